From an optimization exercise on the open Yosys and OpenROAD flow, aimed at small area, a short achievable clock period and few clock cycles; shortcuts taken in it are not production practice. In this exercise RTL edits were held to simulation tests only and were not proved equivalent to the original. Order is by start time. A run may have started before the one above it ended, and the first run may already hold edits. The series may have gaps, and a smaller design here may also do less where the tests do not look. Power and IR drop assume default switching activity.

--- flow/run.sh ---
#!/bin/bash
# synth_recipe.tcl (not shown) runs the flow's synth.tcl, then flattens the netlist and writes it again
# the make line also repeats each setting of config.mk as NAME=value (left out here)
make -C /OpenROAD-flow-scripts/flow DESIGN_CONFIG=/design/flow/config.mk WORK_HOME=/design/flow/orfs CLKGATE_MAP_FILE= SYNTH_SCRIPT=/design/flow/synth_recipe.tcl finish
--- flow/config.mk ---
export PLATFORM = sky130hd
export DESIGN_NAME = cpu
export DESIGN_NICKNAME = cpu
export VERILOG_FILES = /design/flow/design.v
export SDC_FILE = /design/flow/constraint.sdc
export NUM_CORES = 4
export LEC_CHECK = 0
export CAP_MARGIN = 20
export CORE_MARGIN = 2
export CORE_UTILIZATION = 40
export SLEW_MARGIN = 20
--- flow/constraint.sdc ---
create_clock -name core_clock -period 8.0 [get_ports {clk}]
set_input_delay 1.6000 -clock core_clock [delete_from_list [all_inputs] [get_ports {clk}]]
set_output_delay 1.6000 -clock core_clock [all_outputs]
set_load 0.01 [all_outputs]
--- flow/design.v ---
`default_nettype none
typedef enum {
    ADD,
    SUB,
    AND,
    OR,
    XOR,
    SLL,
    SRL,
    SRA,
    EQ,
    NE,
    LT,
    LTU,
    GE,
    GEU
} alu_op_t;
module alu(
    input alu_op_t op,
    input [31:0] lhs,
    input [31:0] rhs,
    output logic [31:0] res);
    logic [4:0] shift_amt;
    assign shift_amt = rhs[4:0];
    always_comb begin
        case (op)
            ADD: res = lhs + rhs;
            SUB: res = lhs - rhs;
            AND: res = lhs & rhs;
            OR: res = lhs | rhs;
            XOR: res = lhs ^ rhs;
            SLL: res = lhs << shift_amt;
            SRL: res = lhs >> shift_amt;
            SRA: res = $signed(lhs) >>> shift_amt;
            EQ: res = lhs == rhs ? 32'h1 : 32'h0;
            NE: res = lhs != rhs ? 32'h1 : 32'h0;
            LT: res = $signed(lhs) < $signed(rhs) ? 32'h1 : 32'h0;
            LTU: res = lhs < rhs ? 32'h1 : 32'h0;
            GE: res = $signed(lhs) >= $signed(rhs) ? 32'h1 : 32'h0;
            GEU: res = lhs >= rhs ? 32'h1 : 32'h0;
            default: res = 32'h0;
        endcase
    end
endmodule
`default_nettype none
module register_file(
    input clk,
    input reset_n,
    input [4:0] read_addr1,
    output [31:0] read_data1,
    input [4:0] read_addr2,
    output [31:0] read_data2,
    input write_enable,
    input [4:0] write_addr,
    input [31:0] write_data);
    logic [31:0] regs[0:31];
    assign read_data1 = read_addr1 == 5'h0 ? 32'h0 : regs[read_addr1];
    assign read_data2 = read_addr2 == 5'h0 ? 32'h0 : regs[read_addr2];
    always_ff @(posedge clk) begin
        if (!reset_n) begin
        end
        else begin
            if (write_enable && write_addr != 0) begin
                regs[write_addr] <= write_data;
            end
        end
    end
endmodule
`default_nettype none
module read_buffer(
    input reset_n,
    input clk,
    input clear,
    input [31:0] mem_read_data,
    input mem_read_data_valid,
    output logic [1:0][31:0] data,
    output logic [1:0] count);
    logic [1:0] count_next;
    always_comb begin
        count_next = count;
        if (clear) begin
            count_next = 2'h0;
        end
        if (mem_read_data_valid) begin
            count_next = count + 2'h1;
        end
    end
    always_ff @(posedge clk) begin
        if (!reset_n) begin
            data <= 64'h0;
            count <= 2'h0;
        end
        else begin
            if (mem_read_data_valid) begin
                data[count[0]] <= mem_read_data;
            end
            count <= count_next;
        end
    end
endmodule
`default_nettype none
module load_unit(
    input reset_n,
    input clk,
    output read_ready,
    input read_req,
    input [31:0] read_addr,
    input [3:0] read_byte_enable,
    output logic [31:0] read_data,
    output logic read_data_valid,
    input mem_ready,
    output logic [31:0] mem_addr,
    output logic [3:0] mem_byte_enable,
    output logic mem_read_req,
    input [31:0] mem_read_data,
    input mem_read_data_valid);
    logic [31:0] read_data_next;
    logic read_data_valid_next;
    logic [31:0] mem_addr_next;
    logic [3:0] mem_byte_enable_next;
    logic mem_read_req_next;
    logic [7:0] read_word_byte_enable;
    logic [7:0] read_word_byte_enable_next;
    localparam STATE_IDLE = 2'h0;
    localparam STATE_LOAD_LOW = 2'h1;
    localparam STATE_LOAD_HIGH = 2'h2;
    logic [1:0] state;
    logic [1:0] state_next;
    logic [1:0] read_addr_low;
    logic [1:0] read_addr_low_next;
    assign read_ready = state == STATE_IDLE;
    logic [1:0][31:0] read_buffer_data;
    logic [1:0] read_buffer_count;
    read_buffer read_buffer0(
        .clk(clk),
        .reset_n(reset_n),
        .clear(read_req),
        .mem_read_data(mem_read_data),
        .mem_read_data_valid(mem_read_data_valid),
        .data(read_buffer_data),
        .count(read_buffer_count));
    always_comb begin
        read_data_next = read_data;
        read_data_valid_next = read_data_valid;
        mem_addr_next = mem_addr;
        mem_byte_enable_next = mem_byte_enable;
        mem_read_req_next = mem_read_req;
        read_word_byte_enable_next = read_word_byte_enable;
        state_next = state;
        read_addr_low_next = read_addr_low;
        read_data_valid_next = 0;
        case (state)
            STATE_IDLE: begin
                if (read_req) begin
                    read_addr_low_next = read_addr[1:0];
                    read_word_byte_enable_next = {4'h0, read_byte_enable} << read_addr_low_next;
                    mem_addr_next = {read_addr[31:2], 2'h0};
                    mem_byte_enable_next = read_word_byte_enable_next[3:0];
                    mem_read_req_next = 1;
                    state_next = STATE_LOAD_LOW;
                end
            end
            STATE_LOAD_LOW: begin
                if (mem_ready) begin
                    if (read_word_byte_enable[7:4] == 4'h0) begin
                        mem_read_req_next = 0;
                        if (read_buffer_count == 2'h1) begin
                            read_data_next = {read_buffer_data[1], read_buffer_data[0]} >> {read_addr_low, 3'h0};
                            read_data_valid_next = 1;
                            state_next = STATE_IDLE;
                        end
                    end
                    else begin
                        mem_addr_next = {mem_addr[31:2] + 30'h1, 2'h0};
                        mem_byte_enable_next = read_word_byte_enable[7:4];
                        state_next = STATE_LOAD_HIGH;
                    end
                end
            end
            STATE_LOAD_HIGH: begin
                if (mem_ready) begin
                    mem_read_req_next = 0;
                end
                if (!mem_read_req_next) begin
                    if (read_buffer_count == 2'h2) begin
                        read_data_next = {read_buffer_data[1], read_buffer_data[0]} >> {read_addr_low, 3'h0};
                        read_data_valid_next = 1;
                        state_next = STATE_IDLE;
                    end
                end
            end
        endcase
    end
    always @(posedge clk) begin
        if (!reset_n) begin
            read_data <= 32'h0;
            read_data_valid <= 0;
            mem_addr <= 32'h0;
            mem_byte_enable <= 4'h0;
            mem_read_req <= 0;
            read_word_byte_enable <= 8'h0;
            state <= STATE_IDLE;
            read_addr_low <= 2'h0;
        end
        else begin
            read_data <= read_data_next;
            read_data_valid <= read_data_valid_next;
            mem_addr <= mem_addr_next;
            mem_byte_enable <= mem_byte_enable_next;
            mem_read_req <= mem_read_req_next;
            read_word_byte_enable <= read_word_byte_enable_next;
            state <= state_next;
            read_addr_low <= read_addr_low_next;
        end
    end
endmodule
`default_nettype none
module store_unit(
    input clk,
    input reset_n,
    output write_ready,
    input write_req,
    input [31:0] write_addr,
    input [31:0] write_data,
    input [3:0] write_byte_enable,
    input mem_ready,
    output logic [31:0] mem_addr,
    output logic [31:0] mem_write_data,
    output logic [3:0] mem_byte_enable,
    output logic mem_write_req);
    logic [31:0] mem_addr_next;
    logic [31:0] mem_write_data_next;
    logic [3:0] mem_byte_enable_next;
    logic mem_write_req_next;
    logic [63:0] write_word;
    logic [63:0] write_word_next;
    logic [7:0] write_word_byte_enable;
    logic [7:0] write_word_byte_enable_next;
    localparam STATE_IDLE = 2'h0;
    localparam STATE_STORE_LOW = 2'h1;
    localparam STATE_STORE_HIGH = 2'h2;
    logic [1:0] state;
    logic [1:0] state_next;
    assign write_ready = state == STATE_IDLE;
    always_comb begin
        mem_addr_next = mem_addr;
        mem_write_data_next = mem_write_data;
        mem_byte_enable_next = mem_byte_enable;
        mem_write_req_next = mem_write_req;
        write_word_next = write_word;
        write_word_byte_enable_next = write_word_byte_enable;
        state_next = state;
        case (state)
            STATE_IDLE: begin
                if (write_req) begin
                    write_word_next = {32'h0, write_data} << {write_addr[1:0], 3'h0};
                    write_word_byte_enable_next = {4'h0, write_byte_enable} << write_addr[1:0];
                    mem_addr_next = {write_addr[31:2], 2'h0};
                    mem_write_data_next = write_word_next[31:0];
                    mem_byte_enable_next = write_word_byte_enable_next[3:0];
                    mem_write_req_next = 1;
                    state_next = STATE_STORE_LOW;
                end
            end
            STATE_STORE_LOW: begin
                if (mem_ready) begin
                    if (write_word_byte_enable[7:4] == 4'h0) begin
                        mem_write_req_next = 0;
                        state_next = STATE_IDLE;
                    end
                    else begin
                        mem_addr_next = {mem_addr[31:2] + 30'h1, 2'h0};
                        mem_write_data_next = write_word_next[63:32];
                        mem_byte_enable_next = write_word_byte_enable[7:4];
                        state_next = STATE_STORE_HIGH;
                    end
                end
            end
            STATE_STORE_HIGH: begin
                if (mem_ready) begin
                    mem_write_req_next = 0;
                    state_next = STATE_IDLE;
                end
            end
        endcase
    end
    always @(posedge clk) begin
        if (!reset_n) begin
            mem_addr <= 32'h0;
            mem_write_data <= 32'h0;
            mem_byte_enable <= 4'h0;
            mem_write_req <= 0;
            write_word <= 64'h0;
            write_word_byte_enable <= 8'h0;
            state <= STATE_IDLE;
        end
        else begin
            mem_addr <= mem_addr_next;
            mem_write_data <= mem_write_data_next;
            mem_byte_enable <= mem_byte_enable_next;
            mem_write_req <= mem_write_req_next;
            write_word <= write_word_next;
            write_word_byte_enable <= write_word_byte_enable_next;
            state <= state_next;
        end
    end
endmodule
`default_nettype none
module core(
    input reset_n,
    input clk,
    input mem_ready,
    output logic [31:0] mem_addr,
    output logic [3:0] mem_byte_enable,
    output logic mem_read_req,
    input [31:0] mem_read_data,
    input mem_read_data_valid,
    input load_unit_read_ready,
    output logic load_unit_read_req,
    output logic [31:0] load_unit_read_addr,
    output logic [3:0] load_unit_read_byte_enable,
    input [31:0] load_unit_read_data,
    input load_unit_read_data_valid,
    input store_unit_write_ready,
    output logic store_unit_write_req,
    output logic [31:0] store_unit_write_addr,
    output logic [31:0] store_unit_write_data,
    output logic [3:0] store_unit_write_byte_enable);
    logic [31:0] mem_addr_next;
    logic [3:0] mem_byte_enable_next;
    logic mem_read_req_next;
    logic load_unit_read_req_next;
    logic [31:0] load_unit_read_addr_next;
    logic [3:0] load_unit_read_byte_enable_next;
    logic [31:0] load_data;
    logic [31:0] load_data_next;
    logic store_unit_write_req_next;
    logic [31:0] store_unit_write_addr_next;
    logic [31:0] store_unit_write_data_next;
    logic [3:0] store_unit_write_byte_enable_next;
    logic [31:0] pc;
    logic [31:0] pc_next;
    logic [31:0] rs1_value;
    logic [31:0] rs2_value;
    logic rd_write_enable;
    logic [31:0] rd_write_value;
    register_file register_file0(
        .clk(clk),
        .reset_n(reset_n),
        .read_addr1(rs1),
        .read_data1(rs1_value),
        .read_addr2(rs2),
        .read_data2(rs2_value),
        .write_enable(rd_write_enable),
        .write_addr(rd),
        .write_data(rd_write_value));
    logic [63:0] cycle;
    logic [63:0] cycle_next;
    logic [63:0] instret;
    logic [63:0] instret_next;
    localparam STATE_INITIAL_INSTRUCTION_FETCH_SETUP = 3'h0;
    localparam STATE_ERROR = 3'h1;
    localparam STATE_INSTRUCTION_FETCH = 3'h2;
    localparam STATE_INSTRUCTION_DECODE = 3'h3;
    localparam STATE_MEM_LOAD = 3'h4;
    localparam STATE_MEM_LOAD_WAIT = 3'h5;
    localparam STATE_MEM_STORE = 3'h6;
    localparam STATE_REG_WRITEBACK = 3'h7;
    logic [2:0] state;
    logic [2:0] state_next;
    alu_op_t alu_op;
    alu_op_t alu_op_next;
    logic [31:0] alu_lhs;
    logic [31:0] alu_lhs_next;
    logic [31:0] alu_rhs;
    logic [31:0] alu_rhs_next;
    logic [31:0] alu_res;
    logic [31:0] instruction;
    logic [31:0] instruction_next;
    logic [6:0] opcode;
    logic [4:0] rd;
    logic [4:0] rs1;
    logic [4:0] rs2;
    logic [2:0] funct3;
    logic [31:0] load_offset;
    logic [31:0] store_offset;
    logic [31:0] jump_offset;
    logic [31:0] branch_offset;
    logic [31:0] i_immediate;
    logic [31:0] u_immediate;
    logic [11:0] csr;
    assign opcode = instruction[6:0];
    assign rd = instruction[11:7];
    assign rs1 = instruction[19:15];
    assign rs2 = instruction[24:20];
    assign funct3 = instruction[14:12];
    assign load_offset = {{20{instruction[31]}}, instruction[31:20]};
    assign store_offset = {{20{instruction[31]}}, {instruction[31:25], instruction[11:7]}};
    assign jump_offset = {{11{instruction[31]}}, {instruction[31], instruction[19:12], instruction[20], instruction[30:21]}, 1'b0};
    assign branch_offset = {{19{instruction[31]}}, instruction[31], instruction[7], instruction[30:25], instruction[11:8], 1'b0};
    assign i_immediate = {{20{instruction[31]}}, instruction[31:20]};
    assign u_immediate = {instruction[31:12], 12'h0};
    assign csr = instruction[31:20];
    alu alu0(
        .op(alu_op),
        .lhs(alu_lhs),
        .rhs(alu_rhs),
        .res(alu_res));
    always_comb begin
        mem_addr_next = mem_addr;
        mem_byte_enable_next = mem_byte_enable;
        mem_read_req_next = mem_read_req;
        load_unit_read_req_next = load_unit_read_req;
        load_unit_read_addr_next = load_unit_read_addr;
        load_unit_read_byte_enable_next = load_unit_read_byte_enable;
        load_data_next = load_data;
        store_unit_write_req_next = store_unit_write_req;
        store_unit_write_addr_next = store_unit_write_addr;
        store_unit_write_data_next = store_unit_write_data;
        store_unit_write_byte_enable_next = store_unit_write_byte_enable;
        pc_next = pc;
        rd_write_enable = 0;
        rd_write_value = 32'h0;
        cycle_next = cycle;
        instret_next = instret;
        state_next = state;
        alu_op_next = alu_op;
        alu_lhs_next = alu_lhs;
        alu_rhs_next = alu_rhs;
        instruction_next = instruction;
        cycle_next = cycle + 64'h1;
        case (state)
            STATE_INITIAL_INSTRUCTION_FETCH_SETUP: begin
                mem_addr_next = pc;
                mem_byte_enable_next = 4'hf;
                mem_read_req_next = 1;
                state_next = STATE_INSTRUCTION_FETCH;
            end
            STATE_ERROR: begin
            end
            STATE_INSTRUCTION_FETCH: begin
                if (mem_ready) begin
                    mem_read_req_next = 0;
                end
                if (!mem_read_req_next && mem_read_data_valid) begin
                    instruction_next = mem_read_data;
                    state_next = STATE_INSTRUCTION_DECODE;
                end
            end
            STATE_INSTRUCTION_DECODE: begin
                state_next = STATE_REG_WRITEBACK;
                case (funct3)
                    3'b000: alu_op_next = ADD;
                    3'b001: alu_op_next = SLL;
                    3'b010: alu_op_next = LT;
                    3'b011: alu_op_next = LTU;
                    3'b100: alu_op_next = XOR;
                    3'b101: alu_op_next = SRL;
                    3'b110: alu_op_next = OR;
                    3'b111: alu_op_next = AND;
                endcase
                alu_lhs_next = rs1_value;
                alu_rhs_next = rs2_value;
                case (opcode)
                    7'b0110111: begin
                    end
                    7'b0010111: begin
                        alu_op_next = ADD;
                        alu_lhs_next = u_immediate;
                        alu_rhs_next = pc;
                    end
                    7'b1101111: begin
                        alu_op_next = ADD;
                        alu_lhs_next = jump_offset;
                        alu_rhs_next = pc;
                    end
                    7'b1100111: begin
                        alu_op_next = ADD;
                        alu_rhs_next = i_immediate;
                    end
                    7'b1100011: begin
                        case (funct3)
                            3'b000: alu_op_next = EQ;
                            3'b001: alu_op_next = NE;
                            3'b100: alu_op_next = LT;
                            3'b101: alu_op_next = GE;
                            3'b110: alu_op_next = LTU;
                            3'b111: alu_op_next = GEU;
                            default: state_next = STATE_ERROR;
                        endcase
                    end
                    7'b0000011: begin
                        state_next = STATE_MEM_LOAD;
                        alu_op_next = ADD;
                        alu_rhs_next = load_offset;
                    end
                    7'b0100011: begin
                        state_next = STATE_MEM_STORE;
                        alu_op_next = ADD;
                        alu_rhs_next = store_offset;
                    end
                    7'b0010011: begin
                        alu_rhs_next = (funct3 == 3'b001 || funct3 == 3'b101) ? {27'h0, rs2} : i_immediate;
                        if (funct3 == 3'b101 && instruction[30]) begin
                            alu_op_next = SRA;
                        end
                    end
                    7'b0110011: begin
                        if (funct3 == 3'b000 && instruction[30]) begin
                            alu_op_next = SUB;
                        end
                        else if (funct3 == 3'b101 && instruction[30]) begin
                            alu_op_next = SRA;
                        end
                    end
                    7'b0001111: begin
                    end
                    7'b1110011: begin
                        case (funct3)
                            3'b000: begin
                            end
                            3'b001, 3'b010, 3'b011, 3'b101, 3'b110, 3'b111: begin
                            end
                            default: state_next = STATE_ERROR;
                        endcase
                    end
                    default: state_next = STATE_ERROR;
                endcase
            end
            STATE_MEM_LOAD: begin
                state_next = STATE_MEM_LOAD_WAIT;
                load_unit_read_req_next = 1;
                load_unit_read_addr_next = alu_res;
                case (funct3)
                    3'b000, 3'b100: load_unit_read_byte_enable_next = 4'b0001;  
                    3'b001, 3'b101: load_unit_read_byte_enable_next = 4'b0011;  
                    3'b010: load_unit_read_byte_enable_next = 4'b1111;  
                endcase
            end
            STATE_MEM_LOAD_WAIT: begin
                if (load_unit_read_ready) begin
                    load_unit_read_req_next = 0;
                    if (load_unit_read_data_valid) begin
                        load_data_next = load_unit_read_data;
                        state_next = STATE_REG_WRITEBACK;
                    end
                end
            end
            STATE_MEM_STORE: begin
                state_next = STATE_REG_WRITEBACK;
                store_unit_write_req_next = 1;
                store_unit_write_addr_next = alu_res;
                store_unit_write_data_next = rs2_value;
                case (funct3)
                    3'b000: store_unit_write_byte_enable_next = 4'b0001;  
                    3'b001: store_unit_write_byte_enable_next = 4'b0011;  
                    3'b010: store_unit_write_byte_enable_next = 4'b1111;  
                endcase
            end
            STATE_REG_WRITEBACK: begin
                if (store_unit_write_ready) begin
                    store_unit_write_req_next = 0;
                end
                if (!store_unit_write_req_next) begin
                    state_next = STATE_INSTRUCTION_FETCH;
                    pc_next = pc + 32'h4;
                    case (opcode)
                        7'b0110111: begin
                            rd_write_enable = 1;
                            rd_write_value = u_immediate;
                        end
                        7'b0010111, 7'b0010011, 7'b0110011: begin
                            rd_write_enable = 1;
                            rd_write_value = alu_res;
                        end
                        7'b1101111: begin
                            rd_write_enable = 1;
                            rd_write_value = pc + 32'h4;
                            pc_next = alu_res;
                        end
                        7'b1100111: begin
                            rd_write_enable = 1;
                            rd_write_value = pc + 32'h4;
                            pc_next = {alu_res[31:1], 1'b0};
                        end
                        7'b1100011: begin
                            if (alu_res[0]) begin
                                pc_next = pc + branch_offset;
                            end
                        end
                        7'b0000011: begin
                            rd_write_enable = 1;
                            case (funct3)
                                3'b000: begin
                                    rd_write_value = {{24{load_data[7]}}, load_data[7:0]};
                                end
                                3'b100: begin
                                    rd_write_value = {24'b0, load_data[7:0]};
                                end
                                3'b001: begin
                                    rd_write_value = {{16{load_data[15]}}, load_data[15:0]};
                                end
                                3'b101: begin
                                    rd_write_value = {16'b0, load_data[15:0]};
                                end
                                3'b010: begin
                                    rd_write_value = load_data;
                                end
                            endcase
                        end
                        7'b1110011: begin
                            case (funct3)
                                3'b001, 3'b010, 3'b011, 3'b101, 3'b110, 3'b111: begin
                                    rd_write_enable = 1;
                                    case (csr)
                                        12'hc00, 12'hc01: rd_write_value = cycle[31:0];  
                                        12'hc02: rd_write_value = instret[31:0];  
                                        12'hc80, 12'hc81: rd_write_value = cycle[63:32];  
                                        12'hc82: rd_write_value = instret[63:32];  
                                        default: state_next = STATE_ERROR;
                                    endcase
                                end
                            endcase
                        end
                    endcase
                    if (pc_next[1:0] != 2'b0) begin
                        state_next = STATE_ERROR;
                    end
                    else begin
                        mem_addr_next = pc_next;
                        mem_byte_enable_next = 4'hf;
                        mem_read_req_next = 1;
                        instret_next = instret + 64'h1;
                    end
                end
            end
            default: state_next = STATE_ERROR;
        endcase
    end
    always_ff @(posedge clk) begin
        if (!reset_n) begin
            mem_addr <= 32'h0;
            mem_byte_enable <= 4'h0;
            mem_read_req <= 0;
            load_unit_read_req <= 0;
            load_unit_read_addr <= 32'h0;
            load_unit_read_byte_enable <= 4'h0;
            load_data <= 32'h0;
            store_unit_write_req <= 0;
            store_unit_write_addr <= 32'h0;
            store_unit_write_data <= 32'h0;
            store_unit_write_byte_enable <= 4'h0;
            pc <= 32'h10000000;
            cycle <= 64'h0;
            instret <= 64'h0;
            state <= STATE_INITIAL_INSTRUCTION_FETCH_SETUP;
            alu_op <= ADD;
            alu_lhs <= 32'h0;
            alu_rhs <= 32'h0;
            instruction <= 32'h0;
        end
        else begin
            mem_addr <= mem_addr_next;
            mem_byte_enable <= mem_byte_enable_next;
            mem_read_req <= mem_read_req_next;
            load_unit_read_req <= load_unit_read_req_next;
            load_unit_read_addr <= load_unit_read_addr_next;
            load_unit_read_byte_enable <= load_unit_read_byte_enable_next;
            load_data <= load_data_next;
            store_unit_write_req <= store_unit_write_req_next;
            store_unit_write_addr <= store_unit_write_addr_next;
            store_unit_write_data <= store_unit_write_data_next;
            store_unit_write_byte_enable <= store_unit_write_byte_enable_next;
            pc <= pc_next;
            cycle <= cycle_next;
            instret <= instret_next;
            state <= state_next;
            alu_op <= alu_op_next;
            alu_lhs <= alu_lhs_next;
            alu_rhs <= alu_rhs_next;
            instruction <= instruction_next;
        end
    end
endmodule
`default_nettype none
module cpu(
    input reset_n,
    input clk,
    input mem_ready,
    output logic [31:0] mem_addr,
    output [31:0] mem_write_data,
    output logic [3:0] mem_byte_enable,
    output logic mem_write_req,
    output logic mem_read_req,
    input [31:0] mem_read_data,
    input mem_read_data_valid);
    logic load_unit_read_ready;
    logic load_unit_read_req;
    logic [31:0] load_unit_read_addr;
    logic [3:0] load_unit_read_byte_enable;
    logic [31:0] load_unit_read_data;
    logic load_unit_read_data_valid;
    logic load_unit_mem_ready;
    logic [31:0] load_unit_mem_addr;
    logic [3:0] load_unit_mem_byte_enable;
    logic load_unit_mem_read_req;
    load_unit load_unit0(
        .reset_n(reset_n),
        .clk(clk),
        .read_ready(load_unit_read_ready),
        .read_req(load_unit_read_req),
        .read_addr(load_unit_read_addr),
        .read_byte_enable(load_unit_read_byte_enable),
        .read_data(load_unit_read_data),
        .read_data_valid(load_unit_read_data_valid),
        .mem_ready(load_unit_mem_ready),
        .mem_addr(load_unit_mem_addr),
        .mem_byte_enable(load_unit_mem_byte_enable),
        .mem_read_req(load_unit_mem_read_req),
        .mem_read_data(mem_read_data),
        .mem_read_data_valid(mem_read_data_valid));
    logic store_unit_write_req;
    logic [31:0] store_unit_write_addr;
    logic [31:0] store_unit_write_data;
    logic [3:0] store_unit_write_byte_enable;
    logic store_unit_write_ready;
    logic store_unit_mem_ready;
    logic [31:0] store_unit_mem_addr;
    logic [3:0] store_unit_mem_byte_enable;
    logic store_unit_mem_write_req;
    store_unit store_unit0(
        .clk(clk),
        .reset_n(reset_n),
        .write_ready(store_unit_write_ready),
        .write_req(store_unit_write_req),
        .write_addr(store_unit_write_addr),
        .write_data(store_unit_write_data),
        .write_byte_enable(store_unit_write_byte_enable),
        .mem_ready(store_unit_mem_ready),
        .mem_addr(store_unit_mem_addr),
        .mem_write_data(mem_write_data),
        .mem_byte_enable(store_unit_mem_byte_enable),
        .mem_write_req(store_unit_mem_write_req));
    logic core_mem_ready;
    logic [31:0] core_mem_addr;
    logic [3:0] core_mem_byte_enable;
    logic core_mem_read_req;
    core core0(
        .reset_n(reset_n),
        .clk(clk),
        .mem_ready(core_mem_ready),
        .mem_addr(core_mem_addr),
        .mem_byte_enable(core_mem_byte_enable),
        .mem_read_req(core_mem_read_req),
        .mem_read_data(mem_read_data),
        .mem_read_data_valid(mem_read_data_valid),
        .load_unit_read_ready(load_unit_read_ready),
        .load_unit_read_req(load_unit_read_req),
        .load_unit_read_addr(load_unit_read_addr),
        .load_unit_read_byte_enable(load_unit_read_byte_enable),
        .load_unit_read_data(load_unit_read_data),
        .load_unit_read_data_valid(load_unit_read_data_valid),
        .store_unit_write_ready(store_unit_write_ready),
        .store_unit_write_req(store_unit_write_req),
        .store_unit_write_addr(store_unit_write_addr),
        .store_unit_write_data(store_unit_write_data),
        .store_unit_write_byte_enable(store_unit_write_byte_enable));
    always_comb begin
        mem_addr = 32'h0;
        mem_byte_enable = 4'h0;
        mem_write_req = 0;
        mem_read_req = 0;
        load_unit_mem_ready = mem_ready;
        store_unit_mem_ready = mem_ready;
        core_mem_ready = mem_ready;
        if (load_unit_mem_read_req) begin
            mem_addr = load_unit_mem_addr;
            mem_byte_enable = load_unit_mem_byte_enable;
            mem_read_req = load_unit_mem_read_req;
            store_unit_mem_ready = 0;
            core_mem_ready = 0;
        end
        else if (store_unit_mem_write_req) begin
            mem_addr = store_unit_mem_addr;
            mem_byte_enable = store_unit_mem_byte_enable;
            mem_write_req = store_unit_mem_write_req;
            load_unit_mem_ready = 0;
            core_mem_ready = 0;
        end
        else if (core_mem_read_req) begin
            mem_addr = core_mem_addr;
            mem_byte_enable = core_mem_byte_enable;
            mem_read_req = core_mem_read_req;
            load_unit_mem_ready = 0;
            store_unit_mem_ready = 0;
        end
    end
endmodule
==> results.cfg, run 1 <==
[status]
outcome = timing/DRC/antenna clean

[routing]
num_vias = 70800
post-route-drc-count = 0
wl_per_cell_um = 32.1
dr.pass1.iters = 7
via_per_inst = 6.49
ant_nets = 0
wirelength_um = 350000
drt_iter0_markers = 9564

[cells_and_area]
drive_gt1_share_pct = 18.6
layout.nets = 7945
regArea_sq_um = 44300
nFillCells = 20400
mostFrequentLayoutCell = edfxtp_1
utilization_pct = 45.3
layout_common_cells = edfxtp_1, nand2_1, mux4_2, nor2_1, dfxtp_1
synthToLayoutAreaGrowth_pct = 12.6
multi_input_area_sq_um = 44200

[run]
cap_violations = 0

[grt]
antenna_found_initial = 14
grt.total_usage_pct = 29.8
grt_max_degree = 222
grt_pass1_wl_um = 496000
overflow = 0
grt_pass1_vias = 67800

[yosys]
synth-seq-area-share_pct = 48.9
synth_edf_count = 1024
synthCells = 7876
synth_area_sq_um = 90600
synth_area_leaders = edfxtp_1, mux4_2, dfxtp_1
yosysTopAreaCell = edfxtp_1
syn_avg_cell_area_sq_um = 11.5
yosys_warnings = 7
ys_seq_elements = 1700
yosysUniqueCellTypes = 92
ys.flop_type = edfxtp_1
netlist.area_leader.share_pct = 33.9
ys_async_sr_fraction_pct = 0

[sta]
worst_pin_slew_ps = 1330
final.setup.tns_ps = 0
rsz0062_at_grt = false
fmax_mhz = 148
final-hold-violation-count = 0
relSlewSlack_pct = 10.5
setup_viol = 0
fin_crit_sh_pct = 84.7
period_minus_slack_ps = 6780
drv_slew = 0
worst_clock_skew_ps = 51.0

[placement]
routabilityCongestion = 1.06
place_hpwl_um = 237000
port_buffers = 105

[cts]
clk_pin_slew_ps = 70
ctsHoldBuffers = 0
cts_setup_buffers = 0
max-clock-path-buffers = 3
ctsResizeCount = 0
clock_sinks = 1700
clk_latency_ps = 880
cts_made_buffers = 186
cts-root-buf = clkbuf_16
cts_tree = yes
htreeDepth = 4

[min_path]
min_path_cells = 2
hp-class = reg2reg

[critical_path]
cp_top_family = simple AND/OR/NAND/NOR gates
slowest_delay_ps = 800
cp_num_cells = 14
cp.arrival_ps = 7490
path_max_fanout = 34
endpoint_kind = flip-flop
critPathSlowestCell = o31ai_4
path_class = reg2reg
start_kind = flip-flop
critical_path_buf_inv_count = 2
cp_data_required_time_ps = 8720
r2r_cells = 14
crit_chain = inv_1 -> ha_1 -> or4_1 -> or4_4 -> o21ai_1 -> a21oi_1 -> or4b_1 -> a31oi_2 -> o311ai_4 -> o31ai_4 -> nand3_2 -> buf_4 -> o311ai_0 -> o41ai_1

[die]
dieArea_sq_um = 230000
rows = 174
num_io_pins = 106
initial_core_util_pct = 40.3
die-width_um = 480
core_area_sq_um = 225000
die_height_um = 480

[power]
leakage_nw = 30.6
max-vdd-ir-drop_uv = 227
powerDensity_nw_per_um2 = 258
[where the power goes]
part,internal [mW],leakage [nW],switching (mW)
Sequential,9.48,14.3,0.580
Combinational,2.32,13.3,4.98
Clock,5.21,3.08,3.73
[metrics by stage]
step / setup slack [ps] / cell area (sq um) / hold WS [ps] / total power, mW / cells
after floorplan: 1900 / 90700 / 417 / 14.3 / 7907
after global placement: 1740 / 95300 / 438 / 17.3 / 10600
after detailed placement: 1560 / 95400 / 444 / 17.3 / 10600
after CTS: 1430 / 102000 / 453 / 26.2 / 10900
after global routing: 950 / 102000 / 469 / 27.1 / 10900
final: 1220 / 102000 / 450 / 26.3 / 10900
[flip-flops by register name (all words and copies together) (netlist names), 32 cells and up, named ones only]
signal / count
core0.mem_addr: 32
store_unit0.mem_write_data: 32
core0.pc: 32
core0.load_unit_read_addr: 32
core0.store_unit_write_addr: 32
core0.instruction: 32
core0.instret: 64
load_unit0.read_data: 32
core0.alu_lhs: 32
core0.store_unit_write_data: 32
core0.load_data: 32
core0.alu_rhs: 32
core0.cycle: 64
core0.register_file0.regs: 1024
[worst paths after layout]
check                     startpoint                  to  slack (ps)
max                core0.alu_lhs[18]   core0.instret[38]        1220
min          load_unit0.read_data[6]  core0.load_data[6]         450
max reg2reg        core0.alu_lhs[18]   core0.instret[38]        1220
min reg2reg  load_unit0.read_data[6]  core0.load_data[6]         450
[cell families (layout without fill, tap and decap cells)]
logic type,count (synthesis),after routing,share of synthesized area (%)
buf+inv,806,821,3.38
fa+ha+maj,145,145,2.03
compound gates,1802,1802,13.0
other cells,1,37,0.00414
xor+xnor,125,125,1.21
flops,1700,1700,48.9
simple gates,2387,2387,11.7
mux,910,910,19.7
[Yosys cell counts (all sizes together), types with 12 or more instances]
master,instances
and4,19
o311ai,26
or4,29
and3,88
a22oi,83
nor2b,42
a221oi,122
mux2,95
nor4,32
o22ai,42
mux2i,124
buf,128
or3,31
nor3,153
mux4,691
o211ai,70
xor2,82
o31ai,23
a211oi,165
a211o,20
and2,38
o41ai,25
clkbuf,518
a22o,28
xnor2,43
dfxtp,676
nor2,750
or2,26
a2111oi,22
edfxtp,1024
o21a,30
o2111ai,12
ha,142
a21o,28
a31oi,30
inv,156
a21oi,611
o21ai,294
nand2b,59
nand2,878
nand3,166
nand4,52
a221o,18
o221ai,36
o21bai,16
[metal layers]
| metal | up-vias | global-route usage [%] | routed length (um) |
|---|---|---|---|
| met1 | 35900 | 39.4 | 136000 |
| met4 | 8 | 16.3 | 22400 |
| met3 | 891 | 6.45 | 34300 |
| met2 | 3927 | 45.6 | 158000 |
| li1 | 30100 | - | - |
| met5 | - | 0 | 54 |
[cell type report]
cell class	instances	area share, %
repair buffers	315	2.71
clock buffers	245	5.00
clock inverters	101	1.21
inverters	160	0.596
multi-input cells	5401	43.3
flip-flops and latches	1700	43.5
well taps	2992	3.67
diodes	5	0.0123
[worst reg2reg max path: cells and delay by family (launching register included)]
family | cells | cell delay, ps
fa+ha+maj | 1 | 550
buf+inv | 2 | 630
flops | 1 | 610
simple gates | 4 | 2650
compound gates | 7 | 2180
Testbench counts, summed over its fixed seeds: cycles 398,543.
==> inputs of run 2 (changes only) <==
==> flow/design.v (replaced) <==
`default_nettype none
module cpu(
    input reset_n,
    input clk,
    input mem_ready,
    output logic [31:0] mem_addr,
    output logic [31:0] mem_write_data,
    output logic [3:0] mem_byte_enable,
    output logic mem_write_req,
    output logic mem_read_req,
    input [31:0] mem_read_data,
    input mem_read_data_valid);
    logic halted;
    logic [31:2] pc_f;       
    logic [31:2] pc_n;       
    logic skid_v;
    logic [31:0] skid;
    logic fo;                
    logic f_after;           
    logic [1:0] disc;        
    logic [1:0] lo;          
    logic e_valid;
    logic [31:0] A;
    logic [31:0] op2;
    logic [31:0] tgt;        
    logic e_cin;
    logic [4:0] e_rd;
    logic e_wen;
    logic [2:0] e_f3;
    logic e_ill;
    logic e_br, e_jal, e_jalr, e_ld, e_st, e_brmis;
    logic e_r_sum, e_r_slt, e_r_sltu, e_r_xor, e_r_or, e_r_and, e_r_sh, e_r_tgt;
    logic e_sll, e_sra;
    logic m_hi, m_done, got_lo;
    logic [63:0] cycle;
    logic [63:0] instret;
    logic [31:0] rf[1:31];
    logic [32:0] sum33;
    logic [31:0] sum;
    logic cout, eq, ltu, lt, taken;
    assign sum33 = {1'b0, A} + {1'b0, op2} + {32'h0, e_cin};
    assign sum = sum33[31:0];
    assign cout = sum33[32];
    assign eq = &(A ^ op2);
    assign ltu = ~cout;
    assign lt = (A[31] == op2[31]) ? A[31] : ltu;
    always_comb begin
        case (e_f3)
            3'b000: taken = eq;
            3'b001: taken = ~eq;
            3'b100: taken = lt;
            3'b101: taken = ~lt;
            3'b110: taken = ltu;
            3'b111: taken = ~ltu;
            default: taken = 1'b0;
        endcase
    end
    function automatic [31:0] rev32(input [31:0] x);
        for (int i = 0; i < 32; i++) rev32[i] = x[31 - i];
    endfunction
    logic [31:0] sh_in, sh_r, sh_res;
    logic [32:0] sh_ext;
    assign sh_in = e_sll ? rev32(A) : A;
    assign sh_ext = $signed({e_sra & A[31], sh_in}) >>> op2[4:0];
    assign sh_r = sh_ext[31:0];
    assign sh_res = e_sll ? rev32(sh_r) : sh_r;
    logic [31:0] res;
    assign res = ({32{e_r_sum}} & sum)
               | {31'h0, (e_r_slt & lt) | (e_r_sltu & ltu)}
               | ({32{e_r_xor}} & (A ^ op2))
               | ({32{e_r_or}} & (A | op2))
               | ({32{e_r_and}} & (A & op2))
               | ({32{e_r_sh}} & sh_res)
               | ({32{e_r_tgt}} & tgt);
    logic [1:0] off;
    logic xw;
    assign off = sum[1:0];
    assign xw = e_f3[1] ? (off != 2'b00) : (e_f3[0] & (off == 2'b11));
    logic [31:0] rot_cur;
    always_comb begin
        case (off)
            2'b00: rot_cur = mem_read_data;
            2'b01: rot_cur = {mem_read_data[7:0], mem_read_data[31:8]};
            2'b10: rot_cur = {mem_read_data[15:0], mem_read_data[31:16]};
            default: rot_cur = {mem_read_data[23:0], mem_read_data[31:24]};
        endcase
    end
    logic [31:0] ld_raw;
    always_comb begin
        ld_raw = rot_cur;
        if (got_lo) begin
            ld_raw[7:0] = tgt[7:0];
            if (off != 2'b11) ld_raw[15:8] = tgt[15:8];
            if (off == 2'b01) ld_raw[23:16] = tgt[23:16];
        end
    end
    logic [31:0] ld_val;
    always_comb begin
        case (e_f3)
            3'b000: ld_val = {{24{ld_raw[7]}}, ld_raw[7:0]};
            3'b100: ld_val = {24'h0, ld_raw[7:0]};
            3'b001: ld_val = {{16{ld_raw[15]}}, ld_raw[15:0]};
            3'b101: ld_val = {16'h0, ld_raw[15:0]};
            default: ld_val = ld_raw;
        endcase
    end
    logic [31:0] wb_data;
    assign wb_data = e_ld ? ld_val : res;
    logic [3:0] be4;
    logic [7:0] be8;
    assign be4 = e_f3[1] ? 4'hf : (e_f3[0] ? 4'h3 : 4'h1);
    assign be8 = {4'h0, be4} << off;
    logic r_disc, r_fetch, r_load;
    assign r_disc = mem_read_data_valid && (disc != 2'd0);
    assign r_fetch = mem_read_data_valid && (disc == 2'd0) && fo && !((lo != 2'd0) && f_after);
    assign r_load = mem_read_data_valid && (disc == 2'd0) && (lo != 2'd0) && !(fo && !f_after);
    logic e_act;
    assign e_act = e_valid && !halted;
    logic e_bus;
    assign e_bus = e_act && (e_ld || e_st) && !m_done;
    logic illegal_now;
    assign illegal_now = e_act && (e_ill || (e_jalr && sum[1]) || (e_br && taken && e_brmis));
    logic e_done;
    always_comb begin
        if (e_ld) e_done = r_load && (!xw || got_lo);
        else if (e_st) e_done = mem_ready && (!xw || m_hi);
        else e_done = 1'b1;
        e_done = e_done && e_act && !illegal_now;
    end
    logic redirect;
    logic [31:2] target;
    assign redirect = e_done && (e_jal || e_jalr || (e_br && taken));
    assign target = e_jalr ? sum[31:2] : tgt[31:2];
    logic e_take;
    assign e_take = (!e_valid || (e_done && !redirect)) && (skid_v || r_fetch) && !halted;
    logic seq_req;
    assign seq_req = !halted && !e_bus && !redirect
                   && ((!fo && !skid_v) || ((fo != skid_v) && e_take));
    always_comb begin
        mem_write_data = tgt;
        case (off)
            2'b01: mem_write_data = {tgt[23:0], tgt[31:24]};
            2'b10: mem_write_data = {tgt[15:0], tgt[31:16]};
            2'b11: mem_write_data = {tgt[7:0], tgt[31:8]};
            default: ;
        endcase
        mem_byte_enable = m_hi ? be8[7:4] : be8[3:0];
        if (e_bus) begin
            mem_addr = {sum[31:2], 2'b00};
            mem_read_req = e_ld;
            mem_write_req = e_st;
        end
        else begin
            mem_addr = {redirect ? target : pc_f, 2'b00};
            mem_read_req = redirect || seq_req;
            mem_write_req = 1'b0;
        end
    end
    logic i_ld, i_mem, i_redir, i_seq;
    assign i_mem = e_bus && mem_ready;
    assign i_ld = i_mem && e_ld;
    assign i_redir = redirect && mem_ready;
    assign i_seq = !e_bus && !redirect && seq_req && mem_ready;
    logic [31:0] ni;
    assign ni = skid_v ? skid : mem_read_data;
    logic [6:0] opc;
    logic [2:0] f3;
    logic [4:0] rd, rs1, rs2;
    assign opc = ni[6:0];
    assign f3 = ni[14:12];
    assign rd = ni[11:7];
    assign rs1 = ni[19:15];
    assign rs2 = ni[24:20];
    logic is_lui, is_auipc, is_jal, is_jalr, is_br, is_ld, is_st, is_opi, is_op, is_fence, is_sys, is_csr, is_alu;
    assign is_lui = opc == 7'b0110111;
    assign is_auipc = opc == 7'b0010111;
    assign is_jal = opc == 7'b1101111;
    assign is_jalr = opc == 7'b1100111;
    assign is_br = opc == 7'b1100011;
    assign is_ld = opc == 7'b0000011;
    assign is_st = opc == 7'b0100011;
    assign is_opi = opc == 7'b0010011;
    assign is_op = opc == 7'b0110011;
    assign is_fence = opc == 7'b0001111;
    assign is_sys = opc == 7'b1110011;
    assign is_csr = is_sys && (f3 != 3'b000);
    assign is_alu = is_op || is_opi;
    logic [11:0] csr;
    logic csr_ok;
    assign csr = ni[31:20];
    assign csr_ok = (csr == 12'hc00) || (csr == 12'hc01) || (csr == 12'hc02)
                 || (csr == 12'hc80) || (csr == 12'hc81) || (csr == 12'hc82);
    logic ill;
    assign ill = !(is_lui || is_auipc || is_jal || is_jalr || is_br || is_ld || is_st
                   || is_opi || is_op || is_fence || is_sys)
              || (is_br && (f3[2:1] == 2'b01))
              || (is_sys && (f3 == 3'b100))
              || (is_csr && !csr_ok)
              || (is_jal && ni[21]);
    logic wen;
    assign wen = (is_lui || is_auipc || is_jal || is_jalr || is_ld || is_alu || is_csr) && (rd != 5'd0);
    logic [31:0] imm_i, imm_s, imm_b, imm_u, imm_j;
    assign imm_i = {{20{ni[31]}}, ni[31:20]};
    assign imm_s = {{20{ni[31]}}, ni[31:25], ni[11:7]};
    assign imm_b = {{19{ni[31]}}, ni[31], ni[7], ni[30:25], ni[11:8], 1'b0};
    assign imm_u = {ni[31:12], 12'h0};
    assign imm_j = {{11{ni[31]}}, ni[31], ni[19:12], ni[20], ni[30:21], 1'b0};
    logic [63:0] instret_cur;
    assign instret_cur = e_done ? instret + 64'h1 : instret;
    logic [31:0] csr_val;
    always_comb begin
        case ({csr[7], csr[1]})
            2'b00: csr_val = cycle[31:0];
            2'b01: csr_val = instret_cur[31:0];
            2'b10: csr_val = cycle[63:32];
            default: csr_val = instret_cur[63:32];
        endcase
    end
    logic [31:0] rs1_val, rs2_val;
    always_comb begin
        rs1_val = (rs1 == 5'd0) ? 32'h0 : rf[rs1];
        rs2_val = (rs2 == 5'd0) ? 32'h0 : rf[rs2];
        if (e_valid && e_wen && e_rd == rs1) rs1_val = wb_data;
        if (e_valid && e_wen && e_rd == rs2) rs2_val = wb_data;
    end
    logic sub_op, slt_op, sltu_op, inv;
    assign sub_op = is_op && (f3 == 3'b000) && ni[30];
    assign slt_op = is_alu && (f3 == 3'b010);
    assign sltu_op = is_alu && (f3 == 3'b011);
    assign inv = sub_op || slt_op || sltu_op || is_br;
    logic [31:0] op2_base, A_next, tgt_next;
    always_comb begin
        if (is_op || is_br) op2_base = rs2_val;
        else if (is_st) op2_base = imm_s;
        else if (is_lui || is_auipc) op2_base = imm_u;
        else if (is_jal) op2_base = 32'h4;
        else if (is_csr) op2_base = csr_val;
        else op2_base = imm_i;
        if (is_lui || is_csr) A_next = 32'h0;
        else if (is_auipc || is_jal) A_next = {pc_n, 2'b00};
        else A_next = rs1_val;
        if (is_st) tgt_next = rs2_val;
        else if (is_jalr) tgt_next = {pc_n + 30'h1, 2'b00};
        else tgt_next = {pc_n, 2'b00} + (is_jal ? imm_j : imm_b);
    end
    always_ff @(posedge clk) begin
        if (e_done && e_wen) rf[e_rd] <= wb_data;
    end
    always_ff @(posedge clk) begin
        if (e_take) begin
            A <= A_next;
            op2 <= inv ? ~op2_base : op2_base;
            tgt <= tgt_next;
            e_cin <= inv;
            e_rd <= rd;
            e_wen <= wen;
            e_f3 <= f3;
            e_ill <= ill;
            e_br <= is_br;
            e_jal <= is_jal;
            e_jalr <= is_jalr;
            e_ld <= is_ld;
            e_st <= is_st;
            e_brmis <= ni[8];
            e_r_sum <= is_lui || is_auipc || is_jal || is_csr || (is_alu && f3 == 3'b000);
            e_r_slt <= slt_op;
            e_r_sltu <= sltu_op;
            e_r_xor <= is_alu && f3 == 3'b100;
            e_r_or <= is_alu && f3 == 3'b110;
            e_r_and <= is_alu && f3 == 3'b111;
            e_r_sh <= is_alu && f3[1:0] == 2'b01;
            e_r_tgt <= is_jalr;
            e_sll <= f3 == 3'b001;
            e_sra <= f3 == 3'b101 && ni[30];
        end
        else begin
            if (i_mem && xw && !m_hi) op2[31:2] <= op2[31:2] + 30'h1;
            if (r_load && xw && !got_lo) tgt[23:0] <= rot_cur[23:0];
        end
        if (r_fetch && !(e_take && !skid_v)) skid <= mem_read_data;
    end
    always_ff @(posedge clk) begin
        if (!reset_n) begin
            halted <= 1'b0;
            pc_f <= 30'h04000000;
            pc_n <= 30'h04000000;
            skid_v <= 1'b0;
            fo <= 1'b0;
            f_after <= 1'b0;
            disc <= 2'd0;
            lo <= 2'd0;
            e_valid <= 1'b0;
            m_hi <= 1'b0;
            m_done <= 1'b0;
            got_lo <= 1'b0;
            cycle <= 64'h0;
            instret <= 64'h0;
        end
        else begin
            cycle <= cycle + 64'h1;
            instret <= instret_cur;
            if (illegal_now) halted <= 1'b1;
            lo <= lo + {1'b0, i_ld} - {1'b0, r_load};
            if (redirect) begin
                skid_v <= 1'b0;
                disc <= disc - {1'b0, r_disc} + {1'b0, fo && !r_fetch};
                fo <= i_redir;
                f_after <= 1'b0;
                pc_f <= i_redir ? target + 30'h1 : target;
                pc_n <= target;
            end
            else begin
                disc <= disc - {1'b0, r_disc};
                fo <= (fo && !r_fetch) || i_seq;
                if (i_seq) f_after <= (lo + {1'b0, i_ld} - {1'b0, r_load}) != 2'd0;
                if (i_ld) f_after <= 1'b0;
                if (i_seq) pc_f <= pc_f + 30'h1;
                if (e_take && skid_v) skid_v <= 1'b0;
                else if (r_fetch && !e_take) skid_v <= 1'b1;
                if (e_take) pc_n <= pc_n + 30'h1;
            end
            if (e_take) e_valid <= 1'b1;
            else if (e_done || illegal_now) e_valid <= 1'b0;
            if (e_take) begin
                m_hi <= 1'b0;
                m_done <= 1'b0;
                got_lo <= 1'b0;
            end
            else begin
                if (i_mem) begin
                    if (xw && !m_hi) m_hi <= 1'b1;
                    else if (e_ld) m_done <= 1'b1;
                end
                if (r_load && xw && !got_lo) got_lo <= 1'b1;
            end
        end
    end
endmodule
==> results.cfg, run 2 <==
[status]
outcome = timing/DRC/antenna clean

[sta]
final.setup.tns_ps = 0
worst_pin_slew_ps = 1280
rsz0062_at_grt = false
worst_clock_skew_ps = 63.6
relSlewSlack_pct = 13.4
fmax_mhz = 128
drv_slew = 0
setup_viol = 0
fin_crit_sh_pct = 98.0
fin_ws_ps = 163
period_minus_slack_ps = 7840
final-hold-violation-count = 0

[yosys]
netlist.area_leader.share_pct = 42.4
synthMuxAreaShare_pct = 11.8
synth-compound-area-share_pct = 13.5
synthXorXnorAreaFrac_pct = 3.05
synth_area_sq_um = 81000
synth-seq-area-share_pct = 47.4
synth_area_leaders = edfxtp_1, mux4_2, nand2_1
synthMostInstantiatedCell = nand2_1
yosysTopAreaCell = edfxtp_1
synthAdderAreaFrac_pct = 1.68
yosysUniqueCellTypes = 97
synth_edf_count = 1145
ys_seq_elements = 1345
ys.flop_type = edfxtp_1
ys_async_sr_fraction_pct = 0
syn_avg_cell_area_sq_um = 10.1
ys_top_cells_by_count = nand2_1, edfxtp_1, nand3_1, nor2_1, clkbuf_1
synthSimpleGateAreaFrac_pct = 18.7
yosys_warnings = 1
synth_top_family_by_area = simple AND/OR/NAND/NOR gates
synthCells = 8053

[critical_path]
crit_chain = inv_1 -> ha_1 -> nand4_1 -> nor4_2 -> a21oi_1 -> or3_1 -> or3_1 -> or3_4 -> or2_2 -> nand2_1 -> nand2_1 -> o21ai_0 -> clkdlybuf4s50_1
critPathSlowestCell = clkdlybuf4s50_1
endpoint_kind = primary output
cp.arrival_ps = 6240
slowest_delay_ps = 650
path_max_fanout = 46
path_class = reg2out
start_kind = flip-flop
cp_data_required_time_ps = 6400

[routing]
via_per_inst = 6.73
wl_per_cell_um = 35.7
drt_iter0_markers = 11900
wirelength_um = 387000
ant_nets = 0
dr.pass1.iters = 6
post-route-drc-count = 0
num_vias = 72900

[placement]
dp_slack_ps = 772
place_hpwl_um = 269000
port_buffers = 103
routabilityCongestion = 1.10

[cts]
cts_made_buffers = 157
htreeDepth = 4
clock_sinks = 1345
cts-root-buf = clkbuf_16
clk_pin_slew_ps = 60
ctsHoldBuffers = 0
clk_latency_ps = 860
max-clock-path-buffers = 3
cts_tree = yes

[die]
dieArea_sq_um = 206000
rows = 165
core_area_sq_um = 202000
die_height_um = 454
initial_core_util_pct = 40.2
die-width_um = 454
num_io_pins = 106

[cells_and_area]
layout_common_cells = nand2_1, edfxtp_1, nand3_1, nor2_1, a21oi_1
nFillCells = 18800
reg_top3 = rf (992), cycle (64), instret (64)
synthToLayoutAreaGrowth_pct = 13.2
mostFrequentLayoutCell = nand2_1
drive_gt1_share_pct = 13.5
layout.nets = 8167
largest_reg_flops = 992
largest-register = rf

[min_path]
hp-class = reg2reg

[grt]
grt.total_usage_pct = 36.7
antenna_found_initial = 27
grt_pass1_vias = 67900
overflow = 0
grt_pass1_wl_um = 536000
grt_max_degree = 128

[power]
leakage_nw = 31.3
powerDensity_nw_per_um2 = 222
max-vdd-ir-drop_uv = 238

[run]
cap_violations = 0
run 2: cell type report:
type,instances,area [sq um],area share [%]
Multi-Input combinational cell,5932,40300,43.9
Sequential cell,1345,38400,41.8
Clock buffer,193,4140,4.51
Timing Repair Buffer,435,4030,4.39
Tap cell,2672,3340,3.64
Clock inverter,95,913,0.996
Inverter,153,582,0.634
Antenna cell,11,27.5,0.0300
run 2: what timing repair did:
action | CTS | global route
resized for setup | 0 | 2
endpoints found under the setup margin | 0 | 4
buffers inserted | 0 | 1
run 2: critical path, delay by kind of cell, from the launching register on:
family                     cells  cell delay (ps)
and+or+nand+nor                8             3130
adders and majority gates      1              640
AOI/OAI and AO/OA              2              390
buffers and inverters          2              730
DFF                            1              490
run 2: logic make-up after synthesis:
group | Yosys count
AOI/OAI and AO/OA | 1632
other | 1
xor gates and xnor gates | 282
and+or+nand+nor | 3369
DFF | 1345
muxes | 540
buffers and inverters | 777
adders and majority gates | 107
run 2: path summary, 6_finish.rpt:
check | start | endpoint | slack (ps) | cells past startpoint
worst max-delay path | A[27] | mem_addr[25] | 160 | 13
worst min register to register | cycle[0] | cycle[0] | 470 | 1
worst min-delay path | cycle[0] | cycle[0] | 470 | 1
worst max register to register | A[0] | A[13] | 1140 | 14
run 2: per-stage QoR:
stage          instance area, sq um  cells  hold WS [ps]  power (mW)  util, %
5_1_grt                       91700  10800           515        20.8     45.5
6_report                      91700  10800           467        20.4     45.5
2_1_floorplan                 81000   8054           426        10.8        -
4_1_cts                       91600  10800           469        20.2     45.4
3_3_place_gp                  86500  10500           442        13.0     42.9
3_5_place_dp                  86500  10500           452        13.0     42.9
run 2: per-layer routing:
layer / up-vias / GRT usage [%] / wire length (um)
met5: - / 0 / 156
met4: 18 / 24.9 / 32300
met3: 1164 / 8.81 / 43800
met2: 5206 / 55.8 / 169000
met1: 36200 / 46.4 / 142000
li1: 30300 / - / -
run 2: power breakdown:
group	leakage [nW]	switching, mW	internal, mW	total [mW]
Sequential	11.8	0.183	8.05	8.24
Combinational	17.0	3.44	1.48	4.91
Clock	2.45	3.19	4.03	7.22
Testbench counts for the RTL of run 2, summed over its fixed seeds: cycles 112,094.
==> inputs of run 3 (changes only) <==
==> flow/design.v (replaced) <==
`default_nettype none
module cpu(
    input reset_n,
    input clk,
    input mem_ready,
    output logic [31:0] mem_addr,
    output logic [31:0] mem_write_data,
    output logic [3:0] mem_byte_enable,
    output logic mem_write_req,
    output logic mem_read_req,
    input [31:0] mem_read_data,
    input mem_read_data_valid);
    logic halted;
    logic [31:2] q_addr;
    logic q_rd, q_wr;
    logic [31:0] q_wdata;
    logic [3:0] q_be;
    logic q_e;               
    logic q_hi;              
    assign mem_addr = {q_addr, 2'b00};
    assign mem_read_req = q_rd;
    assign mem_write_req = q_wr;
    assign mem_write_data = q_wdata;
    assign mem_byte_enable = q_be;
    logic [31:2] pf;         
    logic [31:2] pc_n;       
    logic pcl;               
    logic [1:0] qv;          
    logic [31:0] q0, q1, q2;
    logic [31:1] s1, s2;     
    logic [1:0] fa;          
    logic [1:0] fb;          
    logic [1:0] lo;          
    logic [1:0] disc;        
    logic e_valid;
    logic [31:0] A;
    logic [31:0] op2;
    logic e_cin;
    logic [4:0] e_rd;
    logic e_wen;
    logic [2:0] e_f3;
    logic e_ld, e_st, e_xw;
    logic [1:0] e_off;
    logic e_r_sum, e_r_slt, e_r_sltu, e_r_xor, e_r_or, e_r_and, e_r_sh;
    logic e_sll, e_sra;
    logic got_lo;
    logic [31:0] R;          
    logic e_rok;
    logic [63:0] cycle;
    logic [63:0] instret;
    logic [31:0] rf[1:31];
    logic [32:0] sum33;
    logic [31:0] sum;
    logic ltu, lt;
    assign sum33 = ksadd(A, op2 ^ {32{e_cin}}, e_cin);
    assign sum = sum33[31:0];
    assign ltu = ~sum33[32];
    assign lt = (A[31] != op2[31]) ? A[31] : ltu;
    function automatic [32:0] ksadd(input [31:0] a, input [31:0] b, input cin);
        logic [32:0] g, p;
        g = {a & b, cin};
        p = {a ^ b, 1'b0};
        for (int d = 1; d < 33; d = d * 2)
            for (int i = 32; i >= d; i--) begin
                g[i] = g[i] | (p[i] & g[i - d]);
                p[i] = p[i] & p[i - d];
            end
        ksadd = {g[32], (a ^ b) ^ g[31:0]};
    endfunction
    function automatic [31:0] rev32(input [31:0] x);
        for (int i = 0; i < 32; i++) rev32[i] = x[31 - i];
    endfunction
    logic [31:0] sh_in, sh_r, sh_res;
    logic [32:0] sh_ext;
    assign sh_in = e_sll ? rev32(A) : A;
    assign sh_ext = $signed({e_sra & A[31], sh_in}) >>> op2[4:0];
    assign sh_r = sh_ext[31:0];
    assign sh_res = e_sll ? rev32(sh_r) : sh_r;
    logic [31:0] res;
    assign res = ({32{e_r_sum}} & sum)
               | {31'h0, (e_r_slt & lt) | (e_r_sltu & ltu)}
               | ({32{e_r_xor}} & (A ^ op2))
               | ({32{e_r_or}} & (A | op2))
               | ({32{e_r_and}} & (A & op2));
    logic [31:0] rot_cur;
    always_comb begin
        case (e_off)
            2'b00: rot_cur = mem_read_data;
            2'b01: rot_cur = {mem_read_data[7:0], mem_read_data[31:8]};
            2'b10: rot_cur = {mem_read_data[15:0], mem_read_data[31:16]};
            default: rot_cur = {mem_read_data[23:0], mem_read_data[31:24]};
        endcase
    end
    logic [31:0] ld_raw;
    always_comb begin
        ld_raw = rot_cur;
        if (got_lo) begin
            ld_raw[7:0] = A[7:0];
            if (e_off != 2'b11) ld_raw[15:8] = A[15:8];
            if (e_off == 2'b01) ld_raw[23:16] = A[23:16];
        end
    end
    logic [31:0] ld_val;
    always_comb begin
        case (e_f3)
            3'b000: ld_val = {{24{ld_raw[7]}}, ld_raw[7:0]};
            3'b100: ld_val = {24'h0, ld_raw[7:0]};
            3'b001: ld_val = {{16{ld_raw[15]}}, ld_raw[15:0]};
            3'b101: ld_val = {16'h0, ld_raw[15:0]};
            default: ld_val = ld_raw;
        endcase
    end
    logic [31:0] wb_fast, wb_data;
    assign wb_fast = e_ld ? ld_val : res;
    assign wb_data = e_r_sh ? sh_res : wb_fast;
    logic r_disc, r_fetch, r_load;
    assign r_disc = mem_read_data_valid && (disc != 2'd0);
    assign r_fetch = mem_read_data_valid && (disc == 2'd0) && (fa != 2'd0);
    assign r_load = mem_read_data_valid && (disc == 2'd0) && (fa == 2'd0) && (lo != 2'd0);
    logic acc, acc_f, acc_l, acc_e;
    assign acc = mem_ready && (q_rd || q_wr);
    assign acc_e = acc && q_e;
    assign acc_f = acc && q_rd && !q_e;
    assign acc_l = acc && q_rd && q_e;
    logic e_act, e_done;
    assign e_act = e_valid && !halted;
    always_comb begin
        if (e_ld) e_done = r_load && (!e_xw || got_lo);
        else if (e_st) e_done = acc_e && (!e_xw || q_hi);
        else e_done = 1'b1;
        e_done = e_done && e_act;
    end
    logic [3:0] e_be4;
    logic [7:0] e_be8;
    assign e_be4 = e_f3[1] ? 4'hf : (e_f3[0] ? 4'h3 : 4'h1);
    assign e_be8 = {4'h0, e_be4} << e_off;
    logic [31:0] ni;
    assign ni = q0;
    logic [6:0] opc;
    logic [2:0] f3;
    logic [4:0] rd, rs1, rs2;
    assign opc = ni[6:0];
    assign f3 = ni[14:12];
    assign rd = ni[11:7];
    assign rs1 = ni[19:15];
    assign rs2 = ni[24:20];
    logic is_lui, is_auipc, is_jal, is_jalr, is_br, is_ld, is_st, is_opi, is_op, is_fence, is_sys, is_csr, is_alu;
    assign is_lui = opc == 7'b0110111;
    assign is_auipc = opc == 7'b0010111;
    assign is_jal = opc == 7'b1101111;
    assign is_jalr = opc == 7'b1100111;
    assign is_br = opc == 7'b1100011;
    assign is_ld = opc == 7'b0000011;
    assign is_st = opc == 7'b0100011;
    assign is_opi = opc == 7'b0010011;
    assign is_op = opc == 7'b0110011;
    assign is_fence = opc == 7'b0001111;
    assign is_sys = opc == 7'b1110011;
    assign is_csr = is_sys && (f3 != 3'b000);
    assign is_alu = is_op || is_opi;
    logic [11:0] csr;
    logic csr_ok;
    assign csr = ni[31:20];
    assign csr_ok = (csr == 12'hc00) || (csr == 12'hc01) || (csr == 12'hc02)
                 || (csr == 12'hc80) || (csr == 12'hc81) || (csr == 12'hc82);
    logic ill_dec;
    assign ill_dec = !(is_lui || is_auipc || is_jal || is_jalr || is_br || is_ld || is_st
                       || is_opi || is_op || is_fence || is_sys)
                  || (is_br && (f3[2:1] == 2'b01))
                  || (is_sys && (f3 == 3'b100))
                  || (is_csr && !csr_ok);
    logic wen;
    assign wen = (is_lui || is_auipc || is_jal || is_jalr || is_ld || is_alu || is_csr) && (rd != 5'd0);
    logic [31:0] imm_i, imm_s, imm_b, imm_u, imm_j;
    assign imm_i = {{20{ni[31]}}, ni[31:20]};
    assign imm_s = {{20{ni[31]}}, ni[31:25], ni[11:7]};
    assign imm_b = {{19{ni[31]}}, ni[31], ni[7], ni[30:25], ni[11:8], 1'b0};
    assign imm_u = {ni[31:12], 12'h0};
    assign imm_j = {{11{ni[31]}}, ni[31], ni[19:12], ni[20], ni[30:21], 1'b0};
    logic [63:0] instret_cur;
    assign instret_cur = e_done ? instret + 64'h1 : instret;
    logic [31:0] csr_val;
    always_comb begin
        case ({csr[7], csr[1]})
            2'b00: csr_val = cycle[31:0];
            2'b01: csr_val = instret_cur[31:0];
            2'b10: csr_val = cycle[63:32];
            default: csr_val = instret_cur[63:32];
        endcase
    end
    logic [31:0] rs1_rf, rs2_rf, rs1_val, rs2_val, rs1_e, rs2_e;
    logic dep1, dep2;
    always_comb begin
        rs1_rf = 32'h0;
        rs2_rf = 32'h0;
        for (int i = 1; i < 32; i++) begin
            rs1_rf = rs1_rf | ({32{s1[i]}} & rf[i]);
            rs2_rf = rs2_rf | ({32{s2[i]}} & rf[i]);
        end
    end
    assign dep1 = e_valid && e_wen && (e_rd == rs1);
    assign dep2 = e_valid && e_wen && (e_rd == rs2);
    assign rs1_val = dep1 ? wb_fast : rs1_rf;
    assign rs2_val = dep2 ? wb_fast : rs2_rf;
    assign rs1_e = (dep1 && e_rok) ? R : rs1_rf;
    assign rs2_e = (dep2 && e_rok) ? R : rs2_rf;
    logic stall;
    logic uses1, uses2;
    assign uses1 = !(is_lui || is_auipc || is_jal);
    assign uses2 = is_op || is_br || is_st;
    assign stall = ((is_ld || is_st || is_jalr || is_br) && dep1 && !e_rok)
                || (is_br && dep2 && !e_rok)
                || (e_r_sh && ((dep1 && uses1) || (dep2 && uses2)));
    logic [31:0] addr;
    logic [32:0] addr33;
    assign addr33 = ksadd(rs1_e, is_st ? imm_s : imm_i, 1'b0);
    assign addr = addr33[31:0];
    logic [1:0] d_off;
    logic d_xw;
    logic [3:0] be4;
    logic [7:0] be8;
    logic [31:0] wdata;
    assign d_off = addr[1:0];
    assign d_xw = f3[1] ? (d_off != 2'b00) : (f3[0] & (d_off == 2'b11));
    assign be4 = f3[1] ? 4'hf : (f3[0] ? 4'h3 : 4'h1);
    assign be8 = {4'h0, be4} << d_off;
    always_comb begin
        case (d_off)
            2'b01: wdata = {rs2_val[23:0], rs2_val[31:24]};
            2'b10: wdata = {rs2_val[15:0], rs2_val[31:16]};
            2'b11: wdata = {rs2_val[7:0], rs2_val[31:8]};
            default: wdata = rs2_val;
        endcase
    end
    logic [32:0] diff33;
    logic c_eq, c_ltu, c_lt, taken;
    assign diff33 = {1'b0, rs1_e} - {1'b0, rs2_e};
    assign c_eq = rs1_e == rs2_e;
    assign c_ltu = diff33[32];
    assign c_lt = (rs1_e[31] != rs2_e[31]) ? rs1_e[31] : c_ltu;
    always_comb begin
        case (f3)
            3'b000: taken = c_eq;
            3'b001: taken = ~c_eq;
            3'b100: taken = c_lt;
            3'b101: taken = ~c_lt;
            3'b110: taken = c_ltu;
            3'b111: taken = ~c_ltu;
            default: taken = 1'b0;
        endcase
    end
    logic [31:0] bt;
    logic [31:2] d_tgt;
    logic d_redir, misal, d_ill;
    logic [32:0] bt33;
    assign bt33 = ksadd({pc_n, 2'b00}, is_jal ? imm_j : (is_auipc ? imm_u : imm_b), 1'b0);
    assign bt = bt33[31:0];
    assign d_tgt = is_jalr ? addr[31:2] : bt[31:2];
    assign misal = is_jalr ? addr[1] : (is_jal ? ni[21] : ni[8]);
    assign d_redir = is_jal || is_jalr || (is_br && taken);
    assign d_ill = ill_dec || (d_redir && misal);
    logic avail, e_free, d_take, take_ok, take_redir, take_mem, take_ill;
    assign avail = qv != 2'd0;
    assign e_free = !e_valid || e_done;
    assign d_take = avail && e_free && !stall && !halted;
    assign take_ill = d_take && d_ill;
    logic take_ill_e;
    assign take_ill_e = d_take && ill_dec;
    assign take_ok = d_take && !d_ill;
    assign take_redir = d_take && d_redir;
    assign take_mem = d_take && (is_ld || is_st);
    logic sub_op, slt_op, sltu_op, inv;
    assign sub_op = is_op && (f3 == 3'b000) && ni[30];
    assign slt_op = is_alu && (f3 == 3'b010);
    assign sltu_op = is_alu && (f3 == 3'b011);
    assign inv = sub_op || slt_op || sltu_op;
    logic [31:0] op2_base, A_next;
    always_comb begin
        if (is_op) op2_base = rs2_rf;
        else if (is_lui || is_auipc) op2_base = imm_u;
        else if (is_jal || is_jalr) op2_base = 32'h4;
        else if (is_csr) op2_base = csr_val;
        else op2_base = imm_i;
        if (is_op && dep2) op2_base = wb_fast;
        if (is_lui || is_csr) A_next = 32'h0;
        else if (is_auipc || is_jal || is_jalr) A_next = {pc_n, 2'b00};
        else A_next = rs1_rf;
        if (!(is_lui || is_csr || is_auipc || is_jal || is_jalr) && dep1) A_next = wb_fast;
    end
    logic [1:0] lo_n, fa_t, fb_t;
    logic [2:0] vs_n;
    logic [1:0] qv_n;
    logic push, pop;
    assign lo_n = lo + {1'b0, acc_l} - {1'b0, r_load};
    assign pop = d_take;
    assign push = r_fetch;
    always_comb begin
        fa_t = fa - {1'b0, r_fetch};
        fb_t = fb;
        if (acc_f) begin
            if (lo_n != 2'd0) fb_t = fb_t + 2'd1;
            else fa_t = fa_t + 2'd1;
        end
        if (lo_n == 2'd0) begin
            fa_t = fa_t + fb_t;
            fb_t = 2'd0;
        end
        qv_n = qv - {1'b0, pop} + {1'b0, push};
        vs_n = {1'b0, fa_t} + {1'b0, fb_t} + {1'b0, qv_n};
    end
    logic s_hold, s_hi, s_addr, s_bt, s_f;
    logic [31:2] q_addr_n;
    assign s_hold = q_e && !acc;
    assign s_hi = q_e && acc && e_xw && !q_hi;
    assign s_addr = d_take && (is_ld || is_st || is_jalr);
    assign s_bt = d_take && (is_jal || (is_br && taken));
    assign s_f = !(s_hold || s_hi || s_addr || s_bt);
    assign q_addr_n = ({30{s_hold}} & q_addr)
                    | ({30{s_hi}} & (q_addr + 30'h1))
                    | ({30{s_addr}} & addr[31:2])
                    | ({30{s_bt}} & bt[31:2])
                    | ({30{s_f && q_e}} & pf)
                    | ({30{s_f && !q_e && !acc_f}} & q_addr)
                    | ({30{s_f && !q_e && acc_f}} & (q_addr + 30'h1));
    logic [31:0] q0_n;
    always_comb begin
        if (pop) q0_n = (push && qv == 2'd1) ? mem_read_data : q1;
        else q0_n = (push && qv == 2'd0) ? mem_read_data : q0;
    end
    always_ff @(posedge clk) begin
        if (e_done && e_wen) rf[e_rd] <= wb_data;
    end
    always_ff @(posedge clk) begin
        if (d_take) begin
            A <= A_next;
            op2 <= op2_base;
            e_cin <= inv;
            e_rd <= rd;
            e_wen <= wen;
            e_f3 <= f3;
            e_ld <= is_ld;
            e_st <= is_st;
            e_xw <= d_xw;
            e_off <= d_off;
            e_r_sum <= is_lui || is_auipc || is_jal || is_jalr || is_csr || (is_alu && f3 == 3'b000);
            e_r_slt <= slt_op;
            e_r_sltu <= sltu_op;
            e_r_xor <= is_alu && f3 == 3'b100;
            e_r_or <= is_alu && f3 == 3'b110;
            e_r_and <= is_alu && f3 == 3'b111;
            e_r_sh <= is_alu && f3[1:0] == 2'b01;
            e_sll <= f3 == 3'b001;
            e_sra <= f3 == 3'b101 && ni[30];
            e_rok <= is_lui || is_auipc || is_jal || is_jalr || (is_opi && f3 == 3'b000 && !(dep1 && !e_rok));
            if (is_lui) R <= imm_u;
            else if (is_auipc) R <= bt;
            else if (is_jal || is_jalr) R <= {pc_n + 30'h1, 2'b00};
            else R <= addr;
        end
        else if (r_load && e_xw && !got_lo) begin
            A[23:0] <= rot_cur[23:0];
        end
        q0 <= q0_n;
        for (int i = 1; i < 32; i++) begin
            s1[i] <= q0_n[19:15] == 5'(i);
            s2[i] <= q0_n[24:20] == 5'(i);
        end
        if (pop) begin
            q1 <= (push && qv == 2'd2) ? mem_read_data : q2;
            if (push && qv == 2'd3) q2 <= mem_read_data;
        end
        else if (push) begin
            if (qv == 2'd1) q1 <= mem_read_data;
            if (qv == 2'd2) q2 <= mem_read_data;
        end
        if (q_e && !acc) begin
        end
        else if (q_e && e_xw && !q_hi) begin
            q_be <= e_be8[7:4];
        end
        else if (take_mem) begin
            q_be <= be8[3:0];
            q_wdata <= wdata;
        end
    end
    always_ff @(posedge clk) begin
        if (!reset_n) begin
            halted <= 1'b0;
            q_addr <= 30'h04000000;
            q_rd <= 1'b1;
            q_wr <= 1'b0;
            q_e <= 1'b0;
            q_hi <= 1'b0;
            pf <= 30'h04000000;
            pc_n <= 30'h04000000;
            pcl <= 1'b0;
            qv <= 2'd0;
            fa <= 2'd0;
            fb <= 2'd0;
            lo <= 2'd0;
            disc <= 2'd0;
            e_valid <= 1'b0;
            got_lo <= 1'b0;
            cycle <= 64'h0;
            instret <= 64'h0;
        end
        else begin
            cycle <= cycle + 64'h1;
            instret <= instret_cur;
            lo <= lo_n;
            if (take_ill) halted <= 1'b1;
            q_addr <= q_addr_n;
            if (take_redir) begin
                fa <= 2'd0;
                fb <= 2'd0;
                disc <= disc - {1'b0, r_disc} + fa_t + fb_t;
                qv <= 2'd0;
            end
            else begin
                fa <= fa_t;
                fb <= fb_t;
                disc <= disc - {1'b0, r_disc};
                qv <= qv_n;
            end
            if (d_take) pc_n <= pc_n + 30'h1;
            pcl <= take_redir;
            if (pcl) pc_n <= q_addr;
            if (!q_e) pf <= acc_f ? q_addr + 30'h1 : q_addr;
            if (take_ok) e_valid <= 1'b1;
            else if (e_done || take_ill) e_valid <= 1'b0;
            if (take_ok) got_lo <= 1'b0;
            else if (r_load && e_xw && !got_lo) got_lo <= 1'b1;
            if (halted || take_ill_e) begin
                q_rd <= 1'b0;
                q_wr <= 1'b0;
                q_e <= 1'b0;
            end
            else if (q_e && !acc) begin
            end
            else if (q_e && e_xw && !q_hi) begin
                q_hi <= 1'b1;
            end
            else if (take_mem) begin
                q_rd <= is_ld;
                q_wr <= is_st;
                q_e <= 1'b1;
                q_hi <= 1'b0;
            end
            else begin
                q_rd <= take_redir || (vs_n <= 3'd2);
                q_wr <= 1'b0;
                q_e <= 1'b0;
            end
        end
    end
endmodule
--- a/flow/config.mk
+++ b/flow/config.mk
@@ -6,6 +6,9 @@
 export NUM_CORES = 4
 export LEC_CHECK = 0
+export ABC_CLOCK_PERIOD_IN_PS = 5000
 export CAP_MARGIN = 20
 export CORE_MARGIN = 2
 export CORE_UTILIZATION = 40
+export SETUP_SLACK_MARGIN = 2.5
 export SLEW_MARGIN = 20
+export TNS_END_PERCENT = 20
==> results.cfg, run 3 <==
[critical_path]
cp.arrival_ps = 6230
path_max_fanout = 32
endpoint_kind = flip-flop
r2r_start = s1[6]
ff2ff_setup_slack_ps = 2480
cp_data_required_time_ps = 8710
slowest_delay_ps = 630
critPathSlowestCell = or4_1
start_kind = flip-flop
r2r_cells = 19
crit_start = s1[6]
crit_chain = buf_12 -> a222oi_1 -> nand3_1 -> or4_1 -> nor2_1 -> nor2_1 -> ha_1 -> a211o_1 -> a2111oi_4 -> o221ai_2 -> or3_1 -> nand4_1 -> nor4_4 -> buf_12 -> a32oi_4 -> nor2b_4 -> a221o_1 -> a211oi_2 -> o221ai_1
path_class = reg2reg
r2r_end = q_addr[28]

[cts]
cts-root-buf = clkbuf_16
cts_tree = yes
clk_latency_ps = 900
cts_made_buffers = 168
clock_sinks = 1543
htreeDepth = 4
clk_pin_slew_ps = 60
ctsHoldBuffers = 0
max-clock-path-buffers = 3

[sta]
final-hold-violation-count = 0
rsz0062_at_grt = true
setup_viol = 0
period_minus_slack_ps = 5520
worst_clock_skew_ps = 88.8
fmax_mhz = 181
relSlewSlack_pct = 12.3
drv_slew = 0
final.setup.tns_ps = 0
fin_crit_sh_pct = 69.0
worst_pin_slew_ps = 1310

[yosys]
synthCells = 7316
synth_edf_count = 1235
ys_async_sr_fraction_pct = 0
synth-seq-area-share_pct = 54.0
syn_avg_cell_area_sq_um = 11.0
yosysUniqueCellTypes = 108
netlist.area_leader.share_pct = 46.3
synth_area_sq_um = 80100
yosys_warnings = 1
yosysTopAreaCell = edfxtp_1
synthMostInstantiatedCell = edfxtp_1
synth_area_leaders = edfxtp_1, dfxtp_1, a22oi_1
ys_seq_elements = 1543
ys.flop_type = edfxtp_1
ys_top_cells_by_count = edfxtp_1, nor2_1, a22oi_1, nand2_1, clkbuf_1

[routing]
drt_iter0_markers = 15800
via_per_inst = 7.08
ant_nets = 0
post-route-drc-count = 0
dr.pass1.iters = 11
num_vias = 72700
wirelength_um = 394000
wl_per_cell_um = 38.3

[cells_and_area]
layout_common_cells = edfxtp_1, nor2_1, a22oi_1, nand2_1, a21oi_1
drive_gt1_share_pct = 14.0
reg_top3 = rf (992), cycle (64), instret (64)
synthToLayoutAreaGrowth_pct = 16.4
mostFrequentLayoutCell = edfxtp_1
largest-register = rf
layout.nets = 7700
stdcell_count = 10300
largest_reg_flops = 992

[die]
die_height_um = 452
initial_core_util_pct = 40.2
die-width_um = 452
core_area_sq_um = 199000
dieArea_sq_um = 204000
num_io_pins = 106
rows = 164

[grt]
overflow = 0
grt_pass1_vias = 66200
grt_pass1_wl_um = 525000
grt.total_usage_pct = 36.5
antenna_found_initial = 34
grt_max_degree = 76

[placement]
routabilityCongestion = 1.03
port_buffers = 103
place_hpwl_um = 252000
dp_cells = 9843

[status]
outcome = timing/DRC/antenna clean

[min_path]
hp-class = reg2reg
min_path_cells = 2
min-delay-start = cycle[59]
hold_path_end = cycle[59]

[run]
cap_violations = 0
[run 3: cell type report]
type	count	area [sq um]
clock inverter	88	1160
multi-input combinational	5148	35700
clock buffer	222	4590
inverter	143	552
tap	2656	3320
sequential	1543	43400
timing repair buffer	453	4440
fill	18100	106000
antenna	28	70.1
[run 3: critical path: cells and delay by family (launching register included)]
family,cells,cell delay [ps]
AOI/OAI and AO/OA,8,2460
adders and majority gates,1,330
buffers and inverters,2,380
DFF,1,320
and+or+nand+nor,8,1770
[run 3: metal layers]
layer	track usage (%)	vias up	part of all wire, %
met2	51.8	6981	40
met3	15.7	2125	16
li1	-	28600	-
met5	1.00	-	0.30
met4	26.1	53	9.8
met1	44.2	35000	34
[run 3: cells by family after synthesis]
kind of cell / after synthesis / share of synthesized area (%)
adders and majority gates: 207 / 3.28
other: 1 / 0.00468
muxes: 295 / 4.51
DFF: 1543 / 54.0
xor gates and xnor gates: 341 / 3.73
buffers and inverters: 628 / 3.02
and+or+nand+nor: 2127 / 12.5
AOI/OAI and AO/OA: 2174 / 19.0
[run 3: what timing repair did]
action                     in CTS  in global routing
setup endpoints to repair      78                136
resized for setup             118                132
buffers inserted               13                 79
pin swaps                       5                 42
cloned                          1                  6
[run 3: how the worst max path moves through the flow]
stage                  to  slack (ps)  cells past startpoint
2_1_floorplan        q_rd        2540                     24
3_3_place_gp         q_rd        1050                     22
6_report       q_addr[28]        2480                     19
4_1_cts             R[28]        2430                     22
3_5_place_dp         q_rd        1390                     22
5_1_grt         rf[8][12]        2430                     14
[run 3: through the flow]
step                      setup WS [ps]  hold slack (ps)  utilization [%]  cell area, sq um
after global placement             1050              467             42.8             85300
after detailed placement           1390              483             42.8             85400
after CTS                          2430              496             46.0             91800
after global routing               2430              518             46.7             93200
final                              2480              499             46.8             93300
after floorplan                    2540              424                -             80200
Testbench counts for the RTL of run 3, summed over its fixed seeds: cycles 121,575.
Power of run 3 is left out: the tool's default activity adds up to more than one toggle a clock period on the data nets, which glitch-free logic cannot reach.
==> inputs of run 4 (changes only) <==
--- a/flow/design.v
+++ b/flow/design.v
@@ -14,5 +14,4 @@
     logic [31:2] q_addr;
     logic q_rd, q_wr;
-    logic [31:0] q_wdata;
     logic [3:0] q_be;
     logic q_e;               
@@ -21,5 +20,5 @@
     assign mem_read_req = q_rd;
     assign mem_write_req = q_wr;
-    assign mem_write_data = q_wdata;
+    assign mem_write_data = op2;
     assign mem_byte_enable = q_be;
     logic [31:2] pf;         
@@ -283,4 +282,5 @@
         else op2_base = imm_i;
         if (is_op && dep2) op2_base = wb_fast;
+        if (is_st) op2_base = wdata;
         if (is_lui || is_csr) A_next = 32'h0;
         else if (is_auipc || is_jal || is_jalr) A_next = {pc_n, 2'b00};
@@ -381,5 +381,4 @@
         else if (take_mem) begin
             q_be <= be8[3:0];
-            q_wdata <= wdata;
         end
     end
--- a/flow/config.mk
+++ b/flow/config.mk
@@ -10,5 +10,5 @@
 export CORE_MARGIN = 2
 export CORE_UTILIZATION = 40
-export SETUP_SLACK_MARGIN = 2.5
+export SETUP_SLACK_MARGIN = 3.5
 export SLEW_MARGIN = 20
 export TNS_END_PERCENT = 20
==> results.cfg, run 4 <==
[status]
outcome = timing/DRC/antenna clean

[cells_and_area]
drive_gt1_share_pct = 19.4
mostFrequentLayoutCell = edfxtp_1
nFillCells = 17800
layout_common_cells = edfxtp_1, a22oi_1, nor2_1, nand2_1, buf_4
synthToLayoutAreaGrowth_pct = 20.9
multi_input_area_sq_um = 38500
reg_top3 = rf (992), cycle (64), instret (64)
largest_reg_flops = 992
layout.nets = 8063
largest-register = rf
regArea_sq_um = 42500

[sta]
final-hold-violation-count = 0
relSlewSlack_pct = 10.8
fin_crit_sh_pct = 65.6
setup_viol = 0
fmax_mhz = 190
worst_clock_skew_ps = 95.2
final.setup.tns_ps = 0
period_minus_slack_ps = 5250
rsz0062_at_grt = true
drv_slew = 0
worst_pin_slew_ps = 1330

[grt]
overflow = 0
grt_pass1_wl_um = 554000
antenna_found_initial = 32
grt_pass1_vias = 70000
grt.total_usage_pct = 38.4
grt_max_degree = 75

[die]
rows = 164
die-width_um = 453
die_height_um = 453
dieArea_sq_um = 205000
num_io_pins = 106
core_area_sq_um = 200000
initial_core_util_pct = 40.3

[yosys]
syn_avg_cell_area_sq_um = 10.8
netlist.area_leader.share_pct = 44.8
yosysTopAreaCell = edfxtp_1
synthCells = 7455
ys_async_sr_fraction_pct = 0
ys_top_cells_by_count = edfxtp_1, a22oi_1, nor2_1, nand2_1, clkbuf_1
ys.flop_type = edfxtp_1
yosys_warnings = 1
ys_seq_elements = 1511
synth_edf_count = 1203
synth_area_sq_um = 80600
synth_area_leaders = edfxtp_1, dfxtp_1, a22oi_1
synthMostInstantiatedCell = edfxtp_1
yosysUniqueCellTypes = 104
synth-seq-area-share_pct = 52.5

[cts]
max-clock-path-buffers = 3
clock_sinks = 1511
clk_pin_slew_ps = 70
cts_tree = yes
cts-root-buf = clkbuf_16
clk_latency_ps = 890
cts_made_buffers = 163
ctsHoldBuffers = 0
htreeDepth = 4

[run]
cap_violations = 0

[critical_path]
path_class = reg2reg
crit_chain = buf_12 -> buf_4 -> a22o_1 -> a221oi_1 -> nand3_1 -> or4_4 -> mux2i_4 -> ha_4 -> a211oi_1 -> o21ai_0 -> o211ai_1 -> buf_4 -> and2_4 -> nand3_1 -> o211ai_1 -> a21oi_4 -> o21ai_4 -> buf_4 -> buf_6 -> inv_8 -> a222oi_1 -> a21oi_1
cpMostUsedCell = buf_4
critPathSlowestCell = or4_4
path_max_fanout = 9
cp_data_required_time_ps = 8720
endpoint_kind = flip-flop
slowest_delay_ps = 700
start_kind = flip-flop
cp.arrival_ps = 5970

[routing]
wirelength_um = 412000
num_vias = 77000
dr.pass1.iters = 14
via_per_inst = 7.25
ant_nets = 0
drt_iter0_markers = 16000
post-route-drc-count = 0
wl_per_cell_um = 38.8

[placement]
routabilityCongestion = 1.01
port_buffers = 103
place_hpwl_um = 255000

[min_path]
hp-class = reg2reg
## run 4: through the flow
step	worst slack (ps)	cell area (sq um)	util [%]	cells	hold WS (ps)
after floorplan	2440	80800	-	7456	423
after global placement	1070	85600	42.8	9980	451
after detailed placement	1380	85700	42.8	9981	463
after CTS	3060	95700	47.8	10500	473
after global routing	2800	97400	48.7	10600	486
final	2750	97400	48.7	10600	470
## run 4: final cells by class
| type | instances | area share, % |
|---|---|---|
| multi-input combinational | 5281 | 39.5 |
| clock buffer | 212 | 4.60 |
| antenna | 13 | 0.0334 |
| sequential | 1511 | 43.6 |
| timing repair inverter | 1 | 0.00771 |
| timing repair buffer | 713 | 7.27 |
| clock inverter | 84 | 0.916 |
| tap | 2656 | 3.41 |
| inverter | 149 | 0.604 |
## run 4: worst max-delay path: cells and delay by family (launching register included)
family                     cells  cell delay, ps
AOI/OAI and AO/OA             10            2300
and+or+nand+nor                4            1030
buffers and inverters          6             860
DFF                            1             380
adders and majority gates      1             240
muxes                          1             230
## run 4: final timing paths
kind,startpoint,to,slack (ps),cells past startpoint
max,s2[22],q_addr[5],2750,22
min,pf[4],pf[4],470,2
max reg2reg,s2[22],q_addr[5],2750,22
min reg2reg,pf[4],pf[4],470,2
## run 4: cell families after synthesis
family / count (synthesis) / share of synthesized area [%]
AND/OR/NAND/NOR: 2142 / 12.7
other: 1 / 0.00465
adder cells (fa/ha/maj): 207 / 3.26
AO/OA/AOI/OAI: 2291 / 20.3
XOR/XNOR: 321 / 3.49
multiplexers: 311 / 4.55
flip-flops: 1511 / 52.5
buffers and inverters: 671 / 3.25
## run 4: repair_timing
action	CTS	global route
endpoints found under the setup margin	1847	838
buffers inserted	229	79
cloned	15	5
gates resized for setup	540	161
pin swaps	132	136
## run 4: per-layer routing
metal	share of wire [%]	wire (um)	vias up	global-route usage (%)
li1	-	-	29900	-
met2	39	162000	7602	53.3
met1	34	139000	37200	45.6
met3	17	69100	2268	19.0
met5	0.34	1380	-	1.42
met4	9.6	39600	74	27.7
Testbench counts for the RTL of run 4, summed over its fixed seeds: cycles 121,575.
Power of run 4 is left out for the same reason.
==> inputs of run 5 (changes only) <==
--- a/flow/design.v
+++ b/flow/design.v
@@ -32,4 +32,5 @@
     logic [1:0] lo;          
     logic [1:0] disc;        
+    logic [1:0] vs;          
     logic e_valid;
     logic [31:0] A;
@@ -262,5 +263,5 @@
     assign avail = qv != 2'd0;
     assign e_free = !e_valid || e_done;
-    assign d_take = avail && e_free && !stall && !halted;
+    assign d_take = avail && e_free && !stall && !halted && !pcl;
     assign take_ill = d_take && d_ill;
     logic take_ill_e;
@@ -289,24 +290,34 @@
     end
     logic [1:0] lo_n, fa_t, fb_t;
-    logic [2:0] vs_n;
     logic [1:0] qv_n;
     logic push, pop;
     assign lo_n = lo + {1'b0, acc_l} - {1'b0, r_load};
     assign pop = d_take;
-    assign push = r_fetch;
+    assign push = r_fetch && !pcl;
+    logic [1:0] disc_n;
     always_comb begin
-        fa_t = fa - {1'b0, r_fetch};
-        fb_t = fb;
-        if (acc_f) begin
-            if (lo_n != 2'd0) fb_t = fb_t + 2'd1;
-            else fa_t = fa_t + 2'd1;
-        end
-        if (lo_n == 2'd0) begin
-            fa_t = fa_t + fb_t;
+        disc_n = disc - {1'b0, r_disc};
+        if (pcl) begin
+            disc_n = fa - {1'b0, r_fetch};
+            fa_t = {1'b0, acc_f};
             fb_t = 2'd0;
+            qv_n = 2'd0;
+        end
+        else begin
+            fa_t = fa - {1'b0, r_fetch};
+            fb_t = fb;
+            if (acc_f) begin
+                if (lo_n != 2'd0) fb_t = fb_t + 2'd1;
+                else fa_t = fa_t + 2'd1;
+            end
+            if (lo_n == 2'd0) begin
+                fa_t = fa_t + fb_t;
+                fb_t = 2'd0;
+            end
+            qv_n = qv - {1'b0, pop} + {1'b0, push};
         end
-        qv_n = qv - {1'b0, pop} + {1'b0, push};
-        vs_n = {1'b0, fa_t} + {1'b0, fb_t} + {1'b0, qv_n};
     end
+    logic [1:0] vs_nx;
+    assign vs_nx = pcl ? {1'b0, acc_f} : vs + {1'b0, acc_f} - {1'b0, pop};
     logic s_hold, s_hi, s_addr, s_bt, s_f;
     logic [31:2] q_addr_n;
@@ -399,4 +410,5 @@
             lo <= 2'd0;
             disc <= 2'd0;
+            vs <= 2'd0;
             e_valid <= 1'b0;
             got_lo <= 1'b0;
@@ -410,16 +422,9 @@
             if (take_ill) halted <= 1'b1;
             q_addr <= q_addr_n;
-            if (take_redir) begin
-                fa <= 2'd0;
-                fb <= 2'd0;
-                disc <= disc - {1'b0, r_disc} + fa_t + fb_t;
-                qv <= 2'd0;
-            end
-            else begin
-                fa <= fa_t;
-                fb <= fb_t;
-                disc <= disc - {1'b0, r_disc};
-                qv <= qv_n;
-            end
+            fa <= fa_t;
+            fb <= fb_t;
+            disc <= disc_n;
+            vs <= vs_nx;
+            qv <= qv_n;
             if (d_take) pc_n <= pc_n + 30'h1;
             pcl <= take_redir;
@@ -447,5 +452,5 @@
             end
             else begin
-                q_rd <= take_redir || (vs_n <= 3'd2);
+                q_rd <= take_redir || (vs_nx != 2'd3);
                 q_wr <= 1'b0;
                 q_e <= 1'b0;
==> results.cfg, run 5 <==
[yosys]
synth_area_leaders = edfxtp_1, dfxtp_1, a22oi_1
ys_seq_elements = 1513
synth-seq-area-share_pct = 52.9
ys_async_sr_fraction_pct = 0
synthMostInstantiatedCell = edfxtp_1
syn_avg_cell_area_sq_um = 10.7
ys_top_cells_by_count = edfxtp_1, nor2_1, a22oi_1, nand2_1, clkbuf_1
yosys_warnings = 1
synth_edf_count = 1203
ys.flop_type = edfxtp_1
synth_area_sq_um = 80000
yosysTopAreaCell = edfxtp_1
netlist.area_leader.share_pct = 45.2
synthCells = 7443
yosysUniqueCellTypes = 100

[grt]
grt.met3_usage_pct = 18.0
grt_max_degree = 110
overflow = 0
grt_pass1_vias = 70200
grt.total_usage_pct = 38.4
grtUsageMet1_pct = 46.0
grt-busiest-layer = met2
grt_pass1_wl_um = 554000
use_met2_pct = 54.1
antenna_found_initial = 29

[routing]
wl_per_cell_um = 38.7
drt_iter0_markers = 17000
num_vias = 76800
ant_nets = 0
via_per_inst = 7.23
wirelength_um = 411000
post-route-drc-count = 0
dr.pass1.iters = 15

[critical_path]
slowest_delay_ps = 780
endpoint_kind = flip-flop
start_kind = flip-flop
cp_data_required_time_ps = 8720
critPathSlowestCell = dfxtp_2
crit_chain = buf_4 -> a22oi_1 -> nand4_1 -> or4_4 -> mux2i_4 -> ha_4 -> nand4_1 -> buf_4 -> a2111o_1 -> a31oi_4 -> o2111a_1 -> o31ai_4 -> buf_6 -> buf_6 -> a211oi_4 -> nor3_4 -> buf_12 -> and2_1 -> a221o_1 -> a211o_1
cp_top_family = compound AO/OA/AOI/OAI gates
critical_path_buf_inv_count = 5
path_class = reg2reg
cp.arrival_ps = 6200
path_max_fanout = 21

[sta]
fin_ws_ps = 2520
relSlewSlack_pct = 19.1
setup_viol = 0
final-hold-violation-count = 0
rsz0062_at_grt = true
period_minus_slack_ps = 5480
final.setup.tns_ps = 0
worst_clock_skew_ps = 94.5
worst_pin_slew_ps = 1210
fmax_mhz = 182
fin_crit_sh_pct = 68.5
drv_slew = 0

[placement]
place_hpwl_um = 261000
dp_slack_ps = 1690
port_buffers = 103
routabilityCongestion = 1.05

[cts]
max-clock-path-buffers = 3
htreeDepth = 4
cts_made_buffers = 164
clk_pin_slew_ps = 60
clock_sinks = 1513
cts_tree = yes
clk_latency_ps = 880
cts-root-buf = clkbuf_16

[die]
core_area_sq_um = 199000
dieArea_sq_um = 204000
die-width_um = 451
num_io_pins = 106
initial_core_util_pct = 40.1
rows = 164
die_height_um = 451

[cells_and_area]
largest_reg_flops = 992
layout_common_cells = edfxtp_1, a22oi_1, nor2_1, nand2_1, buf_4
drive_gt1_share_pct = 19.3
reg_top3 = rf (992), cycle (64), instret (64)
utilization_pct = 48.7
largest-register = rf
layout.nets = 8051
synthToLayoutAreaGrowth_pct = 21.3
mostFrequentLayoutCell = edfxtp_1

[run]
cap_violations = 0

[min_path]
hp-class = reg2reg

[status]
outcome = timing/DRC/antenna clean
run 5: changes by cell type in the layout (fill, tap and decap cells not counted), sizes merged, moves of 15 or more:
cell	change
o221ai	-20
a211oi	+15
nand3	+34
o22ai	-19
nor2	+25
a21oi	+20
nand4	-16
a22o	+20
a22oi	-46
nand2	+54
nor2b	-15
o21ai	+32
run 5: per-stage QoR:
step	hold slack, ps	cell area, sq um	std cells
2_1_floorplan	424	80300	7444
3_3_place_gp	458	85300	9965
3_5_place_dp	462	85400	9970
4_1_cts	474	95100	10500
5_1_grt	515	97000	10600
6_report	476	97100	10600
run 5: metal layers:
| layer | part of all wire (%) | up-vias |
|---|---|---|
| met2 | 40 | 7797 |
| met5 | 0.17 | - |
| met1 | 34 | 36700 |
| met4 | 9.9 | 48 |
| met3 | 17 | 2567 |
| li1 | - | 29700 |
run 5: cell type report:
type | instances | area (sq um)
fill | 17800 | 102000
sequential | 1513 | 42500
multi-input combinational | 5296 | 38100
timing repair buffer | 697 | 7010
clock buffer | 210 | 4430
tap | 2656 | 3320
clock inverter | 94 | 1030
inverter | 139 | 551
antenna | 21 | 52.6
run 5: cell families after synthesis:
logic type      share of synthesized area, %
compound gates                          20.0
xor+xnor                                3.58
fa+ha+maj                               3.21
buf+inv                                 3.06
flops                                   52.9
mux                                     4.38
other cells                          0.00469
simple gates                            12.9
run 5: path summary, 6_finish.rpt:
kind | startpoint | end | slack [ps] | cells after the start
hold reg to reg | cycle[0] | cycle[0] | 480 | 1
setup / recovery | s2[31] | q_addr[25] | 2520 | 20
setup reg to reg | s2[31] | q_addr[25] | 2520 | 20
hold / removal | cycle[0] | cycle[0] | 480 | 1
run 5: repair_timing:
action,in CTS,in global routing
pin swaps,161,133
gates cloned,9,5
hold buffers,0,0
endpoints found under the setup margin,1676,1003
buffers inserted,223,92
gates resized for setup,503,213
Testbench counts for the RTL of run 5, summed over its fixed seeds: cycles 121,575.
Power of run 5 is left out for the same reason.
==> inputs of run 6 (changes only) <==
--- a/flow/design.v
+++ b/flow/design.v
@@ -53,5 +53,5 @@
     logic [31:0] sum;
     logic ltu, lt;
-    assign sum33 = ksadd(A, op2 ^ {32{e_cin}}, e_cin);
+    assign sum33 = skadd(A, op2 ^ {32{e_cin}}, e_cin);
     assign sum = sum33[31:0];
     assign ltu = ~sum33[32];
@@ -68,4 +68,16 @@
         ksadd = {g[32], (a ^ b) ^ g[31:0]};
     endfunction
+    function automatic [32:0] skadd(input [31:0] a, input [31:0] b, input cin);
+        logic [32:0] g, p;
+        g = {a & b, cin};
+        p = {a ^ b, 1'b0};
+        for (int d = 1; d < 33; d = d * 2)
+            for (int i = 32; i >= 0; i--)
+                if ((i % (2 * d)) >= d) begin
+                    g[i] = g[i] | (p[i] & g[(i / (2 * d)) * (2 * d) + d - 1]);
+                    p[i] = p[i] & p[(i / (2 * d)) * (2 * d) + d - 1];
+                end
+        skadd = {g[32], (a ^ b) ^ g[31:0]};
+    endfunction
     function automatic [31:0] rev32(input [31:0] x);
         for (int i = 0; i < 32; i++) rev32[i] = x[31 - i];
@@ -254,5 +266,5 @@
     logic d_redir, misal, d_ill;
     logic [32:0] bt33;
-    assign bt33 = ksadd({pc_n, 2'b00}, is_jal ? imm_j : (is_auipc ? imm_u : imm_b), 1'b0);
+    assign bt33 = {1'b0, {pc_n, 2'b00}} + {1'b0, is_jal ? imm_j : (is_auipc ? imm_u : imm_b)};
     assign bt = bt33[31:0];
     assign d_tgt = is_jalr ? addr[31:2] : bt[31:2];
==> results.cfg, run 6 <==
[grt]
grt.met3_usage_pct = 18.5
grt-busiest-layer = met2
grt_max_degree = 104
overflow = 0
use_met2_pct = 56.3
grt_pass1_wl_um = 558000
grtUsageMet1_pct = 46.3
antenna_found_initial = 23
grt.total_usage_pct = 39.4
grt_pass1_vias = 69200

[yosys]
yosys_warnings = 1
yosysUniqueCellTypes = 105
ys_top_cells_by_count = edfxtp_1, a22oi_1, nor2_1, nand2_1, clkbuf_1
synth_area_sq_um = 79100
ys.flop_type = edfxtp_1
yosysTopAreaCell = edfxtp_1
synthCells = 7221
synthMostInstantiatedCell = edfxtp_1
ys_async_sr_fraction_pct = 0
ys_seq_elements = 1513
syn_avg_cell_area_sq_um = 11.0
synth_edf_count = 1203
netlist.area_leader.share_pct = 45.7
synth-seq-area-share_pct = 53.5
synth_area_leaders = edfxtp_1, dfxtp_1, a22oi_1

[sta]
fin_crit_sh_pct = 66.0
worst_pin_slew_ps = 1270
rsz0062_at_grt = true
fmax_mhz = 189
setup_viol = 0
final.setup.tns_ps = 0
drv_slew = 0
worst_clock_skew_ps = 95.5
period_minus_slack_ps = 5280
relSlewSlack_pct = 15.3
final-hold-violation-count = 0

[cts]
clk_latency_ps = 900
clock_sinks = 1513
cts_made_buffers = 166
clk_pin_slew_ps = 60
cts-root-buf = clkbuf_16
htreeDepth = 4
cts_tree = yes
max-clock-path-buffers = 3

[critical_path]
cp_data_required_time_ps = 8770
r2r_start = s2[21]
cpMostUsedCell = buf_12
ff2ff_setup_slack_ps = 2720
critPathSlowestCell = or4_4
r2r_cells = 21
start_kind = flip-flop
cp_num_cells = 21
cp.arrival_ps = 6050
path_max_fanout = 14
crit_chain = buf_4 -> a221oi_1 -> nand3_1 -> or4_4 -> mux2i_1 -> ha_1 -> a211oi_1 -> o211ai_1 -> nand2_1 -> o211ai_1 -> a21oi_4 -> xnor2_4 -> a211oi_4 -> buf_12 -> buf_6 -> a221oi_4 -> buf_6 -> buf_12 -> buf_12 -> o221ai_2 -> o31a_1
critical_path_buf_inv_count = 6
slowest_delay_ps = 660
endpoint_kind = flip-flop
crit_start = s2[21]
path_class = reg2reg
cp_top_family = compound AO/OA/AOI/OAI gates

[cells_and_area]
nFillCells = 17500
finish.instance_area_sq_um = 97300
synthToLayoutAreaGrowth_pct = 23.1
stdcell_count = 10400
largest-register = rf
reg_top3 = rf (992), cycle (64), instret (64)
mostFrequentLayoutCell = edfxtp_1
layout.nets = 7892
largest_reg_flops = 992
layout_common_cells = edfxtp_1, a22oi_1, nor2_1, nand2_1, buf_4
drive_gt1_share_pct = 20.4

[placement]
dp_cells = 9734
routabilityCongestion = 1.02
place_hpwl_um = 258000
port_buffers = 103
dpl_cell_area_sq_um = 84200

[min_path]
hp-class = reg2reg
min-delay-start = cycle[0]
min_path_cells = 1

[die]
dieArea_sq_um = 201000
die_height_um = 449
initial_core_util_pct = 40.2
die-width_um = 449
core_area_sq_um = 197000
rows = 163
num_io_pins = 106

[status]
outcome = timing/DRC/antenna clean

[routing]
dr.pass1.iters = 14
num_vias = 74800
post-route-drc-count = 0
drt_iter0_markers = 15000
via_per_inst = 7.17
wirelength_um = 420000
wl_per_cell_um = 40.2
ant_nets = 0

[run]
cap_violations = 0
==> run 6: cell count changes after synthesis, sizes merged, moves of 14 or more <==
cell    previous run  this run
o211ai            75        53
o21ai            384       367
xnor2            139       157
xor2             188       174
nand2            587       527
nor2             654       616
mux2i            159       140
o221ai            10        26
mux2             106       120
a21oi            350       313
nand3            356       332
==> run 6: layout make-up <==
type                    instances  area [sq um]  area share, %
flip-flops and latches       1513         42500           43.7
repair inverters                1          5.00        0.00514
inverters                     138           532          0.546
well taps                    2640          3300           3.39
multi-input cells            5087         37200           38.3
clock buffers                 205          4420           4.55
clock inverters               100          1180           1.21
repair buffers                742          8040           8.26
diodes                         19          47.5         0.0489
==> run 6: path summary, 6_finish.rpt <==
path                endpoint
setup / recovery  q_addr[30]
hold reg to reg     cycle[0]
setup reg to reg  q_addr[30]
hold / removal      cycle[0]
==> run 6: per-stage QoR <==
step | setup slack (ps) | hold slack (ps) | util [%]
2_1_floorplan | 3040 | 421 | -
3_3_place_gp | 1480 | 442 | 42.8
3_5_place_dp | 1530 | 448 | 42.8
4_1_cts | 2760 | 462 | 48.3
5_1_grt | 2820 | 499 | 49.4
6_report | 2720 | 460 | 49.4
==> run 6: cell families (layout without fill, tap and decap cells) <==
group           Yosys count  count (layout)  share of synthesized area, %
xor+xnor                331             331                          3.67
compound gates         2190            2198                          19.6
simple gates           2054            2054                          12.4
other cells               1              21                       0.00474
buf+inv                 630            1186                          3.04
fa+ha+maj               207             207                          3.34
mux                     295             295                          4.48
flops                  1513            1513                          53.5
==> run 6: metal layers <==
metal,up-vias,wire length (um)
met5,-,1120
met4,43,41400
met3,2297,66300
met2,7287,169000
met1,36200,142000
li1,29000,-
==> run 6: timing repair <==
action | CTS | global route
setup endpoints to repair | 1851 | 1303
gates cloned | 27 | 11
buffers inserted | 260 | 89
pin swaps | 114 | 153
gates resized for setup | 496 | 270
hold buffers | 0 | 0
Testbench counts for the RTL of run 6, summed over its fixed seeds: cycles 121,575.
Power of run 6 is left out for the same reason.

## static timing again, ports no longer ideal
The flow's constraints put no driver on any port. The routed layouts listed below were extracted and timed again, unchanged, in two steps. Step 1 (the two cells are an assumption about what drives the block):
set clk [get_ports {clk}]
set_driving_cell -lib_cell sky130_fd_sc_hd__clkbuf_16 $clk
set_driving_cell -lib_cell sky130_fd_sc_hd__buf_2 [delete_from_list [all_inputs] $clk]
Step 2, shift: input delay + t, output delay - t, t = (earliest + latest rising clock arrival at the registers) / 2. This alone moves slack from input paths to output paths. Slacks: no drivers / after step 1 / after step 2; pairs: no drivers / after step 1.
run	t (ns)	slack for setup (ns)	clock arrival spread, ns	worst register clock-pin slew, ns	worst data-port slew with drivers (ns)
run 1	0.942	1.224 / 1.224 / 1.224	0.053 / 0.053	0.07 / 0.07	0.05
run 2	0.922	0.163 / 0.068 / 0.637	0.064 / 0.063	0.08 / 0.08	0.18
run 3	0.953	2.482 / 2.482 / 1.614	0.089 / 0.089	0.07 / 0.07	0.12
run 4	0.939	2.750 / 2.750 / 2.264	0.095 / 0.095	0.07 / 0.07	0.07
run 5	0.920	2.519 / 2.519 / 2.470	0.094 / 0.095	0.08 / 0.08	0.04
run 6	0.949	2.722 / 2.722 / 2.067	0.098 / 0.098	0.07 / 0.07	0.06
After both steps every run listed still meets setup and hold. For run 3, which loses most, drivers alone change the setup slack by 0.000 ns; drivers and shift together by -0.868 ns.
